Source: an optimization exercise on an open RTL-to-GDS flow (aim: a short achievable clock period and few clock cycles). Production flows keep margins and buffers that such runs may drop.
RTL that was checked went through simulation tests only; none was proved equivalent to the original.
The runs stand in the order in which they began. Some may have run side by side, so a run need not build on the results above it, and the first need not be the original design.
The series may have gaps, and a smaller design here may also do less where the tests do not look.
Only the layout flow was run in runs 1 and 2; the RTL was not checked for function there.
Power figures rest on the tool's default switching activity, not on a simulated workload.

--- flow/config.mk ---
export PLATFORM = sky130hd
export DESIGN_NAME = CPU
export DESIGN_NICKNAME = CPU
export VERILOG_FILES = /design/flow/design.v
export SDC_FILE = /design/flow/constraint.sdc
export NUM_CORES = 4
export LEC_CHECK = 0
export CAP_MARGIN = 20
export CORE_MARGIN = 2
export CORE_UTILIZATION = 40
export SETUP_SLACK_MARGIN = 0.8
export SLEW_MARGIN = 20
--- flow/constraint.sdc ---
create_clock -name core_clock -period 14.0 [get_ports {clk}]
set_input_delay 2.8000 -clock core_clock [delete_from_list [all_inputs] [get_ports {clk}]]
set_output_delay 2.8000 -clock core_clock [all_outputs]
set_load 0.01 [all_outputs]
--- flow/design.v ---
module ALU(
    input [4:0] ALUCtrl,
    input Sign,
    input [31:0] in1,
    input [31:0] in2,
    output reg [31:0] out,
    output reg zero
);
    parameter ADD = 5'd0;
    parameter SUB = 5'd1;
    parameter AND = 5'd2;
    parameter OR = 5'd3;
    parameter XOR = 5'd4;
    parameter NOR = 5'd5;
    parameter SL = 5'd6;
    parameter SR = 5'd7;
    parameter COMP = 5'd8;
    parameter DC = 5'd9;    
    always@* 
    begin
        case(ALUCtrl)
            ADD: begin
                out <= in1 + in2;
                zero <= 1'b0;
            end
            SUB: begin
                out <= in1 - in2;
                if(in1 == in2) zero <= 1'b1;
                else zero <= 1'b0;
            end
            AND: begin
                out <= in1 & in2;
                zero <= 1'b0;
            end
            OR: begin
                out <= in1 | in2;
                zero <= 1'b0;
            end
            XOR: begin
                out <= in1 ^ in2;
                zero <= 1'b0;
            end
            NOR: begin
                out <= ~(in1 | in2);
                zero <= 1'b0;
            end
            SL: begin
                out <= in2 << in1;
                zero <= 1'b0;
            end
            SR: begin
                if(Sign) out <= $signed(in2) >>> $signed(in1);
                else out <= in2 >> in1;
                zero <= 1'b0;
            end
            COMP: begin
                if(Sign) out <= $signed(in1) < $signed(in2) ;
                else out <= in1 < in2;
                zero <= 1'b0;
            end
            default: begin
                out <= 32'b0;
                zero <= 1'b0;
            end
        endcase
    end
endmodule
module ALUControl(
        input [5:0] OpCode,
        input [5:0] Funct,
        output reg [4:0] ALUCtrl,
        output reg Sign
    );
    parameter ADD = 5'd0;
    parameter SUB = 5'd1;
    parameter AND = 5'd2;
    parameter OR = 5'd3;
    parameter XOR = 5'd4;
    parameter NOR = 5'd5;
    parameter SL = 5'd6;
    parameter SR = 5'd7;
    parameter COMP = 5'd8;
    parameter DC = 5'd9;    
    always@*
        begin
            case(OpCode)
                6'h23: begin
                    ALUCtrl <= ADD;
                    Sign <= 1'b1;
                end
                6'h2b: begin
                    ALUCtrl <= ADD;
                    Sign <= 1'b1;
                end
                6'h0f: begin
                    ALUCtrl <= ADD;
                    Sign <= 1'b0;
                end
                6'h08: begin
                    ALUCtrl <= ADD;
                    Sign <= 1'b1;
                end
                6'h09: begin
                    ALUCtrl <= ADD;
                    Sign <= 1'b0;
                end
                6'h0c: begin
                    ALUCtrl <= AND;
                    Sign <= 1'b0;
                end
                6'h0a: begin
                    ALUCtrl <= COMP;
                    Sign <= 1'b1;
                end
                6'h0b: begin
                    ALUCtrl <= COMP;
                    Sign <= 1'b0;
                end
                6'h04: begin
                    ALUCtrl <= SUB;
                    Sign <= 1'b0;    
                end
                6'h00: begin
                    case(Funct)
                        6'h20: begin
                            ALUCtrl <= ADD;
                            Sign <= 1'b1;
                        end
                        6'h21: begin
                            ALUCtrl <= ADD;
                            Sign <= 1'b0;
                        end
                        6'h22: begin
                            ALUCtrl <= SUB;
                            Sign <= 1'b1;
                        end
                        6'h23: begin
                            ALUCtrl <= SUB;
                            Sign <= 1'b0;
                        end
                        6'h24: begin
                            ALUCtrl <= AND;
                            Sign <= 1'b0;
                        end
                        6'h25: begin
                            ALUCtrl <= OR;
                            Sign <= 1'b0;
                        end
                        6'h26: begin
                            ALUCtrl <= XOR;
                            Sign <= 1'b0;
                        end
                        6'h27: begin
                            ALUCtrl <= NOR;
                            Sign <= 1'b0;
                        end
                        6'h00: begin
                            ALUCtrl <= SL;
                            Sign <= 1'b0;
                        end
                        6'h02: begin
                            ALUCtrl <= SR;
                            Sign <= 1'b0;
                        end
                        6'h03: begin
                            ALUCtrl <= SR;
                            Sign <= 1'b1;
                        end
                        6'h2a: begin
                            ALUCtrl <= COMP;
                            Sign <= 1'b1;
                        end
                        6'h2b: begin
                            ALUCtrl <= COMP;
                            Sign <= 1'b0;
                        end
                        default: begin
                            ALUCtrl <= DC;
                            Sign <= 1'b0;
                        end
                    endcase
                end
                default: begin
                    ALUCtrl <= DC;
                    Sign <= 1'b0;
                end
            endcase
        end
endmodule
module Control(OpCode, Funct,
	PCSrc, Branch, RegWrite, RegDst, 
	MemRead, MemWrite, MemtoReg, 
	ALUSrc1, ALUSrc2, ExtOp, LuOp);
	input [5:0] OpCode;
	input [5:0] Funct;
	output [1:0] PCSrc;
	output Branch;
	output RegWrite;
	output [1:0] RegDst;
	output MemRead;
	output MemWrite;
	output [1:0] MemtoReg;
	output ALUSrc1;
	output ALUSrc2;
	output ExtOp;
	output LuOp;
	reg [1:0] PCSrc;
	reg Branch;
	reg RegWrite;
	reg [1:0] RegDst;
	reg MemRead;
	reg MemWrite;
	reg [1:0] MemtoReg;
	reg ALUSrc1;
	reg ALUSrc2;
	reg ExtOp;
	reg LuOp;
	always@*
        begin
            PCSrc <= 2'b00;
            Branch <= 1'b0;
            RegWrite <= 1'b0;
            RegDst <= 2'b00;
            MemRead <= 1'b0;
            MemWrite <= 1'b0;
            MemtoReg <= 2'b00;
            ALUSrc1 <= 1'b0;
            ALUSrc2 <= 1'b0;
            ExtOp <= 1'b0;
            LuOp <= 1'b0;
            case(OpCode)
                6'h23: begin
					PCSrc <= 2'b00;
					Branch <= 1'b0;
					RegWrite <= 1'b1;
					RegDst <= 2'b01;
					MemRead <= 1'b1;
					MemWrite <= 1'b0;
					MemtoReg <= 2'b01;
					ALUSrc1 <= 1'b0;
					ALUSrc2 <= 1'b1;
					ExtOp <= 1'b1;
					LuOp <= 1'b0;
                end
                6'h2b: begin
					PCSrc <= 2'b00;
					Branch <= 1'b0;
					RegWrite <= 1'b0;
					MemRead <= 1'b0;
					MemWrite <= 1'b1;
					ALUSrc1 <= 1'b0;
					ALUSrc2 <= 1'b1;
					ExtOp <= 1'b1;
					LuOp <= 1'b0;
                end
                6'h0f: begin
					PCSrc <= 2'b00;
					Branch <= 1'b0;
					RegWrite <= 1'b1;
					RegDst <= 2'b01;
					MemRead <= 1'b0;
					MemWrite <= 1'b0;
					MemtoReg <= 2'b00;
					ALUSrc1 <= 1'b0;
					ALUSrc2 <= 1'b1;
					LuOp <= 1'b1;
                end
                6'h08: begin
					PCSrc <= 2'b00;
					Branch <= 1'b0;
					RegWrite <= 1'b1;
					RegDst <= 2'b01;
					MemRead <= 1'b0;
					MemWrite <= 1'b0;
					MemtoReg <= 2'b00;
					ALUSrc1 <= 1'b0;
					ALUSrc2 <= 1'b1;
					ExtOp <= 1'b1;
					LuOp <= 1'b0;
                end
                6'h09: begin
					PCSrc <= 2'b00;
					Branch <= 1'b0;
					RegWrite <= 1'b1;
					RegDst <= 2'b01;
					MemRead <= 1'b0;
					MemWrite <= 1'b0;
					MemtoReg <= 2'b00;
					ALUSrc1 <= 1'b0;
					ALUSrc2 <= 1'b1;
					ExtOp <= 1'b1;
					LuOp <= 1'b0;
                end
                6'h0c: begin
                    PCSrc <= 2'b00;
					Branch <= 1'b0;
					RegWrite <= 1'b1;
					RegDst <= 2'b01;
					MemRead <= 1'b0;
					MemWrite <= 1'b0;
					MemtoReg <= 2'b00;
					ALUSrc1 <= 1'b0;
					ALUSrc2 <= 1'b1;
					ExtOp <= 1'b0;
					LuOp <= 1'b0;
                end
                6'h0a: begin
                    PCSrc <= 2'b00;
					Branch <= 1'b0;
					RegWrite <= 1'b1;
					RegDst <= 2'b01;
					MemRead <= 1'b0;
					MemWrite <= 1'b0;
					MemtoReg <= 2'b00;
					ALUSrc1 <= 1'b0;
					ALUSrc2 <= 1'b1;
					ExtOp <= 1'b1;
					LuOp <= 1'b0;
                end
                6'h0b: begin
                    PCSrc <= 2'b00;
					Branch <= 1'b0;
					RegWrite <= 1'b1;
					RegDst <= 2'b01;
					MemRead <= 1'b0;
					MemWrite <= 1'b0;
					MemtoReg <= 2'b00;
					ALUSrc1 <= 1'b0;
					ALUSrc2 <= 1'b1;
					ExtOp <= 1'b1;
					LuOp <= 1'b0;
                end
                6'h04: begin
                    PCSrc <= 2'b00;
					Branch <= 1'b1;
					RegWrite <= 1'b0;
					MemRead <= 1'b0;
					MemWrite <= 1'b0;
					ALUSrc1 <= 1'b0;
					ALUSrc2 <= 1'b0;
					ExtOp <= 1'b1;
					LuOp <= 1'b0;
                end
				6'h02: begin
					PCSrc <= 2'b10;
					Branch <= 1'b0;
					RegWrite <= 1'b0;
					MemRead <= 1'b0;
					MemWrite <= 1'b0;
                end
				6'h03: begin
					PCSrc <= 2'b10;
					Branch <= 1'b0;
					RegWrite <= 1'b1;
					RegDst <= 2'b10;
					MemRead <= 1'b0;
					MemWrite <= 1'b0;
					MemtoReg <= 2'b10;
                end
                6'h00: begin
                    case(Funct)
                        6'h20: begin
							PCSrc <= 2'b00;
							Branch <= 1'b0;
							RegWrite <= 1'b1;
							RegDst <= 2'b00;
							MemRead <= 1'b0;
							MemWrite <= 1'b0;
							MemtoReg <= 2'b00;
							ALUSrc1 <= 1'b0;
							ALUSrc2 <= 1'b0;
                        end
                        6'h21: begin
							PCSrc <= 2'b00;
							Branch <= 1'b0;
							RegWrite <= 1'b1;
							RegDst <= 2'b00;
							MemRead <= 1'b0;
							MemWrite <= 1'b0;
							MemtoReg <= 2'b00;
							ALUSrc1 <= 1'b0;
							ALUSrc2 <= 1'b0;
                        end
                        6'h22: begin
							PCSrc <= 2'b00;
							Branch <= 1'b0;
							RegWrite <= 1'b1;
							RegDst <= 2'b00;
							MemRead <= 1'b0;
							MemWrite <= 1'b0;
							MemtoReg <= 2'b00;
							ALUSrc1 <= 1'b0;
							ALUSrc2 <= 1'b0;
                        end
                        6'h23: begin
							PCSrc <= 2'b00;
							Branch <= 1'b0;
							RegWrite <= 1'b1;
							RegDst <= 2'b00;
							MemRead <= 1'b0;
							MemWrite <= 1'b0;
							MemtoReg <= 2'b00;
							ALUSrc1 <= 1'b0;
							ALUSrc2 <= 1'b0;
                        end
                        6'h24: begin
							PCSrc <= 2'b00;
							Branch <= 1'b0;
							RegWrite <= 1'b1;
							RegDst <= 2'b00;
							MemRead <= 1'b0;
							MemWrite <= 1'b0;
							MemtoReg <= 2'b00;
							ALUSrc1 <= 1'b0;
							ALUSrc2 <= 1'b0;
                        end
                        6'h25: begin
							PCSrc <= 2'b00;
							Branch <= 1'b0;
							RegWrite <= 1'b1;
							RegDst <= 2'b00;
							MemRead <= 1'b0;
							MemWrite <= 1'b0;
							MemtoReg <= 2'b00;
							ALUSrc1 <= 1'b0;
							ALUSrc2 <= 1'b0;
                        end
                        6'h26: begin
							PCSrc <= 2'b00;
							Branch <= 1'b0;
							RegWrite <= 1'b1;
							RegDst <= 2'b00;
							MemRead <= 1'b0;
							MemWrite <= 1'b0;
							MemtoReg <= 2'b00;
							ALUSrc1 <= 1'b0;
							ALUSrc2 <= 1'b0;
                        end
                        6'h27: begin
							PCSrc <= 2'b00;
							Branch <= 1'b0;
							RegWrite <= 1'b1;
							RegDst <= 2'b00;
							MemRead <= 1'b0;
							MemWrite <= 1'b0;
							MemtoReg <= 2'b00;
							ALUSrc1 <= 1'b0;
							ALUSrc2 <= 1'b0;
                        end
                        6'h00: begin
							PCSrc <= 2'b00;
							Branch <= 1'b0;
							RegWrite <= 1'b1;
							RegDst <= 2'b00;
							MemRead <= 1'b0;
							MemWrite <= 1'b0;
							MemtoReg <= 2'b00;
							ALUSrc1 <= 1'b1;
							ALUSrc2 <= 1'b0;
                        end
                        6'h02: begin
							PCSrc <= 2'b00;
							Branch <= 1'b0;
							RegWrite <= 1'b1;
							RegDst <= 2'b00;
							MemRead <= 1'b0;
							MemWrite <= 1'b0;
							MemtoReg <= 2'b00;
							ALUSrc1 <= 1'b1;
							ALUSrc2 <= 1'b0;
                        end
                        6'h03: begin
							PCSrc <= 2'b00;
							Branch <= 1'b0;
							RegWrite <= 1'b1;
							RegDst <= 2'b00;
							MemRead <= 1'b0;
							MemWrite <= 1'b0;
							MemtoReg <= 2'b00;
							ALUSrc1 <= 1'b1;
							ALUSrc2 <= 1'b0;
                        end
                        6'h2a: begin
							PCSrc <= 2'b00;
							Branch <= 1'b0;
							RegWrite <= 1'b1;
							RegDst <= 2'b00;
							MemRead <= 1'b0;
							MemWrite <= 1'b0;
							MemtoReg <= 2'b00;
							ALUSrc1 <= 1'b0;
							ALUSrc2 <= 1'b0;
                        end
                        6'h2b: begin
							PCSrc <= 2'b00;
							Branch <= 1'b0;
							RegWrite <= 1'b1;
							RegDst <= 2'b00;
							MemRead <= 1'b0;
							MemWrite <= 1'b0;
							MemtoReg <= 2'b00;
							ALUSrc1 <= 1'b0;
							ALUSrc2 <= 1'b0;
                        end
						6'h08: begin
							PCSrc <= 2'b11;
							Branch <= 1'b0;
							RegWrite <= 1'b0;
							MemRead <= 1'b0;
							MemWrite <= 1'b0;
                        end
						6'h09: begin
							PCSrc <= 2'b11;
							Branch <= 1'b0;
							RegWrite <= 1'b1;
							RegDst <= 2'b00;
							MemRead <= 1'b0;
							MemWrite <= 1'b0;
							MemtoReg <= 2'b10;
                        end
                        default: begin
                        end
                    endcase
                end
                default: begin
                end
            endcase
        end
endmodule
module RegisterFile(reset, clk, RegWrite, Read_register1, Read_register2, Write_register, Write_data, Read_data1, Read_data2, v0, a0, sp, ra);
	input reset, clk;
	input RegWrite;
	input [4:0] Read_register1, Read_register2, Write_register;
	input [31:0] Write_data;
	output [31:0] Read_data1, Read_data2;
	output [31:0] v0, a0, sp, ra;
	reg [31:0] RF_data[31:1];
	assign Read_data1 = (Read_register1 == 5'b00000)? 32'h00000000: RF_data[Read_register1];
	assign Read_data2 = (Read_register2 == 5'b00000)? 32'h00000000: RF_data[Read_register2];
	assign v0 = RF_data[2];
	assign a0 = RF_data[4];
	assign sp = RF_data[29];
	assign ra = RF_data[31];
	integer i;
	always @(posedge reset or posedge clk)
		if (reset)
			for (i = 1; i < 32; i = i + 1)
				RF_data[i] <= 32'h00000000;
		else if (RegWrite && (Write_register != 5'b00000))
			RF_data[Write_register] <= Write_data;
endmodule
module CPU(reset, clk, PC, Instruction, MemAddr, MemWData, MemRead, MemWrite, MemRData, v0, a0, sp, ra);
	input reset, clk;
	output reg [31:0] PC;
	input [31:0] Instruction;
	output [31:0] MemAddr, MemWData;
	output MemRead, MemWrite;
	input [31:0] MemRData;
	output [31:0] v0, a0, sp, ra;
    wire [5:0] OpCode;
    wire [4:0] Rs;
    wire [4:0] Rt;
    wire [4:0] Rd;
    wire [4:0] Shamt;
    wire [5:0] Funct;
    wire [15:0] imm;
    wire [25:0] target;
    assign OpCode = Instruction[31:26];
    assign Rs = Instruction[25:21];
    assign Rt = Instruction[20:16];
    assign Rd = Instruction[15:11];
    assign Shamt = Instruction[10:6];
    assign Funct = Instruction[5:0];
    assign imm = Instruction[15:0];
    assign target = Instruction[25:0];
    wire [1:0] RegDst;
	wire [1:0] PCSrc;
	wire Branch;
	wire MemRead;
	wire [1:0] MemtoReg;
	wire ExtOp;
	wire LuOp;
	wire MemWrite;
	wire ALUSrc1;
	wire ALUSrc2;
	wire RegWrite;
    Control myCont(OpCode, Funct, PCSrc, Branch, RegWrite, RegDst, MemRead, MemWrite, MemtoReg, ALUSrc1, ALUSrc2, ExtOp, LuOp);
    wire [31:0] imm_ext;
    assign imm_ext = {ExtOp? {16{imm[15]}} : 16'h0000, imm};  
    wire [4:0] Write_register;
    wire [31:0] Write_reg_data;
    wire [31:0] Read_data1;
    wire [31:0] Read_data2;
    assign Write_register = RegDst == 2'b00 ? Rd:
                            RegDst == 2'b01 ? Rt: 5'b11111;  
    RegisterFile myRF(reset, clk, RegWrite, Rs, Rt, Write_register, Write_reg_data, Read_data1, Read_data2, v0, a0, sp, ra);
    wire [4:0] ALUCtrl;
    wire Sign;
    wire [31:0] in1;
    wire [31:0] in2;
    wire [31:0] out;
    wire zero;
    assign in1 = ALUSrc1 ? {17'b0, Shamt} : Read_data1;  
    assign in2 = ALUSrc2 ? (LuOp ? {imm, 16'b0} : imm_ext) : Read_data2;    
    ALUControl myALUC(OpCode, Funct, ALUCtrl, Sign);
    ALU myALU(ALUCtrl, Sign, in1, in2, out, zero);
    wire [31:0] Write_mem_data;
    wire [31:0] Read_mem_data;
    assign Write_mem_data = Read_data2;
    assign MemAddr = out;
    assign MemWData = Write_mem_data;
    assign Read_mem_data = MemRead ? MemRData : 32'h00000000;
    wire [31:0] PC_plus_4;
    assign Write_reg_data = MemtoReg == 2'b00 ? out :
                            MemtoReg == 2'b01 ? Read_mem_data : PC_plus_4;
    wire [31:0] PC_next;
    always @(posedge reset or posedge clk)
    begin
        if(reset) PC <= 32'b0;
        else PC <= PC_next;
    end
    assign PC_plus_4 = PC + 4;
    assign PC_next = PCSrc == 2'b00 ? (zero && Branch ? PC_plus_4 + {imm_ext[29:0], 2'b00} : PC_plus_4):    
                    PCSrc == 2'b10 ? {PC_plus_4[31:28], Instruction[25:0], 2'b00}: Read_data1; 
endmodule
--- flow/run.sh ---
#!/bin/bash
# synth_recipe.tcl (not shown) runs the flow's synth.tcl, then flattens the netlist and writes it again
# the make line also repeats each setting of config.mk as NAME=value (left out here)
make -C /OpenROAD-flow-scripts/flow DESIGN_CONFIG=/design/flow/config.mk WORK_HOME=/design/flow/orfs CLKGATE_MAP_FILE= SYNTH_SCRIPT=/design/flow/synth_recipe.tcl finish
==> results.py, run 1 <==
metrics = {
    "clocking": {
        "worst_skew_pair.late_latency_ns": 0.85,
        "clkSinkCount": 1024,
        "tritoncts": "built",
        "clock_tree.root_cell": "clkbuf_16",
        "cts_buffer_depth": 3,
        "cts_inserted_buffers": 113,
        "htreeDepth": 3,
        "clkSlewWorstSetupHoldPaths_ns": 0.07,
    },
    "pwr": {
        "ir_worst_vdd_mv": 0.1132,
        "pwr_density_cell_nw_per_um2": 128.0,
        "totalPowerFinal_w": 0.01053,
        "leakagePower_nw": 35.37,
    },
    "die": {
        "fp.coreArea_um2": 176300,
        "io-pin-count": 292,
        "dieArea_um2": 180900,
        "std_cell_rows": 154,
        "die_h_um": 425.3,
        "dieWidth_um": 425.3,
        "initial_core_utilization_pct": 40.26,
    },
    "critical_path": {
        "critical_path_rt_ns": 11.20,
        "critPathMaxFanout": 28,
        "critical_path_class": "primary input to output pin",
        "reg2regPathDepth": 24,
        "setup.worst_path.start_class": "primary input",
        "critPathSlowestCell": "and3b_2",
        "crit_path_cell_trace": "buf_2, buf_4, and3b_2, buf_4, and3_1, a2111oi_0, nor4bb_1, a211oi_1, nor2_1, ha_1, o21bai_1, a21oi_1, o21ai_0, a221oi_1, o211ai_1, o21ai_0, o2111ai_1, a2111oi_0, nand4_1, or2_2, clkdlybuf4s50_1",
        "worstPathArrival_ns": 10.63,
        "critical_path.endpoint_type": "output pin",
        "cpPeakStageDelay_ns": 0.75,
    },
    "synth": {
        "ys_dominant_reg_cell": "dfrtp_1",
        "post_synth_main_area_contributors": "dfrtp_1 (36%), nand3_1 (8.3%), nand2_1 (4.7%)",
        "synth_top_area_share_pct": 36.10,
        "synth-warning-count": 6,
        "async_set_or_reset_register_ratio_after_synthesis_pct": 100.0,
        "yosys_register_bits": 1024,
        "post_synth.cell_area_avg_um2": 8.086,
        "yosysUniqueCellTypes": 109,
        "syn-cell-area_um2": 70990,
        "gate_count_of_the_mapped_netlist": 8779,
        "number_of_flops_mapped_to_enable_cells_by_yosys": 0,
        "net_count_synth": 8981,
        "post-synth-top-area-cell": "dfrtp_1",
        "yosysSeqAreaShare_pct": 36.10,
    },
    "routing": {
        "routed_wirelength_mm": 516.5,
        "drc": 0,
        "drt_iter0_markers": 17040,
        "drt-wirelength-per-cell_um": 45.77,
        "final_antenna_net_count": 0,
        "drt-pass1-iter-count": 10,
        "vias": 85930,
        "routed_via_density": 7.615,
    },
    "grt": {
        "grt_start_max_net_pins": 167,
        "grt_first_pass_wirelength_mm": 690.1,
        "initial_antenna_violation_count": 54,
        "grtUsageTotal_pct": 55.31,
        "grt_overflow": 0,
        "first_global_vias": 78580,
    },
    "finish": {
        "flow.area_growth_from_synthesis_pct": 15.92,
        "final_nets": 9022,
        "commonest_non_fill_non_tap_cells_in_the_layout": "nand3_1 (1173), dfrtp_1 (1024), nand2_1 (871), o21ai_0 (542), nor2_1 (530)",
        "nFillCells": 17450,
        "postLayoutCoreUtil_pct": 46.67,
        "finish.instance_area_um2": 82290,
        "mostFrequentLayoutCell": "nand3_1",
        "post_route_cells_drive_above_1_share_pct": 14.57,
    },
    "placement": {
        "gp_congestion": 1.097,
        "detailedPlace.worstSlack_ns": 0.2772,
        "placedInstanceArea_um2": 78140,
        "place.port_buffers": 291,
        "place_hpwl_mm": 369.6,
    },
    "sta": {
        "fmaxAchievable_mhz": 74.44,
        "setup_tns_ns": 0,
        "max_slew_margin_pct": 10.21,
        "timing_hold_violations_final": 0,
        "min_cycle_time_layout_ns": 13.43,
        "finClkSkew_ns": 0.07516,
        "period_share_pct": 95.95,
        "timing_worst_slew_pin_value_ns": 1.335,
        "rsz0062_at_grt": "true",
        "report.final.setup_viol": 0,
        "drv_slew": 0,
        "post-route-worst-setup-slack_ns": 0.5670,
    },
    "run_status": {
        "status": "complete, no violations",
    },
    "worst_hold_path": {
        "timing.hold.worst_path_depth": 2,
        "hold_path_class": "flip-flop to flip-flop",
    },
    "run": {
        "drv.max_cap_violation_count": 0,
    },
}
-- path summary, 6_finish.rpt --
kind                                        end  slack, ns           startpoint
min reg2reg                 myRF.RF_data[23][6]       0.51  myRF.RF_data[23][6]
min in group asynchronous    myRF.RF_data[1][3]       2.46                reset
max reg2reg                myRF.RF_data[23][14]       6.29  myRF.RF_data[17][3]
max                                 MemAddr[31]       0.57      Instruction[18]
max in group asynchronous  myRF.RF_data[13][26]       8.45                reset
min                         myRF.RF_data[23][6]       0.51  myRF.RF_data[23][6]
-- where the power goes --
part / internal, W / leakage [nW] / switching [W] / total (W)
combinational: 0.00107 / 19.5 / 0.00231 / 0.00338
clock: 0.00182 / 1.89 / 0.00141 / 0.00323
sequential: 0.00331 / 14.0 / 0.000622 / 0.00393
total: 0.00620 / 35.4 / 0.00434 / 0.0105
-- area by class of cell --
class	instances	area [µm²]	share of cell area, %
sequential	1024	25620	31.14
inverter	138	526.8	0.6401
tap	2340	2928	3.558
antenna	35	87.58	0.1064
clock buffer	163	3327	4.043
multi-input combinational	6721	42080	51.13
clock inverter	41	550.5	0.6690
timing repair buffer	822	7169	8.712
-- critical path: cells and delay by family --
family	cells	cell delay [ns]
AOI/OAI and AO/OA	10	3.01
buffers and inverters	4	1.91
adders and majority gates	1	0.56
and+or+nand+nor	6	2.20
-- flip-flops by register name, indices dropped and copies added (netlist names) --
| register | cells |
|---|---|
| myRF.RF_data | 992 |
| PC | 32 |
-- cell families after synthesis --
family / count (synthesis) / synth area share, %
XOR/XNOR: 77 / 0.9500
multiplexers: 384 / 6.176
AND/OR/NAND/NOR: 3738 / 25.76
AO/OA/AOI/OAI: 2385 / 22.47
buffers and inverters: 1035 / 6.118
flip-flops: 1024 / 36.10
adder cells (fa/ha/maj): 136 / 2.429
-- through the flow --
| stage | cells | hold slack [ns] |
|---|---|---|
| detailed placement | 11040 | 0.4918 |
| global route | 11260 | 0.5335 |
| global placement | 11040 | 0.4797 |
| finish | 11280 | 0.5078 |
| floorplan | 8779 | 0.4553 |
| CTS | 11240 | 0.5064 |
-- metal layers --
| metal | global-route usage, % | part of all wire, % | vias up |
|---|---|---|---|
| li1 | - | - | 32930 |
| met1 | 64.65 | 34 | 41930 |
| met2 | 76.63 | 39 | 8373 |
| met3 | 23.45 | 15 | 2657 |
| met4 | 49.48 | 11 | 34 |
| met5 | 0.6614 | 0.11 | - |
-- repair_timing --
item                                    CTS  global route
endpoints found under the setup margin    7            11
gates resized for setup                   4            19
hold buffers                              0             0
hold endpoints to repair                  0             0
gates cloned                              0             1
setup buffers                             0             2
pin swaps                                 0             2
-- Yosys cell counts (21+ instances only) --
master / instances
a2111oi_0: 96
a211oi_1: 51
a21o_1: 135
a21oi_1: 431
a221o_1: 32
a221oi_1: 38
a22o_1: 47
a22oi_1: 241
a31oi_1: 136
a32o_1: 22
a32oi_1: 26
a41oi_1: 71
and2_1: 42
and3_1: 168
buf_1: 70
buf_2: 141
buf_6: 26
clkbuf_1: 633
dfrtp_1: 1024
ha_1: 133
inv_1: 131
mux2_2: 268
mux2i_1: 99
nand2_1: 880
nand2b_1: 31
nand3_1: 1175
nand4_1: 321
nor2_1: 603
nor2b_1: 24
nor3_1: 183
nor4_1: 118
o211ai_1: 52
o21ai_0: 547
o21ai_1: 30
o21ai_2: 21
o22ai_1: 132
o31ai_1: 49
or2_2: 22
or3_1: 34
or4_1: 24
xnor2_1: 49
xor2_1: 28
==> run 2: changes to the inputs <==
==> flow/design.v (replaced) <==
module ALU(
	input  [31:0] A,
	input  [31:0] B,
	input  [4:0]  Shamt,
	input  [1:0]  ShiftOp,
	input         Signed,
	input  [7:0]  ResSel,    
	output [31:0] Out
);
	wire [31:0] s_add = A + B;
	wire [31:0] s_sub = A - B;
	wire lt = Signed ? ($signed(A) < $signed(B)) : (A < B);
	wire [31:0] s_shl = B << Shamt;
	wire [31:0] s_shr = $signed({ShiftOp[0] & B[31], B}) >>> Shamt;
	wire [31:0] s_sh  = ShiftOp[1] ? s_shr : s_shl;
	assign Out = ({32{ResSel[0]}} & s_add)
	           | ({32{ResSel[1]}} & s_sub)
	           | ({32{ResSel[2]}} & (A & B))
	           | ({32{ResSel[3]}} & (A | B))
	           | ({32{ResSel[4]}} & (A ^ B))
	           | ({32{ResSel[5]}} & ~(A | B))
	           | ({32{ResSel[6]}} & {31'b0, lt})
	           | ({32{ResSel[7]}} & s_sh);
endmodule
module ALUControl(
	input  [31:0] Instr,
	output        Signed,      
	output [1:0]  ShiftOp      
);
	wire [5:0] op = Instr[31:26];
	wire [5:0] fn = Instr[5:0];
	assign Signed = (op == 6'h00) ? (fn == 6'h2a | fn == 6'h03) : (op == 6'h0a);
	assign ShiftOp = fn[1:0];
endmodule
module Control(
	input  [31:0] Instr,
	output        RegWrite,    
	output [4:0]  Dest,        
	output        UsesRs,
	output        UsesRt,
	output        UseImm,      
	output [31:0] Imm,         
	output        MemRead,
	output        MemWrite,
	output        Beq,
	output        JumpReg,     
	output        Link,        
	output [7:0]  ResSel       
);
	wire [5:0] op = Instr[31:26];
	wire [5:0] fn = Instr[5:0];
	wire [4:0] rs = Instr[25:21];
	wire [4:0] rt = Instr[20:16];
	wire [4:0] rd = Instr[15:11];
	wire [15:0] imm = Instr[15:0];
	wire rtype  = (op == 6'h00);
	wire r_add  = rtype & (fn == 6'h20 | fn == 6'h21);
	wire r_sub  = rtype & (fn == 6'h22 | fn == 6'h23);
	wire r_and  = rtype & (fn == 6'h24);
	wire r_or   = rtype & (fn == 6'h25);
	wire r_xor  = rtype & (fn == 6'h26);
	wire r_nor  = rtype & (fn == 6'h27);
	wire r_slt  = rtype & (fn == 6'h2a);
	wire r_sltu = rtype & (fn == 6'h2b);
	wire r_sll  = rtype & (fn == 6'h00);
	wire r_srl  = rtype & (fn == 6'h02);
	wire r_sra  = rtype & (fn == 6'h03);
	wire r_jr   = rtype & (fn == 6'h08);
	wire r_jalr = rtype & (fn == 6'h09);
	wire i_addi = (op == 6'h08) | (op == 6'h09);
	wire i_andi = (op == 6'h0c);
	wire i_slti = (op == 6'h0a);
	wire i_sltiu= (op == 6'h0b);
	wire i_lui  = (op == 6'h0f);
	wire i_lw   = (op == 6'h23);
	wire i_sw   = (op == 6'h2b);
	wire i_beq  = (op == 6'h04);
	wire i_jal  = (op == 6'h03);
	wire r_alu = r_add | r_sub | r_and | r_or | r_xor | r_nor | r_slt | r_sltu | r_sll | r_srl | r_sra;
	wire i_alu = i_addi | i_andi | i_slti | i_sltiu | i_lui | i_lw;
	assign RegWrite = r_alu | r_jalr | i_alu | i_jal;
	assign Dest = (r_alu | r_jalr) ? rd : i_alu ? rt : i_jal ? 5'd31 : 5'd0;
	assign UsesRs = ~(op == 6'h02 | i_jal);
	assign UsesRt = rtype | i_beq | i_sw;
	assign UseImm = i_addi | i_andi | i_slti | i_sltiu | i_lui | i_lw | i_sw;
	assign Imm = i_lui ? {imm, 16'h0000} : i_andi ? {16'h0000, imm} : {{16{imm[15]}}, imm};
	assign MemRead = i_lw;
	assign MemWrite = i_sw;
	assign Beq = i_beq;
	assign JumpReg = r_jr | r_jalr;
	assign Link = r_jalr | i_jal;
	assign ResSel = {r_sll | r_srl | r_sra,
	                 r_slt | r_sltu | i_slti | i_sltiu,
	                 r_nor, r_xor, r_or, r_and | i_andi,
	                 r_sub,
	                 r_add | i_addi | i_lui | i_lw | i_sw};
endmodule
module RegisterFile(reset, clk, RegWrite, Read_register1, Read_register2, Write_register, Write_data, Read_data1, Read_data2, v0, a0, sp, ra);
	input reset, clk;
	input RegWrite;
	input [4:0] Read_register1, Read_register2, Write_register;
	input [31:0] Write_data;
	output [31:0] Read_data1, Read_data2;
	output [31:0] v0, a0, sp, ra;
	reg [31:0] RF_data[31:1];
	assign Read_data1 = (Read_register1 == 5'b00000)? 32'h00000000: RF_data[Read_register1];
	assign Read_data2 = (Read_register2 == 5'b00000)? 32'h00000000: RF_data[Read_register2];
	assign v0 = RF_data[2];
	assign a0 = RF_data[4];
	assign sp = RF_data[29];
	assign ra = RF_data[31];
	integer i;
	always @(posedge reset or posedge clk)
		if (reset)
			for (i = 1; i < 32; i = i + 1)
				RF_data[i] <= 32'h00000000;
		else if (RegWrite && (Write_register != 5'b00000))
			RF_data[Write_register] <= Write_data;
endmodule
module CPU(reset, clk, PC, Instruction, MemAddr, MemWData, MemRead, MemWrite, MemRData, v0, a0, sp, ra);
	input reset, clk;
	output reg [31:0] PC;
	input [31:0] Instruction;
	output [31:0] MemAddr, MemWData;
	output MemRead, MemWrite;
	input [31:0] MemRData;
	output [31:0] v0, a0, sp, ra;
	reg        d_valid;
	reg [31:0] d_instr;
	reg [31:0] d_pc4;
	reg [31:0] d_pred;       
	reg        e_valid;
	reg        e_regwrite;
	reg [4:0]  e_dest;
	reg        e_memread, e_memwrite, e_beq, e_jumpreg, e_link;
	reg [7:0]  e_ressel;
	reg        e_signed;
	reg [1:0]  e_shiftop;
	reg [4:0]  e_shamt;
	reg [31:0] e_aval, e_bval, e_sval;
	reg [2:0]  e_fa, e_fb, e_fs;   
	reg [31:0] e_pc4, e_btarget, e_pred;
	reg        m_regwrite;
	reg [4:0]  m_dest;
	reg        m_memread, m_memwrite;
	reg [31:0] m_result, m_sdata;
	reg        w_regwrite;
	reg [4:0]  w_dest;
	reg [31:0] w_result;
	reg [31:0] lr;
	wire [31:0] ea = ({32{e_fa[0]}} & e_aval) | ({32{e_fa[1]}} & m_result) | ({32{e_fa[2]}} & w_result);
	wire [31:0] eb = ({32{e_fb[0]}} & e_bval) | ({32{e_fb[1]}} & m_result) | ({32{e_fb[2]}} & w_result);
	wire [31:0] es = ({32{e_fs[0]}} & e_sval) | ({32{e_fs[1]}} & m_result) | ({32{e_fs[2]}} & w_result);
	wire [31:0] alu_out;
	ALU myALU(.A(ea), .B(eb), .Shamt(e_shamt), .ShiftOp(e_shiftop), .Signed(e_signed), .ResSel(e_ressel), .Out(alu_out));
	wire [31:0] e_result = e_link ? e_pc4 : alu_out;
	wire e_taken   = e_valid & e_beq & (ea == eb);
	wire e_jrmiss  = e_valid & e_jumpreg & (ea != e_pred);
	wire redirect  = e_taken | e_jrmiss;
	wire [31:0] redirect_pc = e_beq ? e_btarget : ea;
	wire [5:0] d_op = d_instr[31:26];
	wire [4:0] d_rs = d_instr[25:21];
	wire [4:0] d_rt = d_instr[20:16];
	wire d_regwrite_c, d_usesrs, d_usesrt, d_useimm, d_memread_c, d_memwrite_c, d_beq_c, d_jumpreg_c, d_link_c;
	wire [4:0] d_dest_c;
	wire [31:0] d_imm;
	wire [7:0] d_ressel_c;
	wire d_signed_c;
	wire [1:0] d_shiftop_c;
	Control myCont(.Instr(d_instr), .RegWrite(d_regwrite_c), .Dest(d_dest_c), .UsesRs(d_usesrs), .UsesRt(d_usesrt),
		.UseImm(d_useimm), .Imm(d_imm), .MemRead(d_memread_c), .MemWrite(d_memwrite_c), .Beq(d_beq_c),
		.JumpReg(d_jumpreg_c), .Link(d_link_c), .ResSel(d_ressel_c));
	ALUControl myALUC(.Instr(d_instr), .Signed(d_signed_c), .ShiftOp(d_shiftop_c));
	wire [31:0] rf_rs, rf_rt;
	RegisterFile myRF(reset, clk, w_regwrite, d_rs, d_rt, w_dest, w_result, rf_rs, rf_rt, v0, a0, sp, ra);
	wire [31:0] d_rsval = (w_regwrite && w_dest == d_rs && d_rs != 5'd0) ? w_result : rf_rs;
	wire [31:0] d_rtval = (w_regwrite && w_dest == d_rt && d_rt != 5'd0) ? w_result : rf_rt;
	wire e_wr = e_valid & e_regwrite;
	wire rs_from_m = e_wr & (e_dest == d_rs) & (d_rs != 5'd0);
	wire rs_from_w = ~rs_from_m & m_regwrite & (m_dest == d_rs) & (d_rs != 5'd0);
	wire rt_from_m = e_wr & (e_dest == d_rt) & (d_rt != 5'd0);
	wire rt_from_w = ~rt_from_m & m_regwrite & (m_dest == d_rt) & (d_rt != 5'd0);
	wire stall = d_valid & e_valid & e_memread & (e_dest != 5'd0) &
	             ((d_usesrs & (e_dest == d_rs)) | (d_usesrt & (e_dest == d_rt)));
	wire [31:0] pc4 = PC + 32'd4;
	wire [5:0] f_op = Instruction[31:26];
	wire f_j   = (f_op[5:1] == 5'b00001);
	wire f_jal = f_j & f_op[0];
	wire f_jr  = (f_op == 6'h00) & (Instruction[5:0] == 6'h08);
	wire [31:0] f_pred = f_j ? {pc4[31:28], Instruction[25:0], 2'b00} : f_jr ? lr : pc4;
	always @(posedge reset or posedge clk) begin
		if (reset) begin
			PC <= 32'd0;
			lr <= 32'd0;
			d_valid <= 1'b0; d_instr <= 32'd0; d_pc4 <= 32'd0; d_pred <= 32'd0;
			e_valid <= 1'b0; e_regwrite <= 1'b0; e_dest <= 5'd0;
			e_memread <= 1'b0; e_memwrite <= 1'b0; e_beq <= 1'b0; e_jumpreg <= 1'b0; e_link <= 1'b0;
			e_ressel <= 8'd0; e_signed <= 1'b0; e_shiftop <= 2'd0; e_shamt <= 5'd0;
			e_aval <= 32'd0; e_bval <= 32'd0; e_sval <= 32'd0;
			e_fa <= 3'b001; e_fb <= 3'b001; e_fs <= 3'b001;
			e_pc4 <= 32'd0; e_btarget <= 32'd0; e_pred <= 32'd0;
			m_regwrite <= 1'b0; m_dest <= 5'd0; m_memread <= 1'b0; m_memwrite <= 1'b0;
			m_result <= 32'd0; m_sdata <= 32'd0;
			w_regwrite <= 1'b0; w_dest <= 5'd0; w_result <= 32'd0;
		end else begin
			if (redirect) PC <= redirect_pc;
			else if (!stall) PC <= f_pred;
			if (redirect) d_valid <= 1'b0;
			else if (!stall) begin
				d_valid <= 1'b1;
				d_instr <= Instruction;
				d_pc4 <= pc4;
				d_pred <= f_pred;
			end
			if (e_valid & e_jumpreg & e_link) lr <= e_pc4;
			else if (!redirect && !stall && f_jal) lr <= pc4;
			e_valid <= d_valid & ~redirect & ~stall;
			e_regwrite <= d_regwrite_c & d_valid & ~redirect & ~stall;
			e_dest <= d_dest_c;
			e_memread <= d_memread_c & d_valid & ~redirect & ~stall;
			e_memwrite <= d_memwrite_c & d_valid & ~redirect & ~stall;
			e_beq <= d_beq_c;
			e_jumpreg <= d_jumpreg_c;
			e_link <= d_link_c;
			e_ressel <= d_ressel_c;
			e_signed <= d_signed_c;
			e_shiftop <= d_shiftop_c;
			e_shamt <= d_instr[10:6];
			e_aval <= d_rsval;
			e_fa <= {rs_from_w, rs_from_m, ~(rs_from_w | rs_from_m)};
			if (d_useimm) begin
				e_bval <= d_imm;
				e_fb <= 3'b001;
			end else begin
				e_bval <= d_rtval;
				e_fb <= {rt_from_w, rt_from_m, ~(rt_from_w | rt_from_m)};
			end
			e_sval <= d_rtval;
			e_fs <= {rt_from_w, rt_from_m, ~(rt_from_w | rt_from_m)};
			e_pc4 <= d_pc4;
			e_btarget <= d_pc4 + {d_imm[29:0], 2'b00};
			e_pred <= d_pred;
			m_regwrite <= e_valid & e_regwrite;
			m_dest <= e_dest;
			m_memread <= e_valid & e_memread;
			m_memwrite <= e_valid & e_memwrite;
			m_result <= e_result;
			m_sdata <= es;
			w_regwrite <= m_regwrite;
			w_dest <= m_dest;
			w_result <= m_memread ? MemRData : m_result;
		end
	end
	assign MemAddr = m_result;
	assign MemWData = m_sdata;
	assign MemRead = m_memread;
	assign MemWrite = m_memwrite;
endmodule
==> flow/flow/run.sh (new file) <==
#!/bin/bash
export SETUP_SLACK_MARGIN=9.8
export TNS_END_PERCENT=100
bash standard.sh > standard.log 2>&1
==> flow/standard.sh (new file) <==
#!/bin/bash
# synth_recipe.tcl (not shown) runs the flow's synth.tcl, then flattens the netlist and writes it again
# the make line also repeats each setting of config.mk as NAME=value (left out here)
make -C /OpenROAD-flow-scripts/flow DESIGN_CONFIG=/design/flow/config.mk WORK_HOME=/design/flow/orfs CLKGATE_MAP_FILE= SYNTH_SCRIPT=/design/flow/synth_recipe.tcl "${@:-finish}"
--- a/flow/config.mk
+++ b/flow/config.mk
@@ -7,2 +7,3 @@
 export LEC_CHECK = 0
+export ABC_CLOCK_PERIOD_IN_PS = 3500
 export CAP_MARGIN = 20
@@ -10,3 +11,2 @@
 export CORE_UTILIZATION = 40
-export SETUP_SLACK_MARGIN = 0.8
 export SLEW_MARGIN = 20
removed: flow/run.sh
==> results.py, run 2 <==
metrics = {
    "critical_path": {
        "crit_path_cell_trace": "buf_8, nand2_1, nand2_1, inv_1, xnor2_1, nor4_1, nand4_1, nor2_4, o211ai_4, buf_12, or3_4, buf_12, buf_12, buf_16, o311ai_4",
        "critPathSlowestCell": "dfstp_4",
        "worstPathArrival_ns": 5.26,
        "setup.worst_path.start_class": "flip-flop",
        "critical_path_class": "flip-flop to flip-flop",
        "critical_path_rt_ns": 14.74,
        "cpPeakStageDelay_ns": 0.72,
        "rr_startpoint": "e_fa[0]",
        "cpMostUsedCell": "buf_12",
        "crit_path_start": "e_fa[0]",
        "critPathMaxFanout": 16,
        "critical_path.endpoint_type": "flip-flop",
    },
    "sta": {
        "rsz0062_at_grt": "true",
        "setup_tns_ns": 0,
        "drv_slew": 0,
        "period_share_pct": 32.29,
        "timing_worst_slew_pin_value_ns": 1.344,
        "finClkSkew_ns": 0.07841,
        "timing_hold_violations_final": 0,
        "min_cycle_time_layout_ns": 4.521,
        "max_slew_margin_pct": 9.594,
        "report.final.setup_viol": 0,
        "fmaxAchievable_mhz": 221.2,
    },
    "routing": {
        "drc": 0,
        "drt-pass1-iter-count": 15,
        "routed_via_density": 7.212,
        "final_antenna_net_count": 0,
        "drt_iter0_markers": 14000,
        "vias": 76800,
        "drt-wirelength-per-cell_um": 40.57,
        "routed_wirelength_mm": 432.0,
    },
    "worst_hold_path": {
        "hold_path_class": "flip-flop to flip-flop",
        "holdCritStartpoint": "d_pred[14]",
    },
    "synth": {
        "net_count_synth": 7580,
        "synth-warning-count": 3,
        "post_synth_main_area_contributors": "dfrtp_1 (47%), mux2_2 (16%), a22oi_1 (7.1%)",
        "post-synth-top-area-cell": "dfrtp_1",
        "post_synth.cell_area_avg_um2": 10.79,
        "yosys.area_share.simple_pct": 9.069,
        "post_synthesis_adder_cell_area_fraction_pct": 2.198,
        "async_set_or_reset_register_ratio_after_synthesis_pct": 100.0,
        "yosysUniqueCellTypes": 91,
        "synth_top_area_share_pct": 46.76,
        "number_of_flops_mapped_to_enable_cells_by_yosys": 0,
        "synth_top_family_by_area": "compound AO/OA/AOI/OAI gates",
        "yosys_register_bits": 1490,
        "ys_dominant_reg_cell": "dfrtp_1",
        "most_frequent_cell_after_synthesis": "dfrtp_1",
        "post_synth_mux_area_share_pct": 17.99,
        "synth_xor_area_share_pct": 1.376,
        "synth_compound_gate_area_share_pct": 18.28,
        "yosysSeqAreaShare_pct": 46.86,
        "gate_count_of_the_mapped_netlist": 7376,
        "syn-cell-area_um2": 79580,
        "synthTopCellsByCount": "dfrtp_1 (1487), mux2_2 (1111), a22oi_1 (748)",
    },
    "placement": {
        "place_hpwl_mm": 256.6,
        "gp_congestion": 1.035,
        "place.port_buffers": 291,
    },
    "clocking": {
        "clock_tree.root_cell": "clkbuf_16",
        "cts_inserted_buffers": 161,
        "clkSlewWorstSetupHoldPaths_ns": 0.06,
        "tritoncts": "built",
        "worst_skew_pair.late_latency_ns": 0.88,
        "clkSinkCount": 1490,
        "cts_buffer_depth": 3,
        "cts-hold-fix-buffers": 0,
        "htreeDepth": 4,
    },
    "run": {
        "drv.max_cap_violation_count": 0,
    },
    "grt": {
        "grtUsageTotal_pct": 40.45,
        "grt_overflow": 0,
        "first_global_vias": 71790,
        "initial_antenna_violation_count": 27,
        "grt_first_pass_wirelength_mm": 579.6,
        "grt_start_max_net_pins": 127,
    },
    "die": {
        "io-pin-count": 292,
        "die_h_um": 450.0,
        "std_cell_rows": 163,
        "dieArea_um2": 202500,
        "dieWidth_um": 450.0,
        "initial_core_utilization_pct": 40.27,
        "fp.coreArea_um2": 197600,
    },
    "run_status": {
        "status": "complete, no violations",
    },
    "pwr": {
        "leakagePower_nw": 45.22,
        "pwr_density_cell_nw_per_um2": 115.2,
        "ir_worst_vdd_mv": 0.1094,
    },
    "finish": {
        "commonest_non_fill_non_tap_cells_in_the_layout": "dfrtp_1 (1318), mux2_2 (1109), a22oi_1 (747), buf_4 (569), nand2_1 (436)",
        "largest_register": "myRF.RF_data",
        "mostFrequentLayoutCell": "dfrtp_1",
        "nFillCells": 17490,
        "largest_register_ff_count": 992,
        "final_nets": 8058,
        "postLayoutCoreUtil_pct": 49.81,
        "flow.area_growth_from_synthesis_pct": 23.70,
        "post_route_cells_drive_above_1_share_pct": 36.65,
    },
}
[run 2: cell types whose count changed after synthesis, sizes merged, moves of 162 or more]
cell   change
a22oi    +506
nand2    -366
a21oi    -162
o21ai    -367
mux2     +843
nor2     -314
nand4    -178
dfrtp    +463
nand3   -1008
[run 2: what timing repair did]
action                                 in CTS  in global routing
resized for setup                        1462                335
pin swaps                                  39                 80
buffers inserted                          304                106
setup endpoints to repair                1567                944
cloned                                     24                 31
endpoints found under the hold margin       0                  0
[run 2: where the power goes]
group          switching [W]  total (W)  leakage, nW  internal [W]
registers           0.000319    0.00489         20.0       0.00457
logic                0.00112    0.00180         22.5      0.000682
clock network        0.00197    0.00465         2.76       0.00268
[run 2: cell type report]
class / count / area, µm² / share of cell area, %
Clock inverter: 75 / 1089 / 1.106
Clock buffer: 223 / 4604 / 4.677
Inverter: 176 / 681.9 / 0.6927
Timing Repair inverter: 2 / 12.51 / 0.01271
Timing Repair Buffer: 998 / 9837 / 9.992
Multi-Input combinational cell: 5025 / 41320 / 41.98
Tap cell: 2640 / 3303 / 3.355
Antenna cell: 21 / 52.55 / 0.05338
Sequential cell: 1490 / 37540 / 38.13
[run 2: cell families after synthesis]
| logic type | count (synthesis) |
|---|---|
| AO/OA/AOI/OAI | 1997 |
| AND/OR/NAND/NOR | 1496 |
| multiplexers | 1266 |
| adder cells (fa/ha/maj) | 138 |
| XOR/XNOR | 125 |
| flip-flops | 1490 |
| buffers and inverters | 864 |
[run 2: worst paths after layout]
| kind | slack [ns] | end | depth (start not counted) |
|---|---|---|---|
| worst min-delay path | 0.37 | e_pred[14] | 0 |
| worst min register to register | 0.37 | e_pred[14] | 0 |
| worst max register to register | 9.48 | lr[17] | 15 |
| min in group asynchronous | 2.64 | myRF.RF_data[25][2] | 2 |
| worst max-delay path | 9.48 | lr[17] | 15 |
| max in group asynchronous | 9.86 | myRF.RF_data[4][25] | 7 |
[run 2: worst max-delay path, delay by kind of cell (launching register included)]
family | cells | cell delay (ns)
and+or+nand+nor | 6 | 1.94
buffers and inverters | 6 | 1.11
DFF | 1 | 0.72
AOI/OAI and AO/OA | 2 | 0.41
xor gates and xnor gates | 1 | 0.18
[run 2: per-stage QoR]
stage          power, W  hold slack [ns]  instances  area [µm²]  setup WS, ns
2_1_floorplan  0.005656           0.3486       7376       79590        -9.430
3_3_place_gp   0.006360           0.3544       9858       85700         7.676
3_5_place_dp   0.006371           0.3595       9863       85720         7.585
4_1_cts         0.01113           0.3730      10490       95470         9.553
5_1_grt         0.01158           0.3842      10630       98400         9.552
6_report        0.01134           0.3743      10650       98440         9.479
[run 2: routing by layer]
metal | share of wire [%] | GRT usage (%) | vias to the layer above
met1 | 36 | 51.24 | 38220
li1 | - | - | 28870
met4 | 10 | 30.70 | 34
met2 | 38 | 53.60 | 7412
met5 | 0.098 | 1.136 | -
met3 | 16 | 17.65 | 2272
==> run 3: changes to the inputs <==
==> flow/design.v (replaced) <==
module ALU(
	input  [31:0] A,
	input  [31:0] B,
	input  [4:0]  Shamt,
	input  [1:0]  ShiftOp,
	input         Signed,
	input  [7:0]  ResSel,    
	output [31:0] Out
);
	wire [31:0] s_add = A + B;
	wire [31:0] s_sub = A - B;
	wire lt = Signed ? ($signed(A) < $signed(B)) : (A < B);
	wire [31:0] s_shl = B << Shamt;
	wire [31:0] s_shr = $signed({ShiftOp[0] & B[31], B}) >>> Shamt;
	wire [31:0] s_sh  = ShiftOp[1] ? s_shr : s_shl;
	assign Out = ({32{ResSel[0]}} & s_add)
	           | ({32{ResSel[1]}} & s_sub)
	           | ({32{ResSel[2]}} & (A & B))
	           | ({32{ResSel[3]}} & (A | B))
	           | ({32{ResSel[4]}} & (A ^ B))
	           | ({32{ResSel[5]}} & ~(A | B))
	           | ({32{ResSel[6]}} & {31'b0, lt})
	           | ({32{ResSel[7]}} & s_sh);
endmodule
module ALUControl(
	input  [31:0] Instr,
	output        Signed,      
	output [1:0]  ShiftOp      
);
	wire [5:0] op = Instr[31:26];
	wire [5:0] fn = Instr[5:0];
	assign Signed = (op == 6'h00) ? (fn == 6'h2a | fn == 6'h03) : (op == 6'h0a);
	assign ShiftOp = fn[1:0];
endmodule
module Control(
	input  [31:0] Instr,
	output        RegWrite,    
	output [4:0]  Dest,        
	output        UsesRs,
	output        UsesRt,
	output        UseImm,      
	output [31:0] Imm,         
	output        MemRead,
	output        MemWrite,
	output        Beq,
	output        JumpReg,     
	output        Link,        
	output [7:0]  ResSel       
);
	wire [5:0] op = Instr[31:26];
	wire [5:0] fn = Instr[5:0];
	wire [4:0] rt = Instr[20:16];
	wire [4:0] rd = Instr[15:11];
	wire [15:0] imm = Instr[15:0];
	wire rtype  = (op == 6'h00);
	wire r_add  = rtype & (fn == 6'h20 | fn == 6'h21);
	wire r_sub  = rtype & (fn == 6'h22 | fn == 6'h23);
	wire r_and  = rtype & (fn == 6'h24);
	wire r_or   = rtype & (fn == 6'h25);
	wire r_xor  = rtype & (fn == 6'h26);
	wire r_nor  = rtype & (fn == 6'h27);
	wire r_slt  = rtype & (fn == 6'h2a);
	wire r_sltu = rtype & (fn == 6'h2b);
	wire r_sll  = rtype & (fn == 6'h00);
	wire r_srl  = rtype & (fn == 6'h02);
	wire r_sra  = rtype & (fn == 6'h03);
	wire r_jr   = rtype & (fn == 6'h08);
	wire r_jalr = rtype & (fn == 6'h09);
	wire i_addi = (op == 6'h08) | (op == 6'h09);
	wire i_andi = (op == 6'h0c);
	wire i_slti = (op == 6'h0a);
	wire i_sltiu= (op == 6'h0b);
	wire i_lui  = (op == 6'h0f);
	wire i_lw   = (op == 6'h23);
	wire i_sw   = (op == 6'h2b);
	wire i_beq  = (op == 6'h04);
	wire i_jal  = (op == 6'h03);
	wire r_alu = r_add | r_sub | r_and | r_or | r_xor | r_nor | r_slt | r_sltu | r_sll | r_srl | r_sra;
	wire i_alu = i_addi | i_andi | i_slti | i_sltiu | i_lui | i_lw;
	assign RegWrite = r_alu | r_jalr | i_alu | i_jal;
	assign Dest = (r_alu | r_jalr) ? rd : i_alu ? rt : i_jal ? 5'd31 : 5'd0;
	assign UsesRs = ~(op == 6'h02 | i_jal);
	assign UsesRt = rtype | i_beq | i_sw;
	assign UseImm = i_addi | i_andi | i_slti | i_sltiu | i_lui | i_lw | i_sw;
	assign Imm = i_lui ? {imm, 16'h0000} : i_andi ? {16'h0000, imm} : {{16{imm[15]}}, imm};
	assign MemRead = i_lw;
	assign MemWrite = i_sw;
	assign Beq = i_beq;
	assign JumpReg = r_jr | r_jalr;
	assign Link = r_jalr | i_jal;
	assign ResSel = {r_sll | r_srl | r_sra,
	                 r_slt | r_sltu | i_slti | i_sltiu,
	                 r_nor, r_xor, r_or, r_and | i_andi,
	                 r_sub,
	                 r_add | i_addi | i_lui | i_lw | i_sw};
endmodule
module RegisterFile(reset, clk, RegWrite, Read_register1, Read_register2, Write_register, Write_data, Read_data1, Read_data2, v0, a0, sp, ra);
	input reset, clk;
	input RegWrite;
	input [4:0] Read_register1, Read_register2, Write_register;
	input [31:0] Write_data;
	output [31:0] Read_data1, Read_data2;
	output [31:0] v0, a0, sp, ra;
	wire [31:0] rv [1:31];
	wire [31:1] live;
	genvar g;
	generate
		for (g = 1; g < 32; g = g + 1) begin : rf
			reg [31:0] r;
			wire we = RegWrite & (Write_register == g);
			if (g == 2 || g == 4 || g == 29 || g == 31) begin : port
				always @(posedge reset or posedge clk)
					if (reset) r <= 32'h00000000;
					else if (we) r <= Write_data;
				assign live[g] = 1'b1;
			end else begin : plain
				reg written;
				always @(posedge reset or posedge clk)
					if (reset) written <= 1'b0;
					else if (we) written <= 1'b1;
				always @(posedge clk)
					if (we) r <= Write_data;
				assign live[g] = written;
			end
			assign rv[g] = r;
		end
	endgenerate
	reg [31:0] r1, r2;
	integer k;
	always @* begin
		r1 = 32'h00000000;
		r2 = 32'h00000000;
		for (k = 1; k < 32; k = k + 1) begin
			r1 = r1 | ({32{(Read_register1 == k) & live[k]}} & rv[k]);
			r2 = r2 | ({32{(Read_register2 == k) & live[k]}} & rv[k]);
		end
	end
	assign Read_data1 = r1;
	assign Read_data2 = r2;
	assign v0 = rv[2];
	assign a0 = rv[4];
	assign sp = rv[29];
	assign ra = rv[31];
endmodule
module CPU(reset, clk, PC, Instruction, MemAddr, MemWData, MemRead, MemWrite, MemRData, v0, a0, sp, ra);
	input reset, clk;
	output reg [31:0] PC;
	input [31:0] Instruction;
	output [31:0] MemAddr, MemWData;
	output MemRead, MemWrite;
	input [31:0] MemRData;
	output [31:0] v0, a0, sp, ra;
	reg        d_valid;
	reg [4:0]  d_rs, d_rt;
	reg        d_regwrite;
	reg [4:0]  d_dest;
	reg        d_usesrs, d_usesrt, d_useimm;
	reg [31:0] d_imm;
	reg        d_memread, d_memwrite, d_beq, d_predtaken, d_jumpreg, d_link;
	reg [7:0]  d_ressel;
	reg        d_signed;
	reg [1:0]  d_shiftop;
	reg [4:0]  d_shamt;
	reg        d_li;             
	reg        d_dec;            
	reg [31:0] d_pc4, d_btarget, d_pred;
	reg        x_valid;
	reg        x_regwrite;
	reg [4:0]  x_dest;
	reg        x_memread, x_memwrite, x_beq, x_predtaken, x_jumpreg, x_link;
	reg [7:0]  x_ressel;
	reg        x_signed;
	reg [1:0]  x_shiftop;
	reg [4:0]  x_shamt;
	reg [31:0] x_aval, x_bval, x_sval;
	reg        x_fa, x_fb, x_fs;     
	reg [31:0] x_pc4, x_btarget, x_pred;
	reg        m_rfwe;
	reg        m_alu;            
	reg [4:0]  m_dest;
	reg        m_memread, m_memwrite;
	reg [31:0] m_result, m_addr, m_sdata;
	reg [31:0] lr;               
	reg [31:1] z;                
	reg [31:1] o;                
	wire [31:0] m_wdata = m_alu ? m_result : MemRData;
	wire [31:0] rf_rs, rf_rt;
	RegisterFile myRF(reset, clk, m_rfwe, d_rs, d_rt, m_dest, m_wdata, rf_rs, rf_rt, v0, a0, sp, ra);
	wire [31:0] xa = x_fa ? m_result : x_aval;
	wire [31:0] xb = x_fb ? m_result : x_bval;
	wire [31:0] xs = x_fs ? m_result : x_sval;
	wire [31:0] alu_out;
	ALU myALU(.A(xa), .B(xb), .Shamt(x_shamt), .ShiftOp(x_shiftop), .Signed(x_signed), .ResSel(x_ressel), .Out(alu_out));
	wire [31:0] x_result = x_link ? x_pc4 : alu_out;
	wire [31:0] x_addr = xa + xb;
	wire x_eq      = (xa == xs);
	wire x_bmiss   = x_valid & x_beq & (x_predtaken ^ x_eq);
	wire x_jrmiss  = x_valid & x_jumpreg & (xa != x_pred);
	wire redirect  = x_bmiss | x_jrmiss;
	wire [31:0] redirect_pc = x_beq ? (x_predtaken ? x_pc4 : x_btarget) : xa;
	wire [31:0] d_rsval = (m_rfwe && m_dest == d_rs && d_rs != 5'd0) ? m_wdata : rf_rs;
	wire [31:0] d_rtval = (m_rfwe && m_dest == d_rt && d_rt != 5'd0) ? m_wdata : rf_rt;
	wire x_wr = x_valid & x_regwrite;
	wire d_fa = x_wr & (x_dest == d_rs) & (d_rs != 5'd0);
	wire d_fb = x_wr & (x_dest == d_rt) & (d_rt != 5'd0);
	wire stall = d_valid & x_valid & x_memread & (x_dest != 5'd0) &
	             ((d_usesrs & (x_dest == d_rs)) | (d_usesrt & (x_dest == d_rt)));
	wire [31:0] pc4 = PC + 32'd4;
	wire [5:0] f_op = Instruction[31:26];
	wire [4:0] f_rs = Instruction[25:21];
	wire [4:0] f_rt = Instruction[20:16];
	wire [15:0] f_immf = Instruction[15:0];
	wire f_j    = (f_op[5:1] == 5'b00001);
	wire f_jal  = f_j & f_op[0];
	wire f_jr   = (f_op == 6'h00) & (Instruction[5:0] == 6'h08);
	wire f_jalr = (f_op == 6'h00) & (Instruction[5:0] == 6'h09);
	wire f_isbeq = (f_op == 6'h04);
	wire f_addi = (f_op == 6'h08) | (f_op == 6'h09);
	wire f_li   = (f_addi | (f_op == 6'h0f)) & (f_rs == 5'd0);
	wire f_dec  = f_addi & (f_rs == f_rt) & (f_immf == 16'hFFFF);
	wire d_wr = d_valid & d_regwrite;
	wire pend_xm_rs = (x_wr & (x_dest == f_rs)) | (m_rfwe & (m_dest == f_rs));
	wire pend_xm_rt = (x_wr & (x_dest == f_rt)) | (m_rfwe & (m_dest == f_rt));
	wire pend_d_rs = d_wr & (d_dest == f_rs);
	wire pend_d_rt = d_wr & (d_dest == f_rt);
	wire f_zs = (f_rs == 5'd0) | z[f_rs];
	wire f_zt = (f_rt == 5'd0) | z[f_rt];
	wire f_beqs = f_isbeq & (f_rs == f_rt);
	wire f_beqz = f_isbeq & f_zs & f_zt & ~pend_xm_rs & ~pend_xm_rt & ~pend_d_rs & ~pend_d_rt;
	wire f_beql = f_isbeq & (f_rt == 5'd0) & (f_rs != 5'd0) & o[f_rs] & ~pend_xm_rs &
	              d_valid & d_dec & (d_dest == f_rs);
	wire f_beqt = f_beqs | f_beqz | f_beql;
	wire f_jalr_li = f_jalr & d_valid & d_li & (d_dest == f_rs);
	wire [31:0] f_btarget = pc4 + {{14{f_immf[15]}}, f_immf, 2'b00};
	wire [31:0] f_pred = f_j ? {pc4[31:28], Instruction[25:0], 2'b00} : f_jr ? lr : f_beqt ? f_btarget :
	                     f_jalr_li ? d_imm : pc4;
	wire f_regwrite, f_usesrs, f_usesrt, f_useimm, f_memread, f_memwrite, f_beq, f_jumpreg, f_link;
	wire [4:0] f_dest;
	wire [31:0] f_imm;
	wire [7:0] f_ressel;
	wire f_signed;
	wire [1:0] f_shiftop;
	Control myCont(.Instr(Instruction), .RegWrite(f_regwrite), .Dest(f_dest), .UsesRs(f_usesrs), .UsesRt(f_usesrt),
		.UseImm(f_useimm), .Imm(f_imm), .MemRead(f_memread), .MemWrite(f_memwrite), .Beq(f_beq),
		.JumpReg(f_jumpreg), .Link(f_link), .ResSel(f_ressel));
	ALUControl myALUC(.Instr(Instruction), .Signed(f_signed), .ShiftOp(f_shiftop));
	always @(posedge reset or posedge clk) begin
		if (reset) begin
			PC <= 32'd0;
			lr <= 32'd0;
			z <= {31{1'b1}};
			o <= 31'd0;
			d_valid <= 1'b0;
			x_valid <= 1'b0;
			m_rfwe <= 1'b0; m_memread <= 1'b0; m_memwrite <= 1'b0;
		end else begin
			if (redirect) begin
				PC <= redirect_pc;
				d_valid <= 1'b0;
			end else if (!stall) begin
				PC <= f_pred;
				d_valid <= 1'b1;
				if (f_jal | f_jalr) lr <= pc4;
			end
			x_valid <= d_valid & ~redirect & ~stall;
			m_rfwe <= x_valid & x_regwrite;
			m_memread <= x_valid & x_memread;
			m_memwrite <= x_valid & x_memwrite;
			if (m_rfwe && m_dest != 5'd0) begin
				z[m_dest] <= (m_wdata == 32'd0);
				o[m_dest] <= (m_wdata == 32'd1);
			end
		end
	end
	always @(posedge clk) begin
		if (!redirect && !stall) begin
			d_rs <= f_rs; d_rt <= f_rt;
			d_regwrite <= f_regwrite; d_dest <= f_dest;
			d_usesrs <= f_usesrs; d_usesrt <= f_usesrt;
			d_useimm <= f_useimm; d_imm <= f_imm;
			d_memread <= f_memread; d_memwrite <= f_memwrite;
			d_beq <= f_beq; d_predtaken <= f_beqt;
			d_jumpreg <= f_jumpreg; d_link <= f_link;
			d_ressel <= f_ressel; d_signed <= f_signed; d_shiftop <= f_shiftop;
			d_shamt <= Instruction[10:6];
			d_li <= f_li; d_dec <= f_dec;
			d_pc4 <= pc4; d_btarget <= f_btarget; d_pred <= f_pred;
		end
		x_regwrite <= d_regwrite; x_dest <= d_dest;
		x_memread <= d_memread; x_memwrite <= d_memwrite;
		x_beq <= d_beq; x_predtaken <= d_predtaken;
		x_jumpreg <= d_jumpreg; x_link <= d_link;
		x_ressel <= d_ressel; x_signed <= d_signed; x_shiftop <= d_shiftop; x_shamt <= d_shamt;
		x_aval <= d_rsval;
		x_fa <= d_fa;
		x_bval <= d_useimm ? d_imm : d_rtval;
		x_fb <= d_fb & ~d_useimm;
		x_sval <= d_rtval;
		x_fs <= d_fb;
		x_pc4 <= d_pc4; x_btarget <= d_btarget; x_pred <= d_pred;
		m_alu <= ~x_memread;
		m_dest <= x_dest;
		m_result <= x_result;
		m_addr <= x_addr;
		m_sdata <= xs;
	end
	assign MemAddr = m_addr;
	assign MemWData = m_sdata;
	assign MemRead = m_memread;
	assign MemWrite = m_memwrite;
endmodule
==> results.py, run 3 <==
metrics = {
    "die": {
        "die_h_um": 448.5,
        "dieArea_um2": 201200,
        "io-pin-count": 292,
        "dieWidth_um": 448.5,
        "initial_core_utilization_pct": 40.16,
        "std_cell_rows": 163,
        "fp.coreArea_um2": 196800,
    },
    "sta": {
        "setup_tns_ns": 0,
        "max_slew_margin_pct": 15.76,
        "fmaxAchievable_mhz": 203.2,
        "period_share_pct": 35.15,
        "min_cycle_time_layout_ns": 4.921,
        "finClkSkew_ns": 0.08549,
        "report.final.setup_viol": 0,
        "drv_slew": 0,
        "rsz0062_at_grt": "true",
        "timing_hold_violations_final": 0,
        "timing_worst_slew_pin_value_ns": 1.264,
        "post-route-worst-setup-slack_ns": 9.079,
    },
    "clocking": {
        "cts_buffer_depth": 3,
        "cts-hold-fix-buffers": 0,
        "htreeDepth": 4,
        "clkSlewWorstSetupHoldPaths_ns": 0.06,
        "worst_skew_pair.late_latency_ns": 0.89,
        "tritoncts": "built",
        "cts_inserted_buffers": 176,
        "clkSinkCount": 1642,
        "clock_tree.root_cell": "clkbuf_16",
    },
    "critical_path": {
        "setup.worst_path.start_class": "primary input",
        "critical_path_class": "primary input to flip-flop",
        "critPathMaxFanout": 2,
        "critical_path.endpoint_type": "flip-flop",
        "worstPathArrival_ns": 5.55,
        "critical_path_rt_ns": 14.63,
    },
    "finish": {
        "commonest_non_fill_non_tap_cells_in_the_layout": "edfxtp_1 (1033), buf_4 (537), nand2_1 (505), a221oi_1 (371), a22o_1 (324)",
        "flow.area_growth_from_synthesis_pct": 25.08,
        "largest_register_ff_count": 992,
        "post_route_cells_drive_above_1_share_pct": 28.51,
        "final_nets": 7596,
        "largest_register": "myRF.rf.r",
        "mostFrequentLayoutCell": "edfxtp_1",
    },
    "grt": {
        "grt_start_max_net_pins": 67,
        "grt_overflow": 0,
        "first_global_vias": 67390,
        "grtUsageTotal_pct": 40.83,
        "grt_first_pass_wirelength_mm": 570.1,
        "initial_antenna_violation_count": 44,
    },
    "placement": {
        "place.port_buffers": 291,
        "place_hpwl_mm": 257.7,
        "detailedPlace.worstSlack_ns": 6.443,
        "gp_congestion": 1.008,
    },
    "routing": {
        "routed_via_density": 7.129,
        "drt-pass1-iter-count": 13,
        "drt_iter0_markers": 14870,
        "drc": 0,
        "drt-wirelength-per-cell_um": 41.98,
        "final_antenna_net_count": 0,
        "vias": 72730,
        "routed_wirelength_mm": 428.3,
    },
    "synth": {
        "syn-cell-area_um2": 79040,
        "gate_count_of_the_mapped_netlist": 6783,
        "synth_top_area_share_pct": 39.25,
        "most_frequent_cell_after_synthesis": "edfxtp_1",
        "yosysUniqueCellTypes": 92,
        "number_of_flops_mapped_to_enable_cells_by_yosys": 1033,
        "ys_dominant_reg_cell": "edfxtp_1",
        "net_count_synth": 6993,
        "yosysSeqAreaShare_pct": 56.53,
        "yosys_register_bits": 1642,
        "synthTopCellsByCount": "edfxtp_1 (1033), nand2_1 (517), clkbuf_1 (443)",
        "post_synth_main_area_contributors": "edfxtp_1 (39%), dfxtp_1 (8.2%), dfrtp_1 (8.1%)",
        "synth-warning-count": 2,
        "post-synth-top-area-cell": "edfxtp_1",
        "async_set_or_reset_register_ratio_after_synthesis_pct": 17.42,
        "post_synth.cell_area_avg_um2": 11.65,
    },
    "worst_hold_path": {
        "hold_path_class": "flip-flop to flip-flop",
    },
    "pwr": {
        "ir_worst_vdd_mv": 0.1009,
        "leakagePower_nw": 37.49,
        "pwr_density_cell_nw_per_um2": 171.4,
    },
    "run_status": {
        "status": "complete, no violations",
    },
    "run": {
        "drv.max_cap_violation_count": 0,
    },
}
run 3: cell types whose count changed in the layout (fill, tap and decap cells not counted), moves of 88 or more:
cell / previous run / this run
dfrtp_1: 1318 / 131
edfxtp_1: 0 / 1033
mux2_2: 1109 / 106
a22oi_1: 747 / 247
dfxtp_1: 0 / 294
a22o_1: 70 / 324
a221oi_1: 134 / 371
o21ai_0: 187 / 299
xnor2_1: 85 / 183
mux2i_1: 134 / 224
a222oi_1: 138 / 50
run 3: cells by family after synthesis:
logic type / synth area share, %
AOI/OAI and AO/OA: 18.37
xor gates and xnor gates: 2.870
adders and majority gates: 2.308
buffers and inverters: 3.643
DFF: 56.53
muxes: 6.747
and+or+nand+nor: 9.525
run 3: per-layer routing:
layer | vias up | part of all wire (%) | track usage, %
met5 | - | 0.089 | 0.2841
met4 | 48 | 10 | 29.86
met3 | 2242 | 16 | 16.77
met2 | 7400 | 39 | 55.54
met1 | 35450 | 35 | 51.76
li1 | 27590 | - | -
run 3: path summary, 6_finish.rpt:
| check | startpoint | endpoint | slack (ns) | depth (start not counted) |
|---|---|---|---|---|
| max in group asynchronous | reset | myRF.rf[31].r[21] | 10.06 | 5 |
| worst max-delay path | Instruction[0] | d_pred[28] | 9.08 | 16 |
| worst max register to register | PC[3] | PC[15] | 9.08 | 18 |
| worst min-delay path | d_shamt[1] | x_shamt[1] | 0.29 | 0 |
| worst min register to register | d_shamt[1] | x_shamt[1] | 0.29 | 0 |
| min in group asynchronous | reset | o[22] | 2.45 | 2 |
run 3: timing repair:
item,4_1_cts,5_1_grt
gates resized for setup,1739,265
cloned,23,4
pin swaps,131,107
buffers inserted,346,85
endpoints found under the setup margin,748,615
run 3: cell type report:
| type | instances | area [µm²] |
|---|---|---|
| Fill cell | 17070 | 97950 |
| Clock buffer | 221 | 4776 |
| Tap cell | 2640 | 3303 |
| Timing Repair Buffer | 930 | 8448 |
| Timing Repair inverter | 2 | 10.01 |
| Sequential cell | 1642 | 44900 |
| Clock inverter | 112 | 1216 |
| Multi-Input combinational cell | 4411 | 35250 |
| Inverter | 223 | 903.4 |
| Antenna cell | 20 | 50.05 |
run 3: power by group:
part           internal (W)  leakage [nW]  switching [W]  total [W]
Combinational       0.00206          19.1        0.00317    0.00523
Clock               0.00273          2.94        0.00216    0.00489
Sequential          0.00611          15.5       0.000717    0.00683
run 3: worst max-delay path, cell delays in order:
cell      delay, ns
buf_12         0.10
buf_12         0.13
ha_4           0.17
fa_2           0.39
a211oi_4       0.35
nor4_4         0.08
o21ai_2        0.21
a21oi_2        0.10
o211ai_1       0.24
a32oi_2        0.16
buf_6          0.16
buf_6          0.11
xor2_2         0.14
mux2_4         0.29
nand2_2        0.07
nand2_1        0.05
run 3: metrics by stage:
stage          total power (W)  utilization (%)  cell area, µm²  hold WS [ns]  cells
4_1_cts                0.01637            49.20           96830        0.2877  10090
5_1_grt                0.01729            50.21           98820        0.3091  10190
6_report               0.01694            50.23           98860        0.2892  10200
2_1_floorplan         0.008796                -           80090        0.3233   6783
3_3_place_gp           0.01089            43.64           85890        0.3236   9388
3_5_place_dp           0.01090            43.65           85900        0.3269   9388
Testbench counts for the RTL of run 3, summed over its fixed seeds: cycles 120,534.
==> run 4: changes to the inputs <==
--- a/flow/design.v
+++ b/flow/design.v
@@ -1 +1,30 @@
+module Adder32(
+	input  [31:0] a,
+	input  [31:0] b,
+	input         cin,
+	output [31:0] s,
+	output        cout
+);
+	wire [31:0] p0 = a ^ b;
+	reg  [31:0] g [0:5];
+	reg  [31:0] p [0:5];
+	integer k, i;
+	always @* begin
+		g[0] = a & b;
+		g[0][0] = (a[0] & b[0]) | (p0[0] & cin);
+		p[0] = p0;
+		for (k = 1; k <= 5; k = k + 1)
+			for (i = 0; i < 32; i = i + 1)
+				if (i >= (1 << (k - 1))) begin
+					g[k][i] = g[k-1][i] | (p[k-1][i] & g[k-1][i - (1 << (k - 1))]);
+					p[k][i] = p[k-1][i] & p[k-1][i - (1 << (k - 1))];
+				end else begin
+					g[k][i] = g[k-1][i];
+					p[k][i] = p[k-1][i];
+				end
+	end
+	wire [32:0] c = {g[5], cin};
+	assign s = p0 ^ c[31:0];
+	assign cout = c[32];
+endmodule
 module ALU(
@@ -7,7 +36,10 @@
 	input  [7:0]  ResSel,    
+	output [31:0] Sum,       
 	output [31:0] Out
 );
-	wire [31:0] s_add = A + B;
-	wire [31:0] s_sub = A - B;
-	wire lt = Signed ? ($signed(A) < $signed(B)) : (A < B);
+	wire c_add, c_sub;
+	wire [31:0] s_sub;
+	Adder32 add(.a(A), .b(B), .cin(1'b0), .s(Sum), .cout(c_add));
+	Adder32 sub(.a(A), .b(~B), .cin(1'b1), .s(s_sub), .cout(c_sub));
+	wire lt = Signed ? ((A[31] ^ B[31]) ? A[31] : s_sub[31]) : ~c_sub;
 	wire [31:0] s_shl = B << Shamt;
@@ -15,8 +47,9 @@
 	wire [31:0] s_sh  = ShiftOp[1] ? s_shr : s_shl;
-	assign Out = ({32{ResSel[0]}} & s_add)
+	wire [31:0] s_log = ({32{ResSel[2]}} & (A & B))
+	                  | ({32{ResSel[3]}} & (A | B))
+	                  | ({32{ResSel[4]}} & (A ^ B))
+	                  | ({32{ResSel[5]}} & ~(A | B));
+	assign Out = ({32{ResSel[0]}} & Sum)
 	           | ({32{ResSel[1]}} & s_sub)
-	           | ({32{ResSel[2]}} & (A & B))
-	           | ({32{ResSel[3]}} & (A | B))
-	           | ({32{ResSel[4]}} & (A ^ B))
-	           | ({32{ResSel[5]}} & ~(A | B))
+	           | s_log
 	           | ({32{ResSel[6]}} & {31'b0, lt})
@@ -94,13 +127,17 @@
 	                 r_sub,
-	                 r_add | i_addi | i_lui | i_lw | i_sw};
+	                 r_add | i_addi | i_lui | i_lw | i_sw | r_jalr | i_jal};
 endmodule
-module RegisterFile(reset, clk, RegWrite, Read_register1, Read_register2, Write_register, Write_data, Read_data1, Read_data2, v0, a0, sp, ra);
+module RegisterFile(reset, clk, RegWrite, Read_onehot1, Read_onehot2, Write_register, Write_data, Read_data1, Read_data2, v0, a0, sp, ra);
 	input reset, clk;
 	input RegWrite;
-	input [4:0] Read_register1, Read_register2, Write_register;
+	input [31:0] Read_onehot1, Read_onehot2;
+	input [4:0] Write_register;
 	input [31:0] Write_data;
 	output [31:0] Read_data1, Read_data2;
-	output [31:0] v0, a0, sp, ra;
+	output reg [31:0] v0, a0, sp, ra;
 	wire [31:0] rv [1:31];
-	wire [31:1] live;
+	reg [31:1] written;
+	always @(posedge reset or posedge clk)
+		if (reset) written <= 31'd0;
+		else if (RegWrite && Write_register != 5'd0) written[Write_register] <= 1'b1;
 	genvar g;
@@ -109,17 +146,4 @@
 			reg [31:0] r;
-			wire we = RegWrite & (Write_register == g);
-			if (g == 2 || g == 4 || g == 29 || g == 31) begin : port
-				always @(posedge reset or posedge clk)
-					if (reset) r <= 32'h00000000;
-					else if (we) r <= Write_data;
-				assign live[g] = 1'b1;
-			end else begin : plain
-				reg written;
-				always @(posedge reset or posedge clk)
-					if (reset) written <= 1'b0;
-					else if (we) written <= 1'b1;
-				always @(posedge clk)
-					if (we) r <= Write_data;
-				assign live[g] = written;
-			end
+			always @(posedge clk)
+				if (RegWrite && Write_register == g) r <= Write_data;
 			assign rv[g] = r;
@@ -133,4 +157,4 @@
 		for (k = 1; k < 32; k = k + 1) begin
-			r1 = r1 | ({32{(Read_register1 == k) & live[k]}} & rv[k]);
-			r2 = r2 | ({32{(Read_register2 == k) & live[k]}} & rv[k]);
+			r1 = r1 | ({32{Read_onehot1[k] & written[k]}} & rv[k]);
+			r2 = r2 | ({32{Read_onehot2[k] & written[k]}} & rv[k]);
 		end
@@ -139,6 +163,8 @@
 	assign Read_data2 = r2;
-	assign v0 = rv[2];
-	assign a0 = rv[4];
-	assign sp = rv[29];
-	assign ra = rv[31];
+	always @(posedge clk) begin
+		v0 <= written[2] ? rv[2] : 32'h00000000;
+		a0 <= written[4] ? rv[4] : 32'h00000000;
+		sp <= written[29] ? rv[29] : 32'h00000000;
+		ra <= written[31] ? rv[31] : 32'h00000000;
+	end
 endmodule
@@ -146,3 +172,3 @@
 	input reset, clk;
-	output reg [31:0] PC;
+	output [31:0] PC;
 	input [31:0] Instruction;
@@ -152,4 +178,9 @@
 	output [31:0] v0, a0, sp, ra;
+	reg [31:0] pc;               
+	reg [31:0] pc_out;           
 	reg        d_valid;
 	reg [4:0]  d_rs, d_rt;
+	reg [31:0] d_rs_oh, d_rt_oh;   
+	reg        d_byp_rs, d_byp_rt;  
+	reg        d_hiwrong;        
 	reg        d_regwrite;
@@ -165,3 +196,3 @@
 	reg        d_dec;            
-	reg [31:0] d_pc4, d_btarget, d_pred;
+	reg [31:0] d_pc4, d_pred;
 	reg        x_valid;
@@ -177,2 +208,3 @@
 	reg [31:0] x_pc4, x_btarget, x_pred;
+	reg        x_hiwrong;
 	reg        m_rfwe;
@@ -187,3 +219,5 @@
 	wire [31:0] rf_rs, rf_rt;
-	RegisterFile myRF(reset, clk, m_rfwe, d_rs, d_rt, m_dest, m_wdata, rf_rs, rf_rt, v0, a0, sp, ra);
+	RegisterFile myRF(reset, clk, m_rfwe, d_rs_oh, d_rt_oh, m_dest, m_wdata, rf_rs, rf_rt, v0, a0, sp, ra);
+	wire m_zero = m_alu ? (m_result == 32'd0) : (MemRData == 32'd0);
+	wire m_one  = m_alu & (m_result == 32'd1);
 	wire [31:0] xa = x_fa ? m_result : x_aval;
@@ -191,14 +225,13 @@
 	wire [31:0] xs = x_fs ? m_result : x_sval;
-	wire [31:0] alu_out;
-	ALU myALU(.A(xa), .B(xb), .Shamt(x_shamt), .ShiftOp(x_shiftop), .Signed(x_signed), .ResSel(x_ressel), .Out(alu_out));
-	wire [31:0] x_result = x_link ? x_pc4 : alu_out;
-	wire [31:0] x_addr = xa + xb;
+	wire [31:0] x_result, x_addr;
+	ALU myALU(.A(xa), .B(xb), .Shamt(x_shamt), .ShiftOp(x_shiftop), .Signed(x_signed), .ResSel(x_ressel),
+		.Sum(x_addr), .Out(x_result));
 	wire x_eq      = (xa == xs);
-	wire x_bmiss   = x_valid & x_beq & (x_predtaken ^ x_eq);
-	wire x_jrmiss  = x_valid & x_jumpreg & (xa != x_pred);
+	wire x_bmiss   = x_valid & x_beq & ((x_predtaken ^ x_eq) | (x_predtaken & x_hiwrong));
+	wire x_jrmiss  = x_valid & x_jumpreg & (xs != x_pred);
 	wire redirect  = x_bmiss | x_jrmiss;
-	wire [31:0] redirect_pc = x_beq ? (x_predtaken ? x_pc4 : x_btarget) : xa;
-	wire [31:0] d_rsval = (m_rfwe && m_dest == d_rs && d_rs != 5'd0) ? m_wdata : rf_rs;
-	wire [31:0] d_rtval = (m_rfwe && m_dest == d_rt && d_rt != 5'd0) ? m_wdata : rf_rt;
+	wire [31:0] redirect_pc = x_beq ? (x_eq ? x_btarget : x_pc4) : xs;
 	wire x_wr = x_valid & x_regwrite;
+	wire [31:0] d_rsval = d_byp_rs ? m_wdata : rf_rs;
+	wire [31:0] d_rtval = d_byp_rt ? m_wdata : rf_rt;
 	wire d_fa = x_wr & (x_dest == d_rs) & (d_rs != 5'd0);
@@ -207,3 +240,3 @@
 	             ((d_usesrs & (x_dest == d_rs)) | (d_usesrt & (x_dest == d_rt)));
-	wire [31:0] pc4 = PC + 32'd4;
+	wire [31:0] pc4 = pc + 32'd4;
 	wire [5:0] f_op = Instruction[31:26];
@@ -212,7 +245,9 @@
 	wire [15:0] f_immf = Instruction[15:0];
-	wire f_j    = (f_op[5:1] == 5'b00001);
+	wire f_j    = f_op[1] & ~f_op[3] & ~f_op[5];                   
 	wire f_jal  = f_j & f_op[0];
-	wire f_jr   = (f_op == 6'h00) & (Instruction[5:0] == 6'h08);
-	wire f_jalr = (f_op == 6'h00) & (Instruction[5:0] == 6'h09);
-	wire f_isbeq = (f_op == 6'h04);
+	wire f_rtyp = ~f_op[5] & (f_op[3:0] == 4'd0);                  
+	wire f_jreg = f_rtyp & ~Instruction[5] & Instruction[3];       
+	wire f_jr   = f_jreg & ~Instruction[0];
+	wire f_jalr = f_jreg & Instruction[0];
+	wire f_isbeq = f_op[2] & ~f_op[3];                             
 	wire f_addi = (f_op == 6'h08) | (f_op == 6'h09);
@@ -221,17 +256,21 @@
 	wire d_wr = d_valid & d_regwrite;
-	wire pend_xm_rs = (x_wr & (x_dest == f_rs)) | (m_rfwe & (m_dest == f_rs));
-	wire pend_xm_rt = (x_wr & (x_dest == f_rt)) | (m_rfwe & (m_dest == f_rt));
-	wire pend_d_rs = d_wr & (d_dest == f_rs);
-	wire pend_d_rt = d_wr & (d_dest == f_rt);
-	wire f_zs = (f_rs == 5'd0) | z[f_rs];
-	wire f_zt = (f_rt == 5'd0) | z[f_rt];
-	wire f_beqs = f_isbeq & (f_rs == f_rt);
-	wire f_beqz = f_isbeq & f_zs & f_zt & ~pend_xm_rs & ~pend_xm_rt & ~pend_d_rs & ~pend_d_rt;
-	wire f_beql = f_isbeq & (f_rt == 5'd0) & (f_rs != 5'd0) & o[f_rs] & ~pend_xm_rs &
-	              d_valid & d_dec & (d_dest == f_rs);
-	wire f_beqt = f_beqs | f_beqz | f_beql;
-	wire f_jalr_li = f_jalr & d_valid & d_li & (d_dest == f_rs);
-	wire [31:0] f_btarget = pc4 + {{14{f_immf[15]}}, f_immf, 2'b00};
-	wire [31:0] f_pred = f_j ? {pc4[31:28], Instruction[25:0], 2'b00} : f_jr ? lr : f_beqt ? f_btarget :
-	                     f_jalr_li ? d_imm : pc4;
+	reg [31:0] zok, lok, jl;
+	integer r;
+	always @* begin
+		zok[0] = 1'b1; lok[0] = 1'b0; jl[0] = 1'b0;
+		for (r = 1; r < 32; r = r + 1) begin
+			zok[r] = z[r] & ~(x_wr & (x_dest == r)) & ~(m_rfwe & (m_dest == r)) & ~(d_wr & (d_dest == r));
+			lok[r] = o[r] & ~(x_wr & (x_dest == r)) & ~(m_rfwe & (m_dest == r)) & d_valid & d_dec & (d_dest == r);
+			jl[r]  = d_valid & d_li & (d_dest == r);
+		end
+	end
+	wire f_beqt = f_isbeq & ((f_rs == f_rt) | (zok[f_rs] & zok[f_rt]) | ((f_rt == 5'd0) & lok[f_rs]));
+	wire f_jalr_li = f_jalr & jl[f_rs];
+	wire [8:0] f_blo = {1'b0, pc4[9:2]} + {1'b0, f_immf[7:0]};
+	wire [31:0] f_btarget = {pc4[31:10], f_blo[7:0], 2'b00};
+	wire f_hiwrong = f_blo[8] ? (f_immf[15:8] != 8'hFF) : (f_immf[15:8] != 8'h00);
+	wire [31:0] f_jtarget = {pc4[31:28], Instruction[25:0], 2'b00};
+	wire [31:0] f_other = f_j ? f_jtarget : f_jr ? lr : f_jalr_li ? d_imm : pc4;
+	wire [31:0] f_pred = f_beqt ? f_btarget : f_other;
+	wire [31:0] f_jpred = f_jr ? lr : f_jalr_li ? d_imm : pc4;
 	wire f_regwrite, f_usesrs, f_usesrt, f_useimm, f_memread, f_memwrite, f_beq, f_jumpreg, f_link;
@@ -248,3 +287,3 @@
 		if (reset) begin
-			PC <= 32'd0;
+			pc <= 32'd0;
 			lr <= 32'd0;
@@ -254,9 +293,8 @@
 			x_valid <= 1'b0;
-			m_rfwe <= 1'b0; m_memread <= 1'b0; m_memwrite <= 1'b0;
 		end else begin
 			if (redirect) begin
-				PC <= redirect_pc;
+				pc <= redirect_pc;
 				d_valid <= 1'b0;
 			end else if (!stall) begin
-				PC <= f_pred;
+				pc <= f_pred;
 				d_valid <= 1'b1;
@@ -265,8 +303,5 @@
 			x_valid <= d_valid & ~redirect & ~stall;
-			m_rfwe <= x_valid & x_regwrite;
-			m_memread <= x_valid & x_memread;
-			m_memwrite <= x_valid & x_memwrite;
 			if (m_rfwe && m_dest != 5'd0) begin
-				z[m_dest] <= (m_wdata == 32'd0);
-				o[m_dest] <= (m_wdata == 32'd1);
+				z[m_dest] <= m_zero;
+				o[m_dest] <= m_one;
 			end
@@ -275,4 +310,16 @@
 	always @(posedge clk) begin
+		m_rfwe <= x_valid & x_regwrite;
+		m_memread <= x_valid & x_memread;
+		m_memwrite <= x_valid & x_memwrite;
+		pc_out <= reset ? 32'd0 : redirect ? redirect_pc : stall ? pc : f_pred;
+	end
+	assign PC = pc_out;
+	always @(posedge clk) begin
 		if (!redirect && !stall) begin
 			d_rs <= f_rs; d_rt <= f_rt;
+			d_rs_oh <= (32'd1 << f_rs) & ~32'd1;
+			d_rt_oh <= (32'd1 << f_rt) & ~32'd1;
+			d_byp_rs <= x_wr & (x_dest == f_rs) & (f_rs != 5'd0);
+			d_byp_rt <= x_wr & (x_dest == f_rt) & (f_rt != 5'd0);
+			d_hiwrong <= f_hiwrong;
 			d_regwrite <= f_regwrite; d_dest <= f_dest;
@@ -286,3 +333,6 @@
 			d_li <= f_li; d_dec <= f_dec;
-			d_pc4 <= pc4; d_btarget <= f_btarget; d_pred <= f_pred;
+			d_pc4 <= pc4; d_pred <= f_jpred;
+		end else begin
+			d_byp_rs <= x_wr & (x_dest == d_rs) & (d_rs != 5'd0);
+			d_byp_rt <= x_wr & (x_dest == d_rt) & (d_rt != 5'd0);
 		end
@@ -293,9 +343,10 @@
 		x_ressel <= d_ressel; x_signed <= d_signed; x_shiftop <= d_shiftop; x_shamt <= d_shamt;
-		x_aval <= d_rsval;
-		x_fa <= d_fa;
-		x_bval <= d_useimm ? d_imm : d_rtval;
-		x_fb <= d_fb & ~d_useimm;
-		x_sval <= d_rtval;
-		x_fs <= d_fb;
-		x_pc4 <= d_pc4; x_btarget <= d_btarget; x_pred <= d_pred;
+		x_aval <= d_link ? d_pc4 : d_rsval;
+		x_fa <= d_fa & ~d_link;
+		x_bval <= d_link ? 32'd0 : d_useimm ? d_imm : d_rtval;
+		x_fb <= d_fb & ~d_useimm & ~d_link;
+		x_sval <= d_jumpreg ? d_rsval : d_rtval;
+		x_fs <= d_jumpreg ? d_fa : d_fb;
+		x_pc4 <= d_pc4; x_btarget <= d_pc4 + {d_imm[29:0], 2'b00}; x_pred <= d_pred;
+		x_hiwrong <= d_hiwrong;
 		m_alu <= ~x_memread;
==> results.py, run 4 <==
metrics = {
    "run_status": {
        "status": "complete, no violations",
    },
    "pwr": {
        "switching_power_w": 0.007032,
        "ir_worst_vdd_mv": 0.1399,
        "leakagePower_nw": 39.12,
        "pwr-share-comb_pct": 32.6,
        "totalPowerFinal_w": 0.01909,
        "sequentialPowerShare_pct": 38.3,
        "pwr_density_cell_nw_per_um2": 183.0,
        "power_switching_share_pct": 36.84,
        "clock_power_share_pct": 29.1,
        "p_int_w": 0.01206,
    },
    "clocking": {
        "clkSlewWorstSetupHoldPaths_ns": 0.06,
        "worst_skew_pair.late_latency_ns": 0.90,
        "cts_inserted_buffers": 195,
        "cts_buffer_depth": 3,
        "cts-hold-fix-buffers": 0,
        "clkSinkCount": 1841,
        "htreeDepth": 4,
        "clock_tree.root_cell": "clkbuf_16",
        "tritoncts": "built",
    },
    "synth": {
        "synthTopCellsByCount": "edfxtp_1 (1194), nor2_1 (502), dfxtp_1 (488)",
        "yosys_register_bits": 1841,
        "post_synth_main_area_contributors": "edfxtp_1 (42%), dfxtp_1 (11%), dfrtp_1 (3.7%)",
        "async_set_or_reset_register_ratio_after_synthesis_pct": 8.637,
        "post-synth-top-area-cell": "edfxtp_1",
        "synth-warning-count": 5,
        "syn-cell-area_um2": 86030,
        "post_synth.cell_area_avg_um2": 11.90,
        "number_of_flops_mapped_to_enable_cells_by_yosys": 1194,
        "yosysUniqueCellTypes": 99,
        "yosysSeqAreaShare_pct": 57.70,
        "synth_top_area_share_pct": 41.67,
        "ys_dominant_reg_cell": "edfxtp_1",
        "net_count_synth": 7447,
        "most_frequent_cell_after_synthesis": "edfxtp_1",
        "gate_count_of_the_mapped_netlist": 7230,
    },
    "critical_path": {
        "setup.worst_path.start_class": "primary input",
        "critical_path_class": "primary input to flip-flop",
        "critical_path.endpoint_type": "flip-flop",
        "rr_startpoint": "x_fb",
        "crit_path_start": "Instruction[21]",
        "critical_path_rt_ns": 14.74,
        "critPathMaxFanout": 5,
        "worstPathArrival_ns": 5.58,
    },
    "sta": {
        "max_slew_margin_pct": 5.912,
        "timing_worst_slew_pin_value_ns": 1.401,
        "drv_slew": 0,
        "finClkSkew_ns": 0.04819,
        "setup_tns_ns": 0,
        "period_share_pct": 34.54,
        "rsz0062_at_grt": "true",
        "fmaxAchievable_mhz": 206.8,
        "post-route-worst-setup-slack_ns": 9.164,
        "timing_hold_violations_final": 0,
        "min_cycle_time_layout_ns": 4.836,
        "report.final.setup_viol": 0,
    },
    "finish": {
        "mostFrequentLayoutCell": "edfxtp_1",
        "nFillCells": 18790,
        "final_nets": 7795,
        "post_route_cells_drive_above_1_share_pct": 24.41,
        "largest_register": "myRF.rf.r",
        "largest_register_ff_count": 992,
        "flow.area_growth_from_synthesis_pct": 21.25,
        "commonest_non_fill_non_tap_cells_in_the_layout": "edfxtp_1 (1194), nor2_1 (423), dfxtp_1 (422), a221oi_1 (347), a22oi_1 (343)",
        "finish.instance_area_um2": 104300,
    },
    "worst_hold_path": {
        "holdCritStartpoint": "d_ressel[4]",
        "hold_path_class": "flip-flop to flip-flop",
    },
    "die": {
        "io-pin-count": 292,
        "std_cell_rows": 170,
        "initial_core_utilization_pct": 40.17,
        "dieWidth_um": 467.8,
        "die_h_um": 467.8,
        "fp.coreArea_um2": 214200,
        "dieArea_um2": 218800,
    },
    "grt": {
        "grt_start_max_net_pins": 73,
        "first_global_vias": 70490,
        "gr-usage-met2_pct": 52.91,
        "grtUsageTotal_pct": 38.52,
        "grt-busiest-layer": "met2",
        "groute.layer.met1.usage_pct": 48.65,
        "initial_antenna_violation_count": 28,
        "grt_overflow": 0,
        "grt_first_pass_wirelength_mm": 583.6,
        "groute.layer.met3.usage_pct": 16.25,
    },
    "placement": {
        "detailedPlace.worstSlack_ns": 7.034,
        "placedInstanceArea_um2": 92900,
        "place.port_buffers": 291,
        "place_hpwl_mm": 269.9,
        "gp_congestion": 1.028,
    },
    "routing": {
        "routed_wirelength_mm": 437.6,
        "drc": 0,
        "drt-pass1-iter-count": 11,
        "routed_via_density": 7.124,
        "vias": 75520,
        "drt-wirelength-per-cell_um": 41.28,
        "drt_iter0_markers": 14770,
        "final_antenna_net_count": 0,
    },
    "run": {
        "drv.max_cap_violation_count": 0,
    },
}
run 4: changes by cell type after synthesis, sizes merged, moves of 59 or more:
cell / delta
nand2: -205
a21oi: +63
o21ai: -242
dfxtp: +165
dfrtp: -127
edfxtp: +161
a22oi: +100
mux2: +128
and2: +151
xnor2: -59
nor2: +230
run 4: critical path: stages:
cell	delay, ns
buf_8	0.10
buf_12	0.14
buf_12	0.13
buf_12	0.13
and4b_2	0.27
nand3_2	0.08
nor2_1	0.05
or4_4	0.48
a31oi_4	0.21
buf_6	0.14
nand3_4	0.19
clkbuf_16	0.26
a21oi_2	0.18
o311ai_4	0.13
o41ai_1	0.29
run 4: path summary, 6_finish.rpt:
check                               endpoint  slack (ns)  depth (start not counted)
worst max-delay path              pc_out[26]        9.16                         15
worst min-delay path             x_ressel[4]        0.34                          0
worst max register to register  m_result[31]        9.30                         17
worst min register to register   x_ressel[4]        0.34                          0
max in group asynchronous              z[31]        9.98                          6
min in group asynchronous             pc[31]        2.58                          3
run 4: area by class of cell:
type,instances,area (µm²),area share (%)
clock buffers,250,5456,5.231
multi-input cells,4652,37250,35.71
well taps,2838,3551,3.404
diodes,11,27.53,0.02639
inverters,190,743.2,0.7125
repair buffers,694,6107,5.855
repair inverters,4,22.52,0.02159
flip-flops and latches,1841,49780,47.73
clock inverters,120,1373,1.316
run 4: routing by layer:
layer	routed length (µm)	vias up
met5	495	-
met1	153700	36910
met4	41760	28
li1	-	28760
met3	69890	2230
met2	171700	7583
run 4: power groups by stage:
stage / sequential [W] / combinational (W) / clock, W
2_1_floorplan: 0.00707 / 0.00330 / 0
3_3_place_gp: 0.00733 / 0.00532 / 0
3_5_place_dp: 0.00734 / 0.00536 / 0
4_1_cts: 0.00726 / 0.00573 / 0.00555
5_1_grt: 0.00733 / 0.00641 / 0.00576
6_report: 0.00732 / 0.00622 / 0.00555
run 4: cells by family (layout without fill, tap and decap cells):
kind of cell / after synthesis / in the layout / synth area share, %
AO/OA/AOI/OAI: 1977 / 1977 / 17.03
flip-flops: 1841 / 1841 / 57.70
AND/OR/NAND/NOR: 1777 / 1778 / 10.40
buffers and inverters: 738 / 1258 / 3.397
multiplexers: 532 / 532 / 7.050
XOR/XNOR: 214 / 214 / 2.187
adder cells (fa/ha/maj): 151 / 151 / 2.240
other: 0 / 11 / 0
run 4: through the flow:
step	cells	hold WS, ns	util [%]
after floorplan	7230	0.3233	-
final	10600	0.3400	48.70
after global routing	10590	0.3461	48.69
after detailed placement	10000	0.3268	43.37
after global placement	10000	0.3242	43.37
after CTS	10530	0.3391	47.95
run 4: timing repair:
item | in CTS | in global routing
buffers inserted | 138 | 49
pin swaps | 110 | 84
setup endpoints to repair | 1143 | 684
resized for setup | 1472 | 222
gates cloned | 20 | 9
Testbench counts for the RTL of run 4, summed over its fixed seeds: cycles 120,502.
==> run 5: changes to the inputs <==
--- a/flow/design.v
+++ b/flow/design.v
@@ -209,2 +209,3 @@
 	reg        x_hiwrong;
+	reg        x_dec;
 	reg        m_rfwe;
@@ -220,3 +221,3 @@
 	RegisterFile myRF(reset, clk, m_rfwe, d_rs_oh, d_rt_oh, m_dest, m_wdata, rf_rs, rf_rt, v0, a0, sp, ra);
-	wire m_zero = m_alu ? (m_result == 32'd0) : (MemRData == 32'd0);
+	wire m_zero = m_alu & (m_result == 32'd0);
 	wire m_one  = m_alu & (m_result == 32'd1);
@@ -240,2 +241,17 @@
 	             ((d_usesrs & (x_dest == d_rs)) | (d_usesrt & (x_dest == d_rt)));
+	reg [31:0] zok, lok;
+	integer r;
+	always @* begin
+		zok[0] = 1'b0; lok[0] = 1'b0;
+		for (r = 1; r < 32; r = r + 1) begin
+			zok[r] = z[r] & ~(x_wr & (x_dest == r)) & ~(m_rfwe & (m_dest == r));
+			lok[r] = o[r] & ~(m_rfwe & (m_dest == r)) & x_valid & x_dec & (x_dest == r);
+		end
+	end
+	wire d_zs = (d_rs == 5'd0) | (|(zok & d_rs_oh));
+	wire d_zt = (d_rt == 5'd0) | (|(zok & d_rt_oh));
+	wire d_ls = |(lok & d_rs_oh);
+	wire d_predz = d_valid & d_beq & ~d_predtaken & ((d_zs & d_zt) | ((d_rt == 5'd0) & d_ls));
+	wire d_redirect = d_predz & ~stall & ~redirect;
+	wire [31:0] d_btarget = d_pc4 + {d_imm[29:0], 2'b00};
 	wire [31:0] pc4 = pc + 32'd4;
@@ -256,14 +272,4 @@
 	wire d_wr = d_valid & d_regwrite;
-	reg [31:0] zok, lok, jl;
-	integer r;
-	always @* begin
-		zok[0] = 1'b1; lok[0] = 1'b0; jl[0] = 1'b0;
-		for (r = 1; r < 32; r = r + 1) begin
-			zok[r] = z[r] & ~(x_wr & (x_dest == r)) & ~(m_rfwe & (m_dest == r)) & ~(d_wr & (d_dest == r));
-			lok[r] = o[r] & ~(x_wr & (x_dest == r)) & ~(m_rfwe & (m_dest == r)) & d_valid & d_dec & (d_dest == r);
-			jl[r]  = d_valid & d_li & (d_dest == r);
-		end
-	end
-	wire f_beqt = f_isbeq & ((f_rs == f_rt) | (zok[f_rs] & zok[f_rt]) | ((f_rt == 5'd0) & lok[f_rs]));
-	wire f_jalr_li = f_jalr & jl[f_rs];
+	wire f_beqt = f_isbeq & (f_rs == f_rt);
+	wire f_jalr_li = f_jalr & d_valid & d_li & (d_dest == f_rs);
 	wire [8:0] f_blo = {1'b0, pc4[9:2]} + {1'b0, f_immf[7:0]};
@@ -297,2 +303,5 @@
 				d_valid <= 1'b0;
+			end else if (d_redirect) begin
+				pc <= d_btarget;
+				d_valid <= 1'b0;
 			end else if (!stall) begin
@@ -313,3 +322,3 @@
 		m_memwrite <= x_valid & x_memwrite;
-		pc_out <= reset ? 32'd0 : redirect ? redirect_pc : stall ? pc : f_pred;
+		pc_out <= reset ? 32'd0 : redirect ? redirect_pc : stall ? pc : d_redirect ? d_btarget : f_pred;
 	end
@@ -317,3 +326,3 @@
 	always @(posedge clk) begin
-		if (!redirect && !stall) begin
+		if (!redirect && !stall && !d_redirect) begin
 			d_rs <= f_rs; d_rt <= f_rt;
@@ -334,3 +343,3 @@
 			d_pc4 <= pc4; d_pred <= f_jpred;
-		end else begin
+		end else if (!d_redirect) begin
 			d_byp_rs <= x_wr & (x_dest == d_rs) & (d_rs != 5'd0);
@@ -340,3 +349,3 @@
 		x_memread <= d_memread; x_memwrite <= d_memwrite;
-		x_beq <= d_beq; x_predtaken <= d_predtaken;
+		x_beq <= d_beq; x_predtaken <= d_predtaken | d_predz;
 		x_jumpreg <= d_jumpreg; x_link <= d_link;
@@ -349,4 +358,5 @@
 		x_fs <= d_jumpreg ? d_fa : d_fb;
-		x_pc4 <= d_pc4; x_btarget <= d_pc4 + {d_imm[29:0], 2'b00}; x_pred <= d_pred;
-		x_hiwrong <= d_hiwrong;
+		x_pc4 <= d_pc4; x_btarget <= d_btarget; x_pred <= d_pred;
+		x_hiwrong <= d_hiwrong & d_predtaken;
+		x_dec <= d_dec;
 		m_alu <= ~x_memread;
==> results.py, run 5 <==
metrics = {
    "critical_path": {
        "rr_startpoint": "x_fa",
        "critical_path_class": "primary input to flip-flop",
        "critPathMaxFanout": 4,
        "cpPeakStageDelay_ns": 0.48,
        "critical_path.endpoint_type": "flip-flop",
        "critical_path_buf_inv_count": 3,
        "crit_path_cell_trace": "buf_12, nor4b_4, nand3_2, or4_4, buf_12, buf_16, and2_4, o31ai_4, nor2_1, nor2_1, a211oi_1, o31a_1, a211oi_2",
        "critical_path_rt_ns": 14.78,
        "worstPathArrival_ns": 5.25,
        "setup.worst_path.start_class": "primary input",
        "reg2regPathDepth": 17,
        "critPathSlowestCell": "or4_4",
        "rr_endpoint": "m_result[31]",
        "largest_delay_contributor_family_on_the_critical_path": "simple AND/OR/NAND/NOR gates",
        "reg2reg_setup_slack_ns": 9.56,
    },
    "grt": {
        "grt_overflow": 0,
        "initial_antenna_violation_count": 22,
        "grt_first_pass_wirelength_mm": 585.5,
        "grt_start_max_net_pins": 114,
        "first_global_vias": 68910,
        "grtUsageTotal_pct": 38.94,
    },
    "clocking": {
        "clkSlewWorstSetupHoldPaths_ns": 0.06,
        "clkSinkCount": 1842,
        "tritoncts": "built",
        "cts_inserted_buffers": 198,
        "clock_tree.root_cell": "clkbuf_16",
        "worst_skew_pair.late_latency_ns": 0.91,
        "htreeDepth": 4,
        "cts_buffer_depth": 3,
    },
    "sta": {
        "report.final.setup_viol": 0,
        "fmaxAchievable_mhz": 223.7,
        "max_slew_margin_pct": 12.53,
        "min_cycle_time_layout_ns": 4.471,
        "timing_hold_violations_final": 0,
        "hold-worst-slack_ns": 0.3093,
        "drv_slew": 0,
        "setup_tns_ns": 0,
        "timing_worst_slew_pin_value_ns": 1.312,
        "rsz0062_at_grt": "true",
        "finClkSkew_ns": 0.07478,
        "period_share_pct": 31.93,
    },
    "pwr": {
        "sequentialPowerShare_pct": 41.3,
        "p_int_w": 0.01158,
        "leakagePower_nw": 37.81,
        "switching_power_w": 0.006345,
        "pwr_density_cell_nw_per_um2": 175.3,
        "clock_power_share_pct": 30.5,
        "pwr-share-comb_pct": 28.2,
        "ir_worst_vdd_mv": 0.1490,
        "power_switching_share_pct": 35.39,
    },
    "routing": {
        "drt-pass1-iter-count": 9,
        "vias": 74260,
        "drt-wirelength-per-cell_um": 41.96,
        "drt_iter0_markers": 13880,
        "final_antenna_net_count": 0,
        "routed_via_density": 7.061,
        "drc": 0,
        "routed_wirelength_mm": 441.3,
    },
    "finish": {
        "mostFrequentLayoutCell": "edfxtp_1",
        "post_route_cells_drive_above_1_share_pct": 22.60,
        "postLayoutCoreUtil_pct": 48.12,
        "finish.instance_area_um2": 102300,
        "final_nets": 7711,
        "flow.area_growth_from_synthesis_pct": 19.32,
        "nFillCells": 18890,
        "largest_register": "myRF.rf.r",
        "commonest_non_fill_non_tap_cells_in_the_layout": "edfxtp_1 (1196), dfxtp_1 (411), a221oi_1 (345), a22oi_1 (341), nor2_1 (339)",
        "post_route_non_filler_standard_cell_count": 10520,
        "largest_register_ff_count": 992,
    },
    "synth": {
        "yosysSeqAreaShare_pct": 57.96,
        "syn-cell-area_um2": 85710,
        "post-synth-top-area-cell": "edfxtp_1",
        "yosysUniqueCellTypes": 91,
        "yosys_register_bits": 1842,
        "gate_count_of_the_mapped_netlist": 7196,
        "synth_top_area_share_pct": 41.90,
        "async_set_or_reset_register_ratio_after_synthesis_pct": 8.632,
        "most_frequent_cell_after_synthesis": "edfxtp_1",
        "synthTopCellsByCount": "edfxtp_1 (1196), dfxtp_1 (487), clkbuf_1 (449)",
        "post_synth.cell_area_avg_um2": 11.91,
        "synth-warning-count": 5,
        "net_count_synth": 7413,
        "ys_dominant_reg_cell": "edfxtp_1",
        "number_of_flops_mapped_to_enable_cells_by_yosys": 1196,
        "post_synth_main_area_contributors": "edfxtp_1 (42%), dfxtp_1 (11%), dfrtp_1 (3.7%)",
    },
    "worst_hold_path": {
        "hold_path_class": "flip-flop to flip-flop",
        "holdCritStartpoint": "d_memread",
        "hold_path_end": "x_memread",
        "timing.hold.worst_path_depth": 0,
    },
    "die": {
        "dieWidth_um": 466.9,
        "fp.coreArea_um2": 212500,
        "initial_core_utilization_pct": 40.33,
        "die_h_um": 466.9,
        "std_cell_rows": 169,
        "io-pin-count": 292,
        "dieArea_um2": 218000,
    },
    "placement": {
        "numPlacedInstances": 9940,
        "gp_congestion": 1.015,
        "place.port_buffers": 291,
        "place_hpwl_mm": 276.5,
        "placedInstanceArea_um2": 92000,
    },
    "run": {
        "drv.max_cap_violation_count": 0,
    },
    "run_status": {
        "status": "complete, no violations",
    },
}
-- run 5: how the worst max path moves through the flow --
stage	startpoint	to	slack (ns)	cells after the start
2_1_floorplan	Instruction[3]	pc_out[11]	8.87	11
3_3_place_gp	m_dest[0]	pc_out[23]	6.92	16
3_5_place_dp	m_dest[0]	pc_out[23]	6.87	16
4_1_cts	x_fb	m_result[31]	9.54	17
5_1_grt	x_fa	m_result[31]	9.33	18
6_report	Instruction[5]	pc_out[9]	9.53	13
-- run 5: final cells by class --
type	count	area [µm²]	area share, %
diodes	31	77.57	0.07585
clock buffers	261	5500	5.378
clock inverters	110	1212	1.186
repair inverters	6	37.54	0.03670
repair buffers	639	5558	5.435
multi-input cells	4579	35590	34.80
well taps	2821	3530	3.451
inverters	228	909.6	0.8894
flip-flops and latches	1842	49860	48.75
-- run 5: metrics by stage --
stage / setup WS, ns / total power, W
final: 9.529 / 0.01793
after global routing: 9.329 / 0.01837
after CTS: 9.545 / 0.01755
after detailed placement: 6.872 / 0.01183
after global placement: 6.919 / 0.01179
after floorplan: 8.872 / 0.009785
-- run 5: power by group through the flow --
stage               Sequential [W]  Clock (W)  Combinational [W]
finish                     0.00740    0.00546            0.00506
global route               0.00741    0.00569            0.00527
CTS                        0.00735    0.00548            0.00471
detailed placement         0.00742          0            0.00441
global placement           0.00741          0            0.00438
floorplan                  0.00707          0            0.00271
-- run 5: kinds of logic after synthesis --
logic type / Yosys count / share of synthesized area (%)
DFF: 1842 / 57.96
xor gates and xnor gates: 230 / 2.350
adders and majority gates: 151 / 2.248
and+or+nand+nor: 1656 / 9.886
AOI/OAI and AO/OA: 2013 / 17.27
muxes: 527 / 6.791
buffers and inverters: 777 / 3.490
-- run 5: timing repair --
item | in CTS | in global routing
endpoints found under the setup margin | 962 | 418
hold buffers | 0 | 0
gates resized for setup | 1505 | 186
cloned | 23 | 6
pin swaps | 76 | 109
buffers inserted | 92 | 54
-- run 5: per-layer routing --
layer | up-vias | global-route usage [%] | routed length, µm
li1 | 28490 | - | -
met1 | 36500 | 50.88 | 160700
met2 | 7320 | 52.88 | 172000
met3 | 1933 | 14.90 | 68310
met4 | 20 | 26.53 | 40150
met5 | - | 0.1098 | 191
Testbench counts for the RTL of run 5, summed over its fixed seeds: cycles 123,039.
==> run 6: changes to the inputs <==
--- a/flow/design.v
+++ b/flow/design.v
@@ -116,4 +116,4 @@
 	assign UsesRt = rtype | i_beq | i_sw;
-	assign UseImm = i_addi | i_andi | i_slti | i_sltiu | i_lui | i_lw | i_sw;
-	assign Imm = i_lui ? {imm, 16'h0000} : i_andi ? {16'h0000, imm} : {{16{imm[15]}}, imm};
+	assign UseImm = i_addi | i_andi | i_slti | i_sltiu | i_lui | i_lw | i_sw | i_jal | r_jalr;
+	assign Imm = (i_jal | r_jalr) ? 32'h00000000 : i_lui ? {imm, 16'h0000} : i_andi ? {16'h0000, imm} : {{16{imm[15]}}, imm};
 	assign MemRead = i_lw;
@@ -183,4 +183,2 @@
 	reg [31:0] d_rs_oh, d_rt_oh;   
-	reg        d_byp_rs, d_byp_rt;  
-	reg        d_hiwrong;        
 	reg        d_regwrite;
@@ -235,2 +233,4 @@
 	wire x_wr = x_valid & x_regwrite;
+	wire d_byp_rs = m_rfwe & (m_dest == d_rs) & (d_rs != 5'd0);
+	wire d_byp_rt = m_rfwe & (m_dest == d_rt) & (d_rt != 5'd0);
 	wire [31:0] d_rsval = d_byp_rs ? m_wdata : rf_rs;
@@ -272,3 +272,5 @@
 	wire d_wr = d_valid & d_regwrite;
-	wire f_beqt = f_isbeq & (f_rs == f_rt);
+	wire d_oneok = d_valid & d_dec & (d_dest != 5'd0) & o[d_dest] &
+	               ~(x_wr & (x_dest == d_dest)) & ~(m_rfwe & (m_dest == d_dest));
+	wire f_beqt = f_isbeq & ((f_rs == f_rt) | (d_oneok & (f_rt == 5'd0) & (f_rs == d_dest)));
 	wire f_jalr_li = f_jalr & d_valid & d_li & (d_dest == f_rs);
@@ -276,6 +278,5 @@
 	wire [31:0] f_btarget = {pc4[31:10], f_blo[7:0], 2'b00};
-	wire f_hiwrong = f_blo[8] ? (f_immf[15:8] != 8'hFF) : (f_immf[15:8] != 8'h00);
 	wire [31:0] f_jtarget = {pc4[31:28], Instruction[25:0], 2'b00};
-	wire [31:0] f_other = f_j ? f_jtarget : f_jr ? lr : f_jalr_li ? d_imm : pc4;
-	wire [31:0] f_pred = f_beqt ? f_btarget : f_other;
+	wire [31:0] f_pred = pc4 ^ (({32{f_j}} & (f_jtarget ^ pc4)) | ({32{f_jr}} & (lr ^ pc4)) |
+	                            ({32{f_jalr_li}} & (d_imm ^ pc4)) | ({32{f_beqt}} & (f_btarget ^ pc4)));
 	wire [31:0] f_jpred = f_jr ? lr : f_jalr_li ? d_imm : pc4;
@@ -330,5 +331,2 @@
 			d_rt_oh <= (32'd1 << f_rt) & ~32'd1;
-			d_byp_rs <= x_wr & (x_dest == f_rs) & (f_rs != 5'd0);
-			d_byp_rt <= x_wr & (x_dest == f_rt) & (f_rt != 5'd0);
-			d_hiwrong <= f_hiwrong;
 			d_regwrite <= f_regwrite; d_dest <= f_dest;
@@ -343,5 +341,2 @@
 			d_pc4 <= pc4; d_pred <= f_jpred;
-		end else if (!d_redirect) begin
-			d_byp_rs <= x_wr & (x_dest == d_rs) & (d_rs != 5'd0);
-			d_byp_rt <= x_wr & (x_dest == d_rt) & (d_rt != 5'd0);
 		end
@@ -354,4 +349,4 @@
 		x_fa <= d_fa & ~d_link;
-		x_bval <= d_link ? 32'd0 : d_useimm ? d_imm : d_rtval;
-		x_fb <= d_fb & ~d_useimm & ~d_link;
+		x_bval <= d_useimm ? d_imm : d_rtval;
+		x_fb <= d_fb & ~d_useimm;
 		x_sval <= d_jumpreg ? d_rsval : d_rtval;
@@ -359,3 +354,3 @@
 		x_pc4 <= d_pc4; x_btarget <= d_btarget; x_pred <= d_pred;
-		x_hiwrong <= d_hiwrong & d_predtaken;
+		x_hiwrong <= d_predtaken & (d_btarget[31:10] != d_pc4[31:10]);
 		x_dec <= d_dec;
==> results.py, run 6 <==
metrics = {
    "run_status": {
        "status": "complete, no violations",
    },
    "finish": {
        "flow.area_growth_from_synthesis_pct": 17.24,
        "final_nets": 7879,
        "post_route_non_filler_standard_cell_count": 10700,
        "commonest_non_fill_non_tap_cells_in_the_layout": "edfxtp_1 (1193), a22oi_1 (643), nand2_1 (422), dfxtp_1 (409), nor2_1 (327)",
        "multi_input_comb_area_um2": 35890,
        "largest_register_ff_count": 992,
        "post_route_cells_drive_above_1_share_pct": 20.13,
        "mostFrequentLayoutCell": "edfxtp_1",
        "seqCellArea_um2": 49750,
        "nFillCells": 19370,
        "largest_register": "myRF.rf.r",
    },
    "clocking": {
        "worst_skew_pair.late_latency_ns": 0.91,
        "clkSinkCount": 1839,
        "tritoncts": "built",
        "clock_tree.root_cell": "clkbuf_16",
        "cts-hold-fix-buffers": 0,
        "cts_inserted_buffers": 194,
        "clkSlewWorstSetupHoldPaths_ns": 0.06,
        "htreeDepth": 4,
        "cts_buffer_depth": 3,
    },
    "critical_path": {
        "rr_endpoint": "m_result[31]",
        "critical_path.endpoint_type": "flip-flop",
        "reg2regPathDepth": 21,
        "crit_path_start": "x_fb",
        "reg2reg_setup_slack_ns": 9.39,
        "critPathMaxFanout": 5,
        "critical_path_rt_ns": 14.78,
        "crit_end": "m_result[31]",
        "rr_startpoint": "x_fb",
        "critical_path_class": "flip-flop to flip-flop",
        "setup.worst_path.start_class": "flip-flop",
        "worstPathArrival_ns": 5.39,
    },
    "pwr": {
        "clock_power_share_pct": 25.8,
        "leakagePower_nw": 36.85,
        "sequentialPowerShare_pct": 37.6,
        "switching_power_w": 0.008378,
        "totalPowerFinal_w": 0.02101,
        "power_switching_share_pct": 39.88,
        "ir_worst_vdd_mv": 0.1190,
        "pwr_density_cell_nw_per_um2": 206.8,
        "p_int_w": 0.01263,
        "pwr-share-comb_pct": 36.6,
    },
    "routing": {
        "drt-pass1-iter-count": 14,
        "routed_via_density": 7.086,
        "drt-wirelength-per-cell_um": 41.73,
        "drt_iter0_markers": 15080,
        "final_antenna_net_count": 0,
        "vias": 75800,
        "drc": 0,
        "routed_wirelength_mm": 446.4,
    },
    "synth": {
        "post-synth-top-area-cell": "edfxtp_1",
        "yosysUniqueCellTypes": 102,
        "synth-warning-count": 5,
        "most_frequent_cell_after_synthesis": "edfxtp_1",
        "yosys_register_bits": 1839,
        "synthTopCellsByCount": "edfxtp_1 (1193), a22oi_1 (645), dfxtp_1 (487)",
        "async_set_or_reset_register_ratio_after_synthesis_pct": 8.646,
        "synth_top_area_share_pct": 41.35,
        "gate_count_of_the_mapped_netlist": 7438,
        "post_synth.cell_area_avg_um2": 11.65,
        "number_of_flops_mapped_to_enable_cells_by_yosys": 1193,
        "yosysSeqAreaShare_pct": 57.24,
        "net_count_synth": 7655,
        "post_synth_main_area_contributors": "edfxtp_1 (41%), dfxtp_1 (11%), a22oi_1 (5.6%)",
        "ys_dominant_reg_cell": "edfxtp_1",
        "syn-cell-area_um2": 86640,
    },
    "placement": {
        "gp_congestion": 0.9852,
        "numPlacedInstances": 10170,
        "place.port_buffers": 291,
        "place_hpwl_mm": 282.8,
    },
    "die": {
        "dieWidth_um": 469.4,
        "die_h_um": 469.4,
        "std_cell_rows": 170,
        "fp.coreArea_um2": 215000,
        "initial_core_utilization_pct": 40.29,
        "dieArea_um2": 220300,
        "io-pin-count": 292,
    },
    "grt": {
        "grt_overflow": 0,
        "grtUsageTotal_pct": 38.81,
        "initial_antenna_violation_count": 31,
        "grt_first_pass_wirelength_mm": 596.9,
        "first_global_vias": 70990,
        "grt_start_max_net_pins": 65,
    },
    "sta": {
        "timing_hold_violations_final": 0,
        "rsz0062_at_grt": "true",
        "drv_slew": 0,
        "period_share_pct": 32.92,
        "fmaxAchievable_mhz": 217.0,
        "finClkSkew_ns": 0.08465,
        "max_slew_margin_pct": 17.90,
        "timing_worst_slew_pin_value_ns": 1.231,
        "report.final.setup_viol": 0,
        "setup_tns_ns": 0,
        "min_cycle_time_layout_ns": 4.608,
    },
    "worst_hold_path": {
        "hold_path_class": "flip-flop to flip-flop",
    },
    "run": {
        "drv.max_cap_violation_count": 0,
    },
}
-- run 6: kinds of logic after synthesis --
family,after synthesis,synth area share [%]
AO/OA/AOI/OAI,2026,16.76
flip-flops,1839,57.24
adder cells (fa/ha/maj),151,2.224
multiplexers,469,6.256
AND/OR/NAND/NOR,1923,11.37
buffers and inverters,762,3.408
XOR/XNOR,268,2.742
-- run 6: layer usage --
metal	global-route usage, %	wire [µm]	up-vias
met4	28.42	42510	28
met1	47.60	156300	37280
met2	56.28	184500	7119
li1	-	-	29240
met5	0.2596	460	-
met3	13.80	62680	2142
-- run 6: repair_timing --
action	4_1_cts	5_1_grt
setup endpoints to repair	834	376
resized for setup	1355	147
pin swaps	72	40
cloned	14	6
setup buffers	68	44
hold endpoints to repair	0	0
-- run 6: layout make-up --
type	instances	share of cell area (%)
clock inverter	118	1.387
timing repair buffer	584	4.762
timing repair inverter	2	0.01725
multi-input combinational	4840	35.33
sequential	1839	48.98
clock buffer	249	5.133
antenna	26	0.06405
tap	2838	3.496
inverter	201	0.8290
-- run 6: worst max-delay path, stage by stage (launching register included) --
cell       delay [ns]
dfxtp_4          0.45
buf_6            0.15
buf_16           0.12
mux2_4           0.34
inv_4            0.07
ha_4             0.20
or4_4            0.51
o2bb2a_4         0.23
o31ai_4          0.06
nor2_2           0.09
o41ai_4          0.19
buf_4            0.17
a21oi_4          0.06
buf_12           0.15
o21ai_4          0.14
o2111ai_2        0.11
o211ai_1         0.16
a221o_1          0.22
fa_2             0.43
a222oi_1         0.35
nand3_1          0.11
a21o_1           0.18
-- run 6: stage by stage --
stage	util (%)	hold slack, ns	setup slack [ns]	area [µm²]
2_1_floorplan	-	0.3233	8.286	87460
3_3_place_gp	43.16	0.3244	7.573	92820
3_5_place_dp	43.16	0.3279	7.557	92820
4_1_cts	46.73	0.3413	9.443	100500
5_1_grt	47.21	0.3503	9.298	101500
6_report	47.24	0.3388	9.392	101600
-- run 6: worst min-delay path by stage --
stage	end	from	slack [ns]	cells after the start
after global routing	x_shamt[2]	d_shamt[2]	0.35	0
after detailed placement	x_shamt[2]	d_shamt[2]	0.33	0
after CTS	x_shamt[2]	d_shamt[2]	0.34	0
final	x_shamt[4]	d_shamt[4]	0.34	0
after floorplan	x_memread	d_memread	0.32	0
after global placement	x_memread	d_memread	0.32	0
-- run 6: power by group through the flow --
| stage | Clock (W) | Combinational [W] | Sequential [W] |
|---|---|---|---|
| floorplan | 0 | 0.00422 | 0.00742 |
| global placement | 0 | 0.00687 | 0.00791 |
| detailed placement | 0 | 0.00688 | 0.00790 |
| CTS | 0.00544 | 0.00719 | 0.00783 |
| global route | 0.00566 | 0.00800 | 0.00790 |
| finish | 0.00543 | 0.00769 | 0.00789 |
Testbench counts for the RTL of run 6, summed over its fixed seeds: cycles 120,856.
==> run 7: changes to the inputs <==
--- a/flow/config.mk
+++ b/flow/config.mk
@@ -10,3 +10,3 @@
 export CORE_MARGIN = 2
-export CORE_UTILIZATION = 40
+export CORE_UTILIZATION = 35
 export SLEW_MARGIN = 20
==> results.py, run 7 <==
metrics = {
    "finish": {
        "largest_register": "myRF.rf.r",
        "finish.instance_area_um2": 102700,
        "commonest_non_fill_non_tap_cells_in_the_layout": "edfxtp_1 (1193), a22oi_1 (645), nand2_1 (423), dfxtp_1 (405), nor2_1 (327)",
        "final_nets": 7929,
        "largest_register_ff_count": 992,
        "nFillCells": 23030,
        "postLayoutCoreUtil_pct": 41.75,
        "post_route_cells_drive_above_1_share_pct": 20.73,
        "flow.area_growth_from_synthesis_pct": 18.52,
        "mostFrequentLayoutCell": "edfxtp_1",
    },
    "sta": {
        "report.final.setup_viol": 0,
        "setup_tns_ns": 0,
        "min_cycle_time_layout_ns": 4.828,
        "hold-worst-slack_ns": 0.3422,
        "fmaxAchievable_mhz": 207.1,
        "timing_worst_slew_pin_value_ns": 1.256,
        "finClkSkew_ns": 0.07800,
        "period_share_pct": 34.49,
        "max_slew_margin_pct": 16.27,
        "drv_slew": 0,
        "rsz0062_at_grt": "true",
        "timing_hold_violations_final": 0,
        "post-route-worst-setup-slack_ns": 9.172,
    },
    "clocking": {
        "htreeDepth": 4,
        "clock_tree.root_cell": "clkbuf_16",
        "clkSlewWorstSetupHoldPaths_ns": 0.06,
        "cts-hold-fix-buffers": 0,
        "cts_inserted_buffers": 198,
        "cts_buffer_depth": 3,
        "clkSinkCount": 1839,
        "worst_skew_pair.late_latency_ns": 0.95,
        "tritoncts": "built",
    },
    "grt": {
        "grt_overflow": 0,
        "gr-usage-met2_pct": 50.16,
        "grt-busiest-layer": "met2",
        "grt_start_max_net_pins": 70,
        "groute.layer.met3.usage_pct": 13.47,
        "grt_first_pass_wirelength_mm": 602.9,
        "first_global_vias": 71350,
        "groute.layer.met1.usage_pct": 41.00,
        "initial_antenna_violation_count": 47,
        "grtUsageTotal_pct": 34.57,
    },
    "routing": {
        "routed_via_density": 6.845,
        "drt-wirelength-per-cell_um": 40.61,
        "routed_wirelength_mm": 452.6,
        "drt-pass1-iter-count": 14,
        "vias": 76300,
        "drc": 0,
        "final_antenna_net_count": 0,
        "drt_iter0_markers": 14420,
    },
    "die": {
        "die_h_um": 501.5,
        "io-pin-count": 292,
        "dieArea_um2": 251500,
        "std_cell_rows": 182,
        "initial_core_utilization_pct": 35.23,
        "dieWidth_um": 501.5,
        "fp.coreArea_um2": 245900,
    },
    "placement": {
        "placedInstanceArea_um2": 93430,
        "gp_congestion": 1.006,
        "place_hpwl_mm": 288.0,
        "detailedPlace.worstSlack_ns": 7.557,
        "place.port_buffers": 291,
    },
    "critical_path": {
        "critical_path_class": "flip-flop to flip-flop",
        "critPathMaxFanout": 9,
        "critical_path.endpoint_type": "flip-flop",
        "critical_path_rt_ns": 14.81,
        "setup.worst_path.start_class": "flip-flop",
        "worstPathArrival_ns": 5.64,
    },
    "synth": {
        "yosysUniqueCellTypes": 102,
        "yosysSeqAreaShare_pct": 57.24,
        "most_frequent_cell_after_synthesis": "edfxtp_1",
        "post-synth-top-area-cell": "edfxtp_1",
        "yosys_register_bits": 1839,
        "syn-cell-area_um2": 86640,
        "synth_top_area_share_pct": 41.35,
        "post_synth_main_area_contributors": "edfxtp_1 (41%), dfxtp_1 (11%), a22oi_1 (5.6%)",
        "gate_count_of_the_mapped_netlist": 7438,
        "async_set_or_reset_register_ratio_after_synthesis_pct": 8.646,
        "post_synth.cell_area_avg_um2": 11.65,
        "number_of_flops_mapped_to_enable_cells_by_yosys": 1193,
        "net_count_synth": 7655,
        "synth-warning-count": 5,
        "synthTopCellsByCount": "edfxtp_1 (1193), a22oi_1 (645), dfxtp_1 (487)",
        "ys_dominant_reg_cell": "edfxtp_1",
    },
    "run": {
        "drv.max_cap_violation_count": 0,
    },
    "worst_hold_path": {
        "hold_path_class": "flip-flop to flip-flop",
    },
    "run_status": {
        "status": "complete, no violations",
    },
    "pwr": {
        "pwr_density_cell_nw_per_um2": 204.8,
        "ir_worst_vdd_mv": 0.1416,
        "leakagePower_nw": 37.21,
    },
}
==> run 7: cell counts after synthesis <==
No cell type changed its count.
==> run 7: layout make-up <==
type / count / area (µm²) / share of cell area, %
inverter: 201 / 840.8 / 0.8189
sequential: 1839 / 49750 / 48.45
timing repair buffer: 631 / 5388 / 5.247
clock inverter: 102 / 1191 / 1.160
tap: 3220 / 4029 / 3.924
multi-input combinational: 4840 / 35700 / 34.77
timing repair inverter: 1 / 8.758 / 0.008530
antenna: 40 / 100.1 / 0.09748
clock buffer: 272 / 5672 / 5.524
==> run 7: timing repair <==
action	CTS	global route
buffers inserted	65	75
pin swaps	51	65
cloned	14	7
gates resized for setup	1280	225
setup endpoints to repair	778	407
==> run 7: power by group <==
part           total, W  switching, W  internal (W)  leakage, nW
registers       0.00782      0.000855       0.00697         17.3
clock network   0.00553       0.00242       0.00311         3.33
logic           0.00769       0.00510       0.00259         16.6
==> run 7: per-stage QoR <==
| stage | cells | total power (W) |
|---|---|---|
| 6_report | 11150 | 0.02103 |
| 2_1_floorplan | 7438 | 0.01164 |
| 4_1_cts | 11020 | 0.02044 |
| 3_3_place_gp | 10570 | 0.01479 |
| 5_1_grt | 11120 | 0.02158 |
| 3_5_place_dp | 10570 | 0.01480 |
==> run 7: cell families after synthesis <==
family	after synthesis	share of synthesized area (%)
AO/OA/AOI/OAI	2026	16.76
buffers and inverters	762	3.408
adder cells (fa/ha/maj)	151	2.224
flip-flops	1839	57.24
AND/OR/NAND/NOR	1923	11.37
XOR/XNOR	268	2.742
multiplexers	469	6.256
==> run 7: per-layer routing <==
metal	routed length [µm]	share of wire, %	up-vias
li1	-	-	29350
met1	155400	34	37360
met2	186700	41	7186
met3	64070	14	2363
met4	46000	10	34
met5	359	0.079	-
==> run 7: worst max-delay path: stages, from the launching register on <==
cell and delay, ns:
dfxtp_1 0.83, mux2_2 0.42, inv_1 0.12, ha_1 0.28, nor2b_1 0.16, o21ai_0 0.15, a21oi_1 0.08, nor2_1 0.27
o31ai_2 0.15, a21oi_4 0.29, o21ai_2 0.12, o2111ai_2 0.20, o211ai_1 0.13, a221o_1 0.39, fa_2 0.47, a222oi_1 0.35
nand3_1 0.12, a21o_1 0.18
==> run 7: final timing paths <==
| check | end | from | slack (ns) | depth (start not counted) |
|---|---|---|---|---|
| setup / recovery | m_result[31] | m_result[17] | 9.17 | 17 |
| hold / removal | x_shamt[0] | d_shamt[0] | 0.34 | 0 |
| setup reg to reg | m_result[31] | m_result[17] | 9.17 | 17 |
| hold reg to reg | x_shamt[0] | d_shamt[0] | 0.34 | 0 |
| max in group asynchronous | myRF.written[29] | reset | 10.17 | 3 |
| min in group asynchronous | lr[14] | reset | 2.63 | 2 |

afterwards: timing with drivers on the ports:
Ports are ideal in the flow. The routed layouts listed here were re-timed in OpenROAD. Step 1 assumes that a clkbuf_16 drives the clock port and a buf_2 every other input. Step 2 also shifts input and output timing later by t, the mid clock arrival at the registers, as if the neighbouring blocks saw the same clock. Slacks: ideal ports / drivers / drivers and shift; pairs: ideal ports / drivers.
| run | shift t [ns] | slack for setup (ns) | worst setup path at the end |
|---|---|---|---|
| run 1 | 0.924 | 0.567 / 0.520 / 0.520 | input to output |
| run 2 | 0.938 | 9.479 / 9.479 / 8.683 | input to register |
| run 3 | 0.941 | 9.079 / 9.025 / 8.084 | input to register |
| run 4 | 0.963 | 9.164 / 9.165 / 8.202 | input to register |
| run 5 | 0.960 | 9.529 / 9.534 / 8.574 | input to register |
| run 6 | 0.962 | 9.392 / 9.392 / 8.608 | input to register |
| run 7 | 0.998 | 9.172 / 9.172 / 8.493 | input to register |
After both steps every run listed still meets setup and hold. For run 3, which loses most, drivers alone change the setup slack by -0.054 ns; drivers and shift together by -0.995 ns.
